Background: an optimization exercise with open tools, aiming at small area. Do not read the settings as production practice. In this exercise RTL edits were held to simulation tests only and were not proved equivalent to the original. Runs are listed by start time; runs that overlapped did not see each other's results, and the first one shown may already differ from the original design. The series may have gaps, and a smaller design here may also do less where the tests do not look. In runs 9 and 10 the design's own scripts or RTL, not TritonCTS, make the clock network. No driver is modelled on the clock port, so clock power and skew are understated where the tree is cut down; a real chip needs a root buffer or a tree. Power is estimated from default activity; no workload was simulated.

`design/flow/run.sh`:
```
#!/bin/bash
# synth_recipe.tcl (not shown) runs the flow's synth.tcl, then flattens the netlist and writes it again
# the make line also repeats each setting of config.mk as NAME=value (left out here)
make -C /OpenROAD-flow-scripts/flow DESIGN_CONFIG=/design/flow/config.mk WORK_HOME=/design/flow/orfs CLKGATE_MAP_FILE= SYNTH_SCRIPT=/design/flow/synth_recipe.tcl finish
```
`design/flow/config.mk`:
```
export PLATFORM = sky130hd
export DESIGN_NAME = comm_top
export DESIGN_NICKNAME = comm_top
export VERILOG_FILES = /design/flow/design.v
export SDC_FILE = /design/flow/constraint.sdc
export NUM_CORES = 4
export LEC_CHECK = 0
export CAP_MARGIN = 20
export CORE_MARGIN = 2
export CORE_UTILIZATION = 40
export SLEW_MARGIN = 20
```
`design/flow/constraint.sdc`:
```
create_clock -name core_clock -period 10.0 [get_ports {sys_clk}]
set_input_delay 2.0000 -clock core_clock [delete_from_list [all_inputs] [get_ports {sys_clk}]]
set_output_delay 2.0000 -clock core_clock [all_outputs]
set_load 0.01 [all_outputs]
```
`design/flow/design.v`:
```
`timescale 1ns / 1ps
module clk_div(
   input wire sys_clk,
   input wire sys_clk_rst,
   output wire gen_clk, 
   output wire ps_clk, 
   output wire fsk_clk, 
   output wire gen_en,
   output wire ps_en,
   output wire fsk_en
);
   parameter fsk_div=5;
   parameter ps_div=fsk_div*16;
   parameter gen_div=ps_div*16;
   reg [$clog2(fsk_div)-1:0] fsk_cnt;
   reg [$clog2(ps_div)-1:0] ps_cnt;
   reg [$clog2(gen_div)-1:0] gen_cnt;
   reg gen_clk_reg;
   reg ps_clk_reg;
   reg fsk_clk_reg;
   assign gen_clk=gen_clk_reg;
   assign ps_clk=ps_clk_reg;
   assign fsk_clk=fsk_clk_reg;
   assign gen_en=~(gen_cnt<gen_div-1) & ~gen_clk_reg;
   assign ps_en=~(ps_cnt<ps_div-1) & ~ps_clk_reg;
   assign fsk_en=~(fsk_cnt<fsk_div-1) & ~fsk_clk_reg;
   always@(posedge sys_clk or posedge sys_clk_rst) begin
     if(sys_clk_rst) begin
       gen_cnt<=32'd0;
       ps_cnt<=32'd0;
       fsk_cnt<=32'd0;
       gen_clk_reg<=1'b0;
       ps_clk_reg<=1'b0;
       fsk_clk_reg<=1'b0;
     end
     else begin
       if(gen_cnt<gen_div-1) begin
         gen_cnt<=gen_cnt+32'd1;
         gen_clk_reg<=gen_clk_reg;
       end
       else begin
         gen_cnt<=32'd0;
         gen_clk_reg<=~gen_clk_reg;
       end
       if(ps_cnt<ps_div-1) begin
         ps_cnt<=ps_cnt+32'd1;
         ps_clk_reg<=ps_clk_reg;
       end
       else begin
         ps_cnt<=32'd0;
         ps_clk_reg<=~ps_clk_reg;
       end
       if(fsk_cnt<fsk_div-1) begin
         fsk_cnt<=fsk_cnt+32'd1;
         fsk_clk_reg<=fsk_clk_reg;
       end
       else begin
         fsk_cnt<=32'd0;
         fsk_clk_reg<=~fsk_clk_reg;
       end
     end
   end
endmodule
`timescale 1ns / 1ps
module sig_gen(
  input wire clk,
  input wire rst,
  input wire en,
  output wire [7:0] data_out
);
  reg [7:0] data_out_reg;
  assign data_out=data_out_reg;
  always@(posedge clk or posedge rst) begin
   if(rst) begin
    data_out_reg<=8'd0;
   end
   else if(en) begin
    data_out_reg<=data_out_reg+8'd1;
   end
  end
endmodule
`timescale 1ns / 1ps
module hamming_encode(
    input wire [7:0] bitstream,
    input wire clk,
    input wire rst,
    input wire en,
    output wire [15:0] hammingcode
);    
    reg [2:0] check1;
    reg [2:0] check2;
    reg [15:0] hammingcode_reg;
    assign hammingcode=hammingcode_reg;
always @(*) begin
    check1[2] <= bitstream[7] ^ bitstream[6] ^ bitstream[5];
    check1[1] <= bitstream[7] ^ bitstream[6] ^ bitstream[4];
    check1[0] <= bitstream[7] ^ bitstream[5] ^ bitstream[4];
    check2[2] <= bitstream[3] ^ bitstream[2] ^ bitstream[1];
    check2[1] <= bitstream[3] ^ bitstream[2] ^ bitstream[0];
    check2[0] <= bitstream[3] ^ bitstream[1] ^ bitstream[0];
end
always @(posedge clk or posedge rst) begin
    if (rst) begin
        hammingcode_reg <= 16'd0;
    end
    else if (en) hammingcode_reg <= {2'b11,bitstream[7:4], check1[2:0], bitstream[3:0], check2[2:0]};
end
endmodule
`timescale 1ns / 1ps
module P2S(
   input wire clk, 
   input wire rst,
   input wire en,
   input wire [15:0] din,
   output reg dout,
   output reg sig_valid
    );
    reg [3:0] cnt;
    always@(posedge clk or posedge rst) begin
      if(rst) begin
        cnt <= 4'd0;
        dout <= 1'b0;
        sig_valid <= 1'b0;
      end
      else if(en) begin
      if(din[15:14]==2'b11) begin
        dout <= din[15-cnt];
        sig_valid<=1'b1;
        if(cnt<=14) cnt <= cnt + 4'd1;
        else cnt <= 4'd0;
       end 
       else sig_valid<=1'b0;
      end
    end
endmodule
`timescale 1ns / 1ps
module fsk_modulate (
    input wire clk,
    input wire rst,
    input wire en,
    input wire bit_in,
    input wire sig_valid,
    output wire wave_out
);
    reg [3:0] cnt;
    reg wave_h, wave_l;
    always @(posedge clk or posedge rst) begin
		if (rst) begin
			cnt <= 4'b0000;
			wave_h <= 0;
			wave_l <= 0;
		end
		else if (en) begin
		 if(sig_valid) begin
			if(cnt == 4'b0111) begin
				wave_h <= ~wave_h;
				wave_l <= ~wave_l;
				cnt <= 4'b0000;
			end
			else if(~(cnt%4)) begin
				wave_h <= ~wave_h;
			end
			cnt <= cnt + 1;
		 end
		 else cnt<=4'b0;
		end
    end
    assign wave_out = bit_in?wave_h:wave_l;
endmodule
`timescale 1ns / 1ps
module fsk_demodulate(
   input wire clk,
   input wire rst,
   input wire en,
   input wire in,
   output reg out
 );
    reg [4:0] zeronum;
    reg [4:0] clknum;
    reg last,outreg;
    always@(posedge clk or posedge rst)
    begin
		if (rst) begin
			last<=0;
			zeronum<=0;
			clknum<=5'b0;
			outreg<=0;
			out<=0;
		end
		else if (en) begin
			clknum<=clknum+1;
			if(in!=last)
			begin
				zeronum<=zeronum+1;
			end
			if(clknum == 3) 
			begin
				if(zeronum > 1)
				begin
					outreg<=1;
				end
				else
				begin
					outreg<=0;
				end
			end 
			if(clknum == 15)
			begin
				clknum<=0;
				zeronum<=0;
				out<=outreg;
			end
			last<=in;
		end
    end
endmodule
`timescale 1ns / 1ps
module S2P(
  input wire clk, 
  input wire rst,
  input wire en,
  input wire din,
  output reg [13:0] hammingcode
    );
    reg [1:0] current;
    reg [1:0] next;
    parameter IDLE = 2'b00;
    parameter START = 2'b01;
    parameter RECEIVE = 2'b11;
    reg [13:0] temp_reg;
    reg current_bit;
    reg [15:0] cnt;
    reg flag; 
    always@(posedge clk or posedge rst) begin
      if(rst) begin
       current <= IDLE;
      end
      else if(en) begin
       current <= next;
      end
    end
    always@(*) begin
     case(current)
      IDLE:
        if(current_bit) next<=START;
        else next<=IDLE;
      START:
        if(current_bit) next<=RECEIVE;
        else next<=IDLE; 
      RECEIVE:begin
        if(cnt<13) begin
         next <= RECEIVE; 
        end
        else begin
         next <= IDLE;
        end
      end
      default:next <= IDLE;
     endcase
    end
    always@(posedge clk or posedge rst) begin
     if(rst) begin
      current_bit <= 1'b0;
      temp_reg <= 14'b0;
      cnt <= 16'd0;
      flag <= 1'b0;
      hammingcode <= 14'b0;
     end
     else if(en) begin
      current_bit<=din;
      case(current)
        IDLE:begin
         flag<=1'b0;
         temp_reg<=14'b0;
        end
        START:begin
         flag<=1'b0;
         temp_reg<=14'b0;
        end
        RECEIVE:begin
         temp_reg[13-cnt]<=current_bit;
         cnt<=cnt+16'd1;
         flag<=1'b0;
         if(cnt==13) begin
          flag<=1'b1;
          cnt<=16'd0;
         end
        end
        default:begin
         flag<=1'b0;
         temp_reg<=14'b0;
        end
      endcase
      if(flag) begin
       hammingcode <= temp_reg;
      end
     end
    end
endmodule
`timescale 1ns / 1ps
module hamming_decode(
    input [13:0] code,
    input clk,
    input rst,
    input en,
    output reg [7:0] bitstream
    );
    reg [2:0] check1;
    reg [2:0] check2;
always @(*) begin
    check1[2] <= code[13] ^ code[12] ^ code[11] ^ code[9];
    check1[1] <= code[13] ^ code[12] ^ code[10] ^ code[8];
    check1[0] <= code[13] ^ code[11] ^ code[10] ^ code[7];
    check2[2] <= code[6] ^ code[5] ^ code[4] ^ code[2];
    check2[1] <= code[6] ^ code[5] ^ code[3] ^ code[1];
    check2[0] <= code[6] ^ code[4] ^ code[3] ^ code[0];
end
always @(posedge clk or posedge rst) begin
     if (rst) begin
       bitstream <= 4'd0;
     end
     else if (en) begin
        case(check1)
            3'b111: bitstream[7:4] <= {~code[13], code[12:10]};
            3'b110: bitstream[7:4] <= {code[13], ~code[12], code[11:10]};
            3'b101: bitstream[7:4] <= {code[13:12], ~code[11], code[10]};
            3'b011: bitstream[7:4] <= {code[13:11], ~code[10]};
            default: bitstream[7:4] <= code[13:10];
        endcase
        case(check2)
            3'b111: bitstream[3:0] <= {~code[6], code[5:3]};
            3'b110: bitstream[3:0] <= {code[6], ~code[5], code[4:3]};
            3'b101: bitstream[3:0] <= {code[6:5], ~code[4], code[3]};
            3'b011: bitstream[3:0] <= {code[6:4], ~code[3]};
            default: bitstream[3:0] <= code[6:3];
        endcase
     end
end
endmodule
`timescale 1ns / 1ps
module Tx_top(
  input wire sys_clk,
  input wire sys_clk_rst,
  input wire rst,
  output wire [7:0] data_out, 
  output wire [15:0] hammingcode,
  output wire fsk_out 
);
  wire gen_clk;
  wire ps_clk;
  wire fsk_clk;
  wire gen_en;
  wire ps_en;
  wire fsk_en;
  clk_div my_clk_div(
   .sys_clk(sys_clk),
   .sys_clk_rst(sys_clk_rst),
   .gen_clk(gen_clk),
   .ps_clk(ps_clk),
   .fsk_clk(fsk_clk),
   .gen_en(gen_en),
   .ps_en(ps_en),
   .fsk_en(fsk_en)
  );
  sig_gen my_sig_gen(
    .clk(sys_clk),
    .en(gen_en),
    .rst(rst),
    .data_out(data_out)
  );
  hamming_encode my_hamming_encode(
    .bitstream(data_out),
    .clk(sys_clk),
    .en(gen_en),
    .rst(rst),
    .hammingcode(hammingcode)
  );
  wire dout;
  wire sig_valid;
  P2S my_P2S(
    .clk(sys_clk),
    .en(ps_en),
    .rst(rst),
    .din(hammingcode),
    .dout(dout),
    .sig_valid(sig_valid)
  );
  fsk_modulate my_fsk_modulate(
    .clk(sys_clk),
    .en(fsk_en),
    .rst(rst),
    .bit_in(dout),
    .sig_valid(sig_valid),
    .wave_out(fsk_out)
  );
endmodule
`timescale 1ns / 1ps
module Rx_top(
  input wire sys_clk,
  input wire sys_clk_rst,
  input wire rst,
  input wire bit_in, 
  output wire [13:0] hammingcode,
  output wire [7:0] sig_out
);
  wire gen_clk;
  wire ps_clk;
  wire fsk_clk;
  wire gen_en;
  wire ps_en;
  wire fsk_en;
  clk_div my_clk_div(
   .sys_clk(sys_clk),
   .sys_clk_rst(sys_clk_rst),
   .gen_clk(gen_clk),
   .ps_clk(ps_clk),
   .fsk_clk(fsk_clk),
   .gen_en(gen_en),
   .ps_en(ps_en),
   .fsk_en(fsk_en)
  );
  wire de_fsk_out;
  fsk_demodulate my_fsk_demodulate(
    .clk(sys_clk),
    .en(fsk_en),
    .rst(rst),
    .in(bit_in),
    .out(de_fsk_out)
  );
  S2P my_S2P(
    .clk(sys_clk),
    .en(ps_en),
    .rst(rst),
    .din(de_fsk_out),
    .hammingcode(hammingcode)
  );
  hamming_decode my_hamming_decode(
    .code(hammingcode),
    .clk(sys_clk),
    .en(gen_en),
    .rst(rst),
    .bitstream(sig_out)
  );
endmodule
`timescale 1ns / 1ps
module comm_top(
  input wire sys_clk,
  input wire sys_clk_rst,
  input wire rst,
  input wire bit_in, 
  output wire bit_out, 
  output wire [7:0] data_trans, 
  output wire [7:0] data_recev 
);
  wire [15:0] en_hamming_code; 
  wire [13:0] de_hamming_code; 
Tx_top my_Tx_top(
  .sys_clk(sys_clk),
  .sys_clk_rst(sys_clk_rst),
  .rst(rst),
  .data_out(data_trans), 
  .hammingcode(en_hamming_code),
  .fsk_out(bit_out) 
);
Rx_top my_Rx_top(
  .sys_clk(sys_clk),
  .sys_clk_rst(sys_clk_rst),
  .rst(rst),
  .bit_in(bit_in), 
  .hammingcode(de_hamming_code),
  .sig_out(data_recev) 
);
endmodule
```
==> notes.md, run 1 <==
Final layout:
- The post-route netlist has under 10% of its cells at a drive strength greater than 1.
- At the end of the flow, the number of nets in the layout was between 800 and 900.
- The register with the most flip-flops in the layout has 16 of them.
- The utilization of the core after routing is between 40% and 50%.
- The filler cell count is 1828.
- The layout overhead on the synthesized area is 12.74%.
- The total inserted antenna cells is 0.

Global routing:
- The initial antenna violation count is 0.
- The via count of the first global-routing pass is around 5200.
- For this run the aggregate overflow at the end of global routing stands at 0.
- The first global-routing pass estimated ~25000 um of wire.
- Across every metal layer, demand over resource in global routing totals between 10 and 15%.
- Entering global routing, the biggest net connects 70 pins.

Routing:
- Summing over every cut layer, the via total after detailed routing is 5433.
- In the final routed layout, each cell accounts on average for between 10 and 15 um.
- The number of vias per cell after detailed routing is ~5.0.
- After detailed routing, the number of remaining DRC violations is 0.
- The final layout contains routed wiring with a total length of about 14000 um.
- The count of nets left with antenna violations once routing finished came out at 0.
- The first TritonRoute pass finished after 5 iterations.
- In this run, the number of DRC markers left after iteration 0 of detailed routing was roughly 360.

Outcome:
- The flow ran to the end and the layout has no timing, DRC or antenna violations.

Worst setup path:
- The startpoint identified for the worst register-to-register timing path is my_Rx_top.my_S2P.cnt[2].
- The startpoint type of the worst setup path is a register.
- In this run the worst path has a maximum fanout of 11.
- The worst setup path is captured at a register.
- In this run the worst setup path begins at my_Rx_top.my_S2P.cnt[2].
- The kind of critical path is register to register.
- The data arrival time at the worst-slack endpoint is just under 4 ns.
- The worst path required time is a little over 10 ns.

Synthesis:
- After synthesis the cells add up to 7858 um2.
- The fraction of synthesized area in multiplexers is 3.965%.
- Counting flops with a built-in enable in the synthesized netlist gives 0.
- The share of synthesized area occupied by flip-flops and latches is 48.41%.
- The largest total area in the synthesized netlist belongs to sky130_fd_sc_hd__dfrtp_1.
- The average size of a mapped cell is around 9.8 um2.
- The cell count after synthesis is approximately 800.
- The XOR/XNOR share of the synthesized area is approximately an eighth.
- The most used flip-flop cell after synthesis is sky130_fd_sc_hd__dfrtp_1.
- The flip-flop and latch count after synthesis is around 150.
- The library cell with the highest instance count after synthesis is sky130_fd_sc_hd__dfrtp_1.
- The synthesized netlist contains 64 unique library cells.
- The synthesized design devotes to its leading area cell type about 48% of total area.
- The synthesized netlist devotes about a fifth of its cell area to simple gates.
- Counting instances in the post-synthesis netlist gives the leading cell types as sky130_fd_sc_hd__dfrtp_1 (152), sky130_fd_sc_hd__nand2_1 (103), sky130_fd_sc_hd__nor2_1 (89).
- The compound-gate portion of the synthesized area is about 10%.
- The number of warnings issued by yosys is 8.
- By area the synthesized netlist is led by sky130_fd_sc_hd__dfrtp_1 (48%), sky130_fd_sc_hd__xnor2_1 (6.9%), sky130_fd_sc_hd__nand2_1 (4.9%).
- The combinational family with the most area after synthesis is simple AND/OR/NAND/NOR gates.
- The number of nets handed over by synthesis was ~820.
- The fraction of registers with async set or reset after synthesis is 100.0%.
- After Yosys synthesis, full adders, half adders and majority gates account for between 3 and 4% of the synthesized area.

Timing:
- Of the available clock period, the critical path in the final layout requires between 30% and 40%.
- The highest achievable clock rate is 0.2778 GHz.
- Setup repair after global routing left no endpoint under its margin.
- The smallest clock period supported by the final layout is computed as between 3 and 4 ns.
- The final number of hold-violating endpoints is 0.
- The total count of max-transition violations in the final report is 0.
- The final number of setup-violating endpoints is 0.
- The clock skew is between 0.006 and 0.007 ns.
- For the pin with the worst max-slew slack, the measured transition is 0.9313 ns.
- Summed over all failing endpoints, the final setup total negative slack is 0 ns.
- The worst slew slack as a fraction of its limit is approximately 38%.

Clocking:
- The root buffer cell chosen for the clock tree is sky130_fd_sc_hd__clkbuf_16.
- In this run, post-CTS hold repair placed 0 buffers.
- The clock-pin slew on the worst setup and hold paths is around 0.060 ns.
- The tree built by TritonCTS fans out to approximately 150 sinks.
- Clock tree synthesis inserted a total of 17 buffers.
- The insertion delay to the later sink of the worst-skew pair is roughly 0.42 ns.
- The post-cts gate resize count is 0.
- The clock tree from TritonCTS is yes.
- Once the clock tree was built, the setup fixing pass inserted 0 buffers.
- The number of H-tree levels is 4.
- In this run the deepest clock path goes through 2 buffers.

Floorplanning:
- The die covers about 21000 um2.
- The number of top-level design ports is 21.
- The cell row count is ~50.
- The die is between 100 and 150 um tall.
- Once the floorplan was initialized, standard cells occupied 40.51% of the core.
- In this run the horizontal extent of the chip is ~140 um.
- In this run the standard cell core region covers between 15000 and 20000 um2.

Min path:
- In this run the most critical hold path is launched from my_Tx_top.my_clk_div.fsk_cnt[0].
- The min-delay analysis places its worst path in the category register to register.

Power:
- The areal power density over the cells is 147.5 nW/um2.
- IR analysis of the VDD net gives a maximum drop of around 0.00011 V.
- The leakage power figure is between 3 and 4 nW.

Placement:
- The HPWL after detailed placement is 9534 um.
- The number of input and output port buffers inserted is 20.
- The final weighted congestion in routability-driven placement is 0.7915.

Job:
- The tool flagged a number of max-cap violations equal to 0.
==> through the flow <==
step | cell area (um2) | cells | worst slack, ns | total power (W) | hold WS, ns
after floorplan | 7858 | 799 | 5.268 | 0.0006589 | 0.4031
after global placement | 8255 | 1053 | 6.257 | 0.0006679 | 0.4189
after detailed placement | 8255 | 1053 | 6.257 | 0.0006685 | 0.4188
after CTS | 8855 | 1084 | 6.388 | 0.001326 | 0.4270
after global routing | 8859 | 1084 | 6.023 | 0.001364 | 0.4390
final | 8859 | 1084 | 6.401 | 0.001307 | 0.4251
==> cell families (layout without fill, tap and decap cells) <==
| family | after synthesis | after routing |
|---|---|---|
| muxes | 24 | 24 |
| buffers and inverters | 45 | 65 |
| and+or+nand+nor | 332 | 332 |
| adders and majority gates | 20 | 20 |
| AOI/OAI and AO/OA | 122 | 122 |
| xor gates and xnor gates | 104 | 104 |
| DFF | 152 | 152 |
==> final timing paths <==
check	to	slack, ns	depth (start not counted)
setup reg to reg	my_Rx_top.my_S2P.temp_reg[1]	6.40	12
setup / recovery	my_Rx_top.my_S2P.temp_reg[1]	6.40	12
hold reg to reg	my_Tx_top.my_clk_div.fsk_cnt[0]	0.43	1
hold / removal	my_Tx_top.my_clk_div.fsk_cnt[0]	0.43	1
max in group asynchronous	my_Rx_top.my_fsk_demodulate.last	6.83	3
min in group asynchronous	my_Tx_top.my_P2S.sig_valid	1.95	2
==> report_power, final <==
| group | leakage (nW) | switching (W) | internal [W] |
|---|---|---|---|
| Sequential | 2.02 | 0.00000713 | 0.000621 |
| Clock | 0.282 | 0.000258 | 0.000393 |
| Combinational | 1.57 | 0.0000184 | 0.00000868 |
==> layout make-up <==
class                           count  area [um2]  share of cell area (%)
Multi-Input combinational cell    602        3864                   43.62
Inverter                           13       52.55                  0.5932
Tap cell                          265       331.6                   3.743
Timing Repair Buffer               21       207.7                   2.345
Clock buffer                       17       425.4                   4.802
Sequential cell                   152        3804                   42.94
Clock inverter                     14       173.9                   1.963
==> worst max-delay path: stages, from the launching register on <==
cell and delay [ns]:
sky130_fd_sc_hd__dfrtp_1 0.47, sky130_fd_sc_hd__ha_1 0.37, sky130_fd_sc_hd__a2111oi_4 0.68, sky130_fd_sc_hd__a21oi_1 0.14
sky130_fd_sc_hd__o32ai_1 0.23, sky130_fd_sc_hd__nor2_1 0.10, sky130_fd_sc_hd__and3_1 0.17, sky130_fd_sc_hd__ha_1 0.29
sky130_fd_sc_hd__nand2b_1 0.10, sky130_fd_sc_hd__nor4_1 0.40, sky130_fd_sc_hd__o21ai_0 0.22, sky130_fd_sc_hd__o21ai_0 0.20
sky130_fd_sc_hd__o21ai_0 0.10
==> layout by cell type (no fill, tap or decap), types with 7 or more instances in the layout <==
cell type / synthesis / final
sky130_fd_sc_hd__mux2_2: 17 / 17
sky130_fd_sc_hd__xnor2_1: 62 / 62
sky130_fd_sc_hd__nand3_1: 29 / 29
sky130_fd_sc_hd__o21ai_0: 56 / 56
sky130_fd_sc_hd__inv_1: 13 / 11
sky130_fd_sc_hd__dfrtp_1: 152 / 152
sky130_fd_sc_hd__nor2b_1: 17 / 17
sky130_fd_sc_hd__nand2_1: 103 / 103
sky130_fd_sc_hd__and3_1: 7 / 7
sky130_fd_sc_hd__clkbuf_16: 0 / 17
sky130_fd_sc_hd__nand2b_1: 10 / 10
sky130_fd_sc_hd__nor2_1: 89 / 88
sky130_fd_sc_hd__nand4_1: 15 / 15
sky130_fd_sc_hd__clkdlybuf4s50_1: 0 / 20
sky130_fd_sc_hd__xor2_1: 41 / 41
sky130_fd_sc_hd__nor3_1: 19 / 19
sky130_fd_sc_hd__or3_1: 8 / 8
sky130_fd_sc_hd__nor4_1: 9 / 9
sky130_fd_sc_hd__ha_1: 19 / 19
sky130_fd_sc_hd__a21oi_1: 24 / 24
==> layer usage <==
layer / track usage, % / vias to the layer above / wire length (um)
li1: - / 2765 / -
met1: 21.12 / 2593 / 7247
met2: 23.01 / 63 / 6371
met3: 3.609 / 12 / 347
met4: 4.446 / 0 / 154
met5: 0 / - / 0
==> run 2: changes to the inputs <==
==> design/flow/design.v (replaced) <==
`timescale 1ns / 1ps
module comm_top(
  input wire sys_clk,
  input wire sys_clk_rst,
  input wire rst,
  input wire bit_in,
  output wire bit_out,
  output wire [7:0] data_trans,
  output wire [7:0] data_recev
);
  reg [2:0] c5;
  reg [8:0] k;
  always @(posedge sys_clk or posedge sys_clk_rst)
    if (sys_clk_rst) begin
      c5 <= 3'd0;
      k  <= 9'd0;
    end else if (c5[2]) begin
      c5 <= 3'd0;
      k  <= k + 9'd1;
    end else
      c5 <= c5 + 3'd1;
  wire fsk_en = c5[2] & ~k[0];
  wire ps_en  = c5[2] & (k[4:0] == 5'd15);
  wire gen_en = c5[2] & (k == 9'd255);
  reg [7:0] prev;
  reg [3:0] pcnt;
  reg       valid, dout;
  reg [3:0] mcnt;
  reg       wave_h, wave_l;
  assign data_trans = prev + 8'd1;
  wire started = valid | ~&prev;
  wire [2:0] p1 = {prev[7]^prev[6]^prev[5], prev[7]^prev[6]^prev[4], prev[7]^prev[5]^prev[4]};
  wire [2:0] p2 = {prev[3]^prev[2]^prev[1], prev[3]^prev[2]^prev[0], prev[3]^prev[1]^prev[0]};
  wire [15:0] word = {2'b11, prev[7:4], p1, prev[3:0], p2};
  wire tx_bit = word[~pcnt];
  always @(posedge sys_clk or posedge rst)
    if (rst) begin
      prev   <= 8'hFF;
      pcnt   <= 4'd0;
      valid  <= 1'b0;
      dout   <= 1'b0;
      mcnt   <= 4'd0;
      wave_h <= 1'b0;
      wave_l <= 1'b0;
    end else begin
      if (gen_en) prev <= data_trans;
      if (ps_en & started) begin
        valid <= 1'b1;
        dout  <= tx_bit;
        pcnt  <= pcnt + 4'd1;
      end
      if (fsk_en) begin
        if (valid) begin
          wave_h <= ~wave_h;
          if (mcnt == 4'd7) wave_l <= ~wave_l;
          mcnt <= mcnt + 4'd1;
        end else
          mcnt <= 4'd0;
      end
    end
  assign bit_out = dout ? wave_h : wave_l;
  reg       last, dm_out;
  reg [3:0] clknum;
  reg [1:0] zn;
  reg       cb, flag;
  reg [3:0] s;
  reg [7:0] hcd, drecv;
  reg [6:0] sr;
  reg [3:0] hi;
  function [3:0] corr(input [6:0] x);
    reg [2:0] c;
    begin
      c = {x[6]^x[5]^x[4]^x[2], x[6]^x[5]^x[3]^x[1], x[6]^x[4]^x[3]^x[0]};
      corr = x[6:3] ^ {c == 3'b111, c == 3'b110, c == 3'b101, c == 3'b011};
    end
  endfunction
  wire [3:0] nib = corr(sr);
  always @(posedge sys_clk or posedge rst)
    if (rst) begin
      last   <= 1'b0;
      dm_out <= 1'b0;
      clknum <= 4'd0;
      zn     <= 2'd0;
      cb     <= 1'b0;
      flag   <= 1'b0;
      s      <= 4'd0;
      hcd    <= 8'd0;
      drecv  <= 8'd0;
    end else begin
      if (fsk_en) begin
        clknum <= clknum + 4'd1;
        last   <= bit_in;
        if (clknum == 4'd15) begin
          zn     <= 2'd0;
          dm_out <= zn[1];
        end else if ((bit_in != last) && (clknum < 4'd3))
          zn <= zn + 2'd1;
      end
      if (ps_en) begin
        cb   <= dm_out;
        s    <= (s[3:1] == 3'd0 && !cb) ? 4'd0 : s + 4'd1;
        flag <= (s == 4'd15);
        if (flag) hcd <= {hi, nib};
      end
      if (gen_en) drecv <= hcd;
    end
  always @(posedge sys_clk)
    if (ps_en) begin
      sr <= {sr[5:0], cb};
      if (s == 4'd9) hi <= nib;
    end
  assign data_recev = drecv;
endmodule
==> run 2 against run 1 <==
Net effect:
- clock-buffer cell count fell by 7
- flip-flop and latch count fell by 79
- clock skew rose by 0.0038 ns
- largest power group is now registers
- hold slack improved by 0.0050 ns
- final area fell by 55%
- largest cell class is now registers
- still clean on timing, DRC and antenna
==> notes.md, run 2 <==
Global routing:
- The initial antenna violation count came to 0.
- Entering global routing, the biggest net connects just over 50 pins.
- For this run, the total global-route usage over all layers was measured as approximately an eighth.
- The via count of the first global-routing pass is ~2200.
- For this run the aggregate overflow at the end of global routing stands at 0.
- The first global-routing pass estimated 10170 um of wire.

Synthesis:
- The top cell type by area accounts for between 30% and 40% of the synthesized area.
- By count the netlist is led by sky130_fd_sc_hd__dfrtp_1 (54), sky130_fd_sc_hd__nand2_1 (38), sky130_fd_sc_hd__xnor2_1 (27).
- The synthesized netlist contains 47 unique library cells.
- Synthesis produced 311 cells.
- The fraction of synthesized area in multiplexers is under 10%.
- The XOR/XNOR share of the synthesized area is approximately 11%.
- Sequential cells were found to cover between 50% and 60% of the synthesized design area.
- The netlist area before placement is 3520 um2.
- The fraction of registers with async set or reset after synthesis is between 80% and 90%.
- For this run, the number of Yosys warnings is 1.
- The library cell with the highest instance count after synthesis is sky130_fd_sc_hd__dfrtp_1.
- The compound-gate portion of the synthesized area is under 10%.
- After Yosys synthesis, full adders, half adders and majority gates account for around 4.3% of the synthesized area.
- Counting flops and latches in the post-synthesis netlist gives between 70 and 80.
- By area the synthesized netlist is led by sky130_fd_sc_hd__dfrtp_1 (38%), sky130_fd_sc_hd__edfxtp_1 (9.4%), sky130_fd_sc_hd__xnor2_1 (6.7%).
- In this run, synthesis inferred 11 flip-flops with an integrated enable.
- The net count after synthesis is 327.
- The post-synthesis simple-gate area fraction is 13.69%.
- A synthesized cell averages 11.32 um2.
- The cell type with the largest total area after synthesis is sky130_fd_sc_hd__dfrtp_1.
- The most used flip-flop cell after synthesis is sky130_fd_sc_hd__dfrtp_1.
- By area, the combinational part of the netlist is dominated by simple AND/OR/NAND/NOR gates.

Floorplanning:
- The number of top-level design ports is 21.
- The floorplan step defined a die boundary enclosing ~9600 um2.
- The x dimension of the die is just under 100 um.
- The cell row count is 34.
- The core region is ~8600 um2.
- The initial utilization of the core area, before any placement, comes to 40.76%.
- The die is 97.81 um tall.

Final layout:
- The number of flip-flops in the largest register is 9.
- For this run, the post-layout net count is 346.
- Relative to the synthesized area, the layout overhead comes to 13.01%.
- The fraction of final layout cells sized beyond drive strength 1 is 14.33%.
- Leaving out fill and tap cells, the most frequent cell in the layout is sky130_fd_sc_hd__dfrtp_1.
- The repair_antennas step left the layout with diodes totalling 0.
- k holds more flip-flops than any other register.
- Leaving out fill and tap cells, the most frequent cells in the layout are sky130_fd_sc_hd__dfrtp_1 (54), sky130_fd_sc_hd__nand2_1 (38), sky130_fd_sc_hd__xnor2_1 (27).
- Measured on the finished design, the core utilization comes to between 40 and 50%.

Min path:
- The path category of the worst min-delay check is register to register.

Timing:
- Setup violations remaining at the end of the flow were counted as 0.
- For the pin with the worst max-slew slack, the measured transition is around 0.72 ns.
- Setup repair after global routing left no endpoint under its margin.
- The final number of hold-violating endpoints is 0.
- Between clock sinks in the finished design, the worst skew comes to ~0.011 ns.
- Subtracting the final worst setup slack from the clock period gives about 4.4 ns.
- The total count of max-transition violations in the final report was 0.
- The sum of negative setup slack is 0 ns.
- In this run the tightest slew margin relative to its limit is between 50% and 60%.
- The highest achievable clock rate is about 0.23 GHz.
- Dividing the final minimum period by the clock period gives a little over two fifths.

Clocking:
- In this run the post-CTS setup repair buffer count came out at 0.
- The number of clock buffers added by TritonCTS is 9.
- The largest buffer count on any clock path is 2.
- The number of sinks on the clock net is between 70 and 80.
- Buffers inserted to repair hold after CTS numbered 0.
- The clock tree from TritonCTS is yes.
- The post-cts gate resize count is 0.
- The later pin in the worst-skew pair is clocked with a latency of between 0.3 and 0.4 ns.
- The clock root buffer is sky130_fd_sc_hd__clkbuf_8.
- The H-tree generated during clock tree synthesis spans 3 levels.
- After clock tree synthesis, the clock-pin slew on the worst setup and hold paths is 0.08 ns.

Routing:
- Once detail routing completed, the nets flagged for antenna violations numbered 0.
- In the final routed layout, each cell accounts on average for about 13 um.
- Using the TritonRoute via totals, the vias-per-cell ratio works out to 4.995.
- The sum of routed wire length over all layers is between 5000 and 6000 um.
- Summing over every cut layer, the via total after detailed routing is about 2200.
- For this run, the detailed router's first-pass iteration total came to 4.
- After detailed routing, the number of remaining DRC violations is 0.
- The count of routing violations after the opening detailed-route iteration is 54.

Placement:
- Detailed placement ended at an HPWL of around 3900 um.
- The count of buffers added on input and output ports is 20.
- Routability-driven placement finished with a final weighted congestion of just under 0.8.

Worst setup path:
- The worst setup path is of the register to output pin kind.
- For this design, the slowest cell found on the critical path is sky130_fd_sc_hd__dfstp_2.
- The setup check on the worst reg-to-reg path leaves a slack of approximately 7.6 ns.
- The signal on the critical path passes through nand3_1 > or2_2 > nor2_1 > xor2_1 > clkdlybuf4s50_1.
- The critical path's largest stage delay is roughly 0.63 ns.
- STA classifies the critical path startpoint as a register.
- Data arrives at the worst endpoint at around 2.4 ns.
- The worst path required time is about 8.0 ns.
- In this run the worst path has a maximum fanout of 11.
- STA classifies the critical path endpoint as an output pin.

Power:
- The worst-case IR drop observed on VDD is roughly 0.00007 V.
- In this run the static leakage power is approximately 1.7 nW.
- In this run the power density over the cells is about 130 nW/um2.

Job:
- The tool flagged a number of max-cap violations equal to 0.

Outcome:
- The flow ran to the end and the layout has no timing, DRC or antenna violations.
run 2: final timing paths:
kind / from / endpoint / cells past startpoint
min in group asynchronous: sys_clk_rst / k[1] / 2
max in group asynchronous: rst / zn[1] / 3
worst max-delay path: prev[1] / data_trans[7] / 5
worst min register to register: c5[0] / c5[0] / 1
worst max register to register: k[0] / drecv[1] / 7
worst min-delay path: c5[0] / c5[0] / 1
run 2: cells by family after synthesis:
logic type | count (synthesis)
AOI/OAI and AO/OA | 38
muxes | 23
adders and majority gates | 12
and+or+nand+nor | 100
buffers and inverters | 21
DFF | 73
xor gates and xnor gates | 44
run 2: per-stage QoR:
step | cell area [um2] | cells | hold slack (ns) | total power, W | setup slack (ns)
2_1_floorplan | 3520 | 311 | 0.4031 | 0.0003147 | 6.507
6_report | 3978 | 443 | 0.4301 | 0.0005133 | 5.611
4_1_cts | 3978 | 443 | 0.4394 | 0.0005226 | 5.574
5_1_grt | 3978 | 443 | 0.4642 | 0.0005391 | 5.447
3_5_place_dp | 3807 | 427 | 0.4290 | 0.0003188 | 5.968
3_3_place_gp | 3807 | 427 | 0.4143 | 0.0003183 | 5.988
run 2: area by class of cell:
type / count / area, um2
multi-input cells: 217 / 1543
flip-flops and latches: 73 / 1892
inverters: 8 / 30.03
repair buffers: 21 / 207.7
fillers: 810 / 4658
clock inverters: 6 / 32.53
well taps: 108 / 135.1
clock buffers: 10 / 137.6
run 2: where the power goes:
| part | internal (W) | leakage [nW] | switching (W) |
|---|---|---|---|
| Combinational | 0.00000322 | 0.735 | 0.00000606 |
| Clock | 0.0000947 | 0.0852 | 0.000106 |
| Sequential | 0.000302 | 0.869 | 0.00000102 |
run 2: critical path, delay by kind of cell, from the launching register on:
kind	cells	cell delay [ns]
buffers and inverters	1	0.56
and+or+nand+nor	3	0.67
DFF	1	0.63
xor gates and xnor gates	1	0.19
run 2: routing by layer:
layer / GRT usage [%] / share of wire (%) / up-vias
met5: 0 / 0 / -
met4: 5.128 / 1.4 / 0
met3: 3.865 / 3.8 / 6
met2: 19.89 / 45 / 25
met1: 17.87 / 50 / 1065
li1: - / - / 1117
==> run 3: changes to the inputs <==
--- a/design/flow/config.mk
+++ b/design/flow/config.mk
@@ -8,4 +8,5 @@
 export CAP_MARGIN = 20
 export CORE_MARGIN = 2
 export CORE_UTILIZATION = 40
+export CTS_BUF_LIST = sky130_fd_sc_hd__clkbuf_4
 export SLEW_MARGIN = 20
==> run 3 against run 2 <==
Net effect:
- still clean
- die area unchanged
- fmax shrank 1.3%
- synthesized cell count stayed put
- area after synthesis did not move
- clock skew increased by 0.0075 ns
- core utilization down 0.77 points
- combinational power about the same
- final area decreased by 1.7%
- non-clock buffer count stayed put
- sequential power about the same
- first-iteration DRC count shrank 7.4%
- worst setup slack got worse by 0.059 ns
==> notes.md, run 3 <==
Placement:
- Port buffering added 20 buffers.
- Counting tap cells, the placed design contains a total of 427 instances.
- Summed over all nets, the half-perimeter wirelength after detailed placement is 3900 um.
- At the end of routability-driven placement, the weighted congestion stood at slightly below 0.8.

Global routing:
- Entering global routing, the biggest net connects 51 pins.
- The via count of the first global-routing pass is roughly 2200.
- The global-route layer with the greatest usage is met2.
- The met1 usage in global routing is roughly 18%.
- For this run the aggregate overflow at the end of global routing stands at 0.
- Global routing consumed, over all layers together, roughly an eighth of the routing resources.
- The met2 global-route usage is about a fifth.
- The first-pass GRT wire length is 10020 um.
- The initial antenna violation count is 0.
- Global routing used 3.865% of the available met3 tracks.

Synthesis:
- The fraction of post-synthesis cell area in the top cell type by area is 38.39%.
- Yosys attributes the largest share of cell area to sky130_fd_sc_hd__dfrtp_1 (38%), sky130_fd_sc_hd__edfxtp_1 (9.4%), sky130_fd_sc_hd__xnor2_1 (6.7%).
- The share of synthesized area occupied by flip-flops and latches is between 50% and 60%.
- Counting instances in the post-synthesis netlist gives the leading cell types as sky130_fd_sc_hd__dfrtp_1 (54), sky130_fd_sc_hd__nand2_1 (38), sky130_fd_sc_hd__xnor2_1 (27).
- The library cell with the highest instance count after synthesis is sky130_fd_sc_hd__dfrtp_1.
- The synthesized netlist occupies a cell area of around 3500 um2.
- The post-synthesis cell type count is 47.
- The cell type with the largest total area after synthesis is sky130_fd_sc_hd__dfrtp_1.
- After synthesis, the share of flip-flops with an asynchronous set or reset is about 85%.
- Synthesis produced slightly above 300 cells.
- The flip-flop and latch count after synthesis is 73.
- The most used flip-flop cell after synthesis is sky130_fd_sc_hd__dfrtp_1.
- The net count after synthesis is about 330.
- In this run, synthesis inferred 11 flip-flops with an integrated enable.
- The average size of a mapped cell is between 10 and 15 um2.
- For this run, the number of Yosys warnings is 1.

Min path:
- The path category of the worst min-delay check is register to register.

Routing:
- The sum of routed wire length over all layers is 5633 um.
- The count of nets left with antenna violations once routing finished came out at 0.
- The count of routing violations after the opening detailed-route iteration is 50.
- The final route contains 2225 vias.
- The number of vias per cell after detailed routing is 5.023.
- The first-pass iteration count of the detailed router is 6.
- For this run, design rule violations remaining after detail routing come to 0.
- The mean routed wirelength per cell is 12.72 um.

Final layout:
- The number of flip-flops in the largest register is 9.
- The most common cell after layout, fill and taps aside is sky130_fd_sc_hd__dfrtp_1.
- The layout overhead on the synthesized area is 11.13%.
- The finished layout holds between 400 and 500 standard cells, fillers aside.
- Of the cells placed in the final design, the portion with a size suffix greater than 1 is around 14%.
- The multi-input combinational cells in the finished layout cover a total of ~1500 um2.
- More flip-flops sit in one register than any other, and that register is k.
- The number of antenna diodes in the final layout is 0.
- The filler cell count is 815.
- The top cell types in the final layout, fill and taps aside, are sky130_fd_sc_hd__dfrtp_1 (54), sky130_fd_sc_hd__nand2_1 (38), sky130_fd_sc_hd__xnor2_1 (27).
- The number of nets in the layout is about 350.
- The sequential cell area is roughly 1900 um2.

Timing:
- Clock skew on the completed layout was measured at between 0.015 and 0.02 ns.
- The worst hold-check slack is between 0.4 and 0.5 ns.
- Setup repair after global routing left no endpoint under its margin.
- The worst slew slack as a fraction of its limit is about half.
- Adding up every negative setup slack in the final design gives 0 ns.
- The measured slew at the worst slew-check pin is 0.7265 ns.
- The highest achievable clock rate is around 0.22 GHz.
- The final number of hold-violating endpoints was 0.
- The shortest period the worst path allows is 4.448 ns.
- The final number of setup-violating endpoints is 0.
- The post-route fraction of the period consumed by the critical path is 44.48%.
- The total count of max-transition violations in the final report was 0.

Clocking:
- The clock-pin slew on the worst setup and hold paths is about 0.12 ns.
- The number of hold buffers added after CTS was 0.
- The number of H-tree levels is 3.
- After clock tree synthesis, the setup repair step added 0 buffers.
- The clock tree from TritonCTS is yes.
- For this design, the sink count on the clock tree is 73.
- After clock tree synthesis, the repair step resized 0 gates.
- The clock root buffer is sky130_fd_sc_hd__clkbuf_4.
- The later pin in the worst-skew pair is clocked with a latency of 0.40 ns.
- TritonCTS created 9 clock buffers.
- The largest buffer count on any clock path is 2.

Floorplanning:
- The chip height is around 98 um.
- The effective utilization at floorplan is between 40% and 50%.
- The floorplan step defined a core boundary enclosing 8636 um2.
- The initialized floorplan defines 34 standard-cell rows.
- The die outline area is 9566 um2.
- The number of top-level design ports is 21.
- The floorplan step set the die width to 97.81 um.

Worst setup path:
- The critical path's largest stage delay is ~0.64 ns.
- The type of destination of the critical path is an output pin.
- The origin of the critical flop-to-flop path is k[0].
- The data arrival time at the worst-slack endpoint is 2.45 ns.
- The worst setup path is launched from a register.
- The kind of critical path is register to output pin.
- In this run the worst setup path terminates at data_trans[7].
- For the worst setup path, the data required time is approximately 8.0 ns.
- The worst register-to-register path has a depth of 7.
- The standard cell with the maximum stage delay on the critical path is sky130_fd_sc_hd__dfstp_2.
- The terminus of the critical flop-to-flop path is drecv[1].
- Walking the worst path, the cells encountered are nand3_1 > or2_2 > nor2_1 > xor2_1 > clkdlybuf4s50_1.
- The most critical setup path has its startpoint at prev[1].
- The critical-path maximum fanout is 11.
- The setup slack of the worst register-to-register path is 7.59 ns.

Power:
- The leakage power figure is roughly 1.7 nW.
- The maximum vdd ir drop is just under 0.00005 V.
- For this design the ratio of total power to cell area is 117.5 nW/um2.

Job:
- The tool flagged a number of max-cap violations equal to 0.

Outcome:
- The run finished with no timing, DRC or antenna violations.
## run 3: cell types whose count changed in the layout (fill, tap and decap cells not counted), sizes merged
cell | previous run | this run
clkbuf | 10 | 9
clkinv | 4 | 5
## run 3: worst min-delay path by stage
stage | from | end | slack, ns | cells past startpoint
after CTS | c5[0] | c5[0] | 0.45 | 1
after global routing | c5[0] | c5[0] | 0.47 | 1
after floorplan | c5[0] | c5[0] | 0.40 | 1
after detailed placement | c5[0] | c5[0] | 0.43 | 1
after global placement | c5[0] | c5[0] | 0.41 | 1
final | c5[0] | c5[0] | 0.44 | 1
## run 3: cell families (layout without fill, tap and decap cells)
kind of cell	Yosys count	after routing	share of synthesized area, %
muxes	23	23	7.252
xor gates and xnor gates	44	44	11.38
DFF	73	73	53.75
buffers and inverters	21	45	2.417
and+or+nand+nor	100	100	13.69
adders and majority gates	12	12	4.266
AOI/OAI and AO/OA	38	38	7.252
## run 3: report_power, final
part           switching [W]  leakage, nW  internal (W)
combinational     0.00000603        0.735    0.00000322
clock              0.0000988       0.0563     0.0000483
sequential        0.00000103        0.869      0.000302
total               0.000106         1.66      0.000354
## run 3: stage by stage
stage | cell area [um2] | worst slack [ns] | utilization [%] | power [W]
5_1_grt | 3911 | 5.362 | 45.29 | 0.0004834
3_5_place_dp | 3807 | 5.968 | 44.09 | 0.0003188
4_1_cts | 3911 | 5.484 | 45.29 | 0.0004703
2_1_floorplan | 3520 | 6.507 | - | 0.0003147
3_3_place_gp | 3807 | 5.988 | 44.09 | 0.0003183
6_report | 3911 | 5.552 | 45.29 | 0.0004595
## run 3: area by class of cell
type / instances / share of cell area [%]
multi-input cells: 217 / 39.44
well taps: 108 / 3.455
inverters: 8 / 0.7678
clock buffers: 9 / 1.727
repair buffers: 21 / 5.310
clock inverters: 7 / 0.9277
flip-flops and latches: 73 / 48.37
## run 3: critical path: cells and delay by family (launching register included)
| kind | cells | cell delay, ns |
|---|---|---|
| buffers and inverters | 1 | 0.56 |
| AND/OR/NAND/NOR | 3 | 0.67 |
| flip-flops | 1 | 0.64 |
| XOR/XNOR | 1 | 0.18 |
## run 3: per-layer routing
layer  vias up  part of all wire [%]  wire [um]
met3         4                   4.1        233
li1       1116                     -          -
met5         -                     0          0
met4         0                  0.76         43
met2        29                    45       2537
met1      1076                    50       2818
==> run 4: changes to the inputs <==
==> design/flow/flow/run.sh (new file) <==
#!/bin/bash
# Own layout flow: the standard ORFS flow (standard.sh) with these changes:
#  - synthesis maps logic with an area-oriented ABC script (flow/synth_area.tcl),
#  - ports are buffered with the smallest buffer (buf_1),
#  - clock tree built from small clock buffers, without dummy loads.
# All tool output goes to standard.log here; ORFS's per-step logs stay in orfs/logs.
set -euo pipefail
F=$(cd "$(dirname "$0")" && pwd)
bash standard.sh \
  SYNTH_SCRIPT=$F/synth_area.tcl \
  "BUFFER_PORTS_ARGS=-buffer_cell sky130_fd_sc_hd__buf_1" \
  "CTS_ARGS=-sink_clustering_enable -repair_clock_nets -buf_list {sky130_fd_sc_hd__clkbuf_4 sky130_fd_sc_hd__clkbuf_8} -dont_use_dummy_load" \
  finish > standard.log 2>&1
==> design/flow/flow/area.abc (new file) <==
strash
balance
rewrite
refactor
balance
rewrite
rewrite -z
balance
refactor -z
rewrite -z
balance
balance
rewrite
refactor
balance
rewrite
rewrite -z
balance
refactor -z
rewrite -z
balance
dch -f
amap
topo
==> design/flow/flow/synth_area.tcl (new file) <==
# The standard flow's synthesis script (synth_recipe.tcl), with one change: Yosys's abc call maps the
# logic with the area-oriented ABC script area.abc beside this file instead of ORFS's
# speed script. Registers are mapped before abc runs, so they are the same as in the
# standard synthesis.
set area_abc_script [file join [file dirname [file normalize [info script]]] area.abc]
proc use_area_abc {name1 name2 op} {
  global abc_args area_abc_script
  set i [lsearch -exact $abc_args -script]
  if { $i >= 0 && [lindex $abc_args [expr {$i + 1}]] ne $area_abc_script } {
    set abc_args [lreplace $abc_args [expr {$i + 1}] [expr {$i + 1}] $area_abc_script]
  }
}
trace add variable ::abc_args write use_area_abc

proc synth {args} { yosys synth -nofsm -noshare {*}$args }
source $::env(SCRIPTS_DIR)/synth.tcl
# left out here: clear keep_hierarchy, flatten, clean up, hide names made inside functions, write 1_2_yosys.v
==> design/flow/standard.sh (new file) <==
#!/bin/bash
# synth_recipe.tcl (not shown) runs the flow's synth.tcl, then flattens the netlist and writes it again
# the make line also repeats each setting of config.mk as NAME=value (left out here)
make -C /OpenROAD-flow-scripts/flow DESIGN_CONFIG=/design/flow/config.mk WORK_HOME=/design/flow/orfs CLKGATE_MAP_FILE= SYNTH_SCRIPT=/design/flow/synth_recipe.tcl "${@:-finish}"
--- a/design/flow/config.mk
+++ b/design/flow/config.mk
@@ -8,5 +8,4 @@
 export CAP_MARGIN = 20
 export CORE_MARGIN = 2
 export CORE_UTILIZATION = 40
-export CTS_BUF_LIST = sky130_fd_sc_hd__clkbuf_4
 export SLEW_MARGIN = 20
removed: design/flow/run.sh
==> run 4 against run 3 <==
Net effect:
- flip-flop and latch count is the same
- critical path type unchanged
- core utilization grew 0.70 points
- synthesized cell count grew 2.6%
- first-iteration DRC count grew 48%
- combinational power shrank 23%
- clock skew grew 0.0047 ns
- critical endpoint unchanged
- sequential power is essentially flat
==> notes.md, run 4 <==
Timing:
- After routing, the total negative slack on setup checks comes to 0 ns.
- The worst pin sits at a relative slew slack of approximately half.
- The final number of setup-violating endpoints is 0.
- The final number of hold-violating endpoints is 0.
- Setup repair after global routing left no endpoint under its margin.
- Between clock sinks in the finished design, the worst skew comes to between 0.02 and 0.025 ns.
- Timing would allow up to approximately 0.25 GHz.
- The measured slew at the worst slew-check pin is around 0.74 ns.
- The worst path uses around two fifths of the clock period.
- The final critical-path setup slack is around 6.0 ns.
- The total count of max-transition violations in the final report is 0.
- The worst hold-check slack is 0.4339 ns.
- After layout, the minimum clock period comes to between 4 and 5 ns.

Job:
- Across the run, the number of max-cap violations was 0.

Clocking:
- The clock root buffer is sky130_fd_sc_hd__clkbuf_8.
- After clock tree synthesis, the clock-pin slew on the worst setup and hold paths is about 0.06 ns.
- The number of setup buffers added after CTS is 0.
- The number of clock buffers inserted by TritonCTS is 9.
- The largest buffer count on any clock path is 2.
- The H-tree was split into 3 levels.
- The clock tree from TritonCTS is yes.
- The post-cts gate resize count is 0.
- Clock latency on the worst-skew pair, taken at its later pin, is ~0.35 ns.
- For this design, the sink count on the clock tree is 73.
- In this run, post-CTS hold repair placed 0 buffers.

Worst setup path:
- STA classifies the critical path endpoint as an output pin.
- In this run the worst path has a maximum fanout of 5.
- In this run the register-to-register setup slack is between 7 and 8 ns.
- The kind of critical path is register to output pin.
- The worst setup path is launched from a register.
- The worst path required time is 8.00 ns.
- The data arrival time at the worst-slack endpoint is ~2.0 ns.

Floorplanning:
- The die outline area is just under 9000 um2.
- The chip height is approximately 94 um.
- In this run the core area contains 32 standard-cell rows.
- Once the floorplan was initialized, standard cells occupied between 40% and 50% of the core.
- The standard cell core area is between 7000 and 8000 um2.
- For this design the top-level I/O count stands at 21.
- The x dimension of the die is 93.98 um.

Placement:
- The half-perimeter wire length after detailed placement is between 4000 and 5000 um.
- At the end of routability-driven placement, the weighted congestion stood at around 0.78.
- At the placement stage, the worst setup path has a slack of 6.332 ns.
- The number of input and output port buffers inserted is 20.
- The total placed cells including tap cells is roughly 440.

Global routing:
- The first-pass GRT wire length is around 10000 um.
- The maximum number of pins on one net before global-route repair is between 50 and 60.
- The initial antenna violation count came to 0.
- The via count of the first global-routing pass is between 2000 and 2500.
- The global-route congestion overflow total is 0.
- The overall routing resource usage is about 15%.

Synthesis:
- Counting flops with an async set or reset pin after synthesis yields a share of between 80 and 90%.
- Synthesis inferred 73 register bits.
- Dividing the synthesized area by the synthesized cell count gives between 10 and 15 um2.
- The share of synthesized area occupied by flip-flops and latches is between 50 and 60%.
- The most used flip-flop cell after synthesis is sky130_fd_sc_hd__dfrtp_1.
- The netlist area before placement is between 3000 and 4000 um2.
- The commonest cells after synthesis are sky130_fd_sc_hd__dfrtp_1 (54), sky130_fd_sc_hd__nor2_1 (47), sky130_fd_sc_hd__clkinv_1 (37).
- For this run, the number of Yosys warnings is 1.
- Counting flops with a built-in enable in the synthesized netlist gives 11.
- The cell type with the largest total area after synthesis is sky130_fd_sc_hd__dfrtp_1.
- The cell count after synthesis is roughly 320.
- By area the synthesized netlist is led by sky130_fd_sc_hd__dfrtp_1 (42%), sky130_fd_sc_hd__edfxtp_1 (10%), sky130_fd_sc_hd__dfstp_2 (6.5%).
- The net count after synthesis is roughly 340.
- The library cell with the highest instance count after synthesis is sky130_fd_sc_hd__dfrtp_1.
- The fraction of post-synthesis cell area in the top cell type by area is between 40% and 50%.
- The post-synthesis cell type count is 32.

Final layout:
- In the final layout, the share of cells above drive strength 1 is under 10%.
- Leaving out fill and tap cells, the most frequent cell in the layout is sky130_fd_sc_hd__dfrtp_1.
- Leaving out filler cells and counting taps, the final layout contains approximately 450.
- More flip-flops sit in one register than any other, and that register is k.
- The layout overhead on the synthesized area is 10.32%.
- The number of antenna diodes in the final layout is 0.
- At the end of the flow, the number of nets in the layout was around 370.
- The register with the most flip-flops in the layout has 9 of them.
- Leaving out fill and tap cells, the most frequent cells in the layout are sky130_fd_sc_hd__dfrtp_1 (54), sky130_fd_sc_hd__nor2_1 (47), sky130_fd_sc_hd__clkinv_1 (36).

Routing:
- The sum of routed wire length over all layers is 5819 um.
- The number of vias after detailed routing is about 2300.
- After the first detailed-routing iteration, the DRC count stood at 74.
- The antenna violation net count after detailed routing is 0.
- The mean routed wirelength per cell is ~13 um.
- The number of vias per cell after detailed routing is approximately 5.1.
- For this run, the detailed router's first-pass iteration total came to 4.
- For this run, design rule violations remaining after detail routing come to 0.

Min path:
- The min-delay analysis places its worst path in the category register to register.

Power:
- IR analysis of the VDD net gives a maximum drop of around 0.000061 V.
- Power spread over the standard cell area amounts to 135.1 nW/um2.
- Summed over all cells, the static leakage comes to 1.447 nW.
- The overall power is approximately 0.00048 W.

Outcome:
- The run finished with no timing, DRC or antenna violations.
[run 4: cell count changes after synthesis, sizes merged, moves of 7 or more]
cell / change
o21ai: +13
xnor2: -28
o22a: +22
inv: -8
clkbuf: -7
o22ai: +7
clkinv: +37
nand3: -8
nor2: +30
mux2: -20
xor2: -15
a21oi: +17
[run 4: critical path: stages, from the launching register on]
cell and delay, ns:
sky130_fd_sc_hd__dfstp_2 0.57, sky130_fd_sc_hd__clkinv_1 0.13, sky130_fd_sc_hd__nor3_1 0.24, sky130_fd_sc_hd__nand2_1 0.14, sky130_fd_sc_hd__nor3_1 0.20, sky130_fd_sc_hd__nand2_1 0.07, sky130_fd_sc_hd__o21ai_0 0.14, sky130_fd_sc_hd__buf_1 0.19
[run 4: final cells by class]
class | count | area (um2)
tap | 102 | 127.6
fill | 762 | 4195
inverter | 37 | 138.9
clock buffer | 9 | 123.9
multi-input combinational | 209 | 1207
timing repair buffer | 21 | 82.58
sequential | 73 | 1892
[run 4: worst paths after layout]
kind,from,end,depth (start not counted)
min in group asynchronous,sys_clk_rst,k[1],2
min reg2reg,c5[0],c5[0],1
min,c5[0],c5[0],1
max,prev[0],data_trans[7],7
max reg2reg,c5[2],wave_l,7
max in group asynchronous,rst,pcnt[0],3
[run 4: per-layer routing]
metal	vias up	track usage, %	part of all wire, %
met3	7	4.093	2.7
met2	29	22.14	44
met5	-	0	0
met1	1077	20.15	52
met4	0	6.884	1.2
li1	1195	-	-
[run 4: where the power goes]
group / internal (W) / total [W] / switching (W)
logic: 0.00000150 / 0.00000714 / 0.00000564
registers: 0.000302 / 0.000303 / 0.000000774
clock network: 0.0000803 / 0.000173 / 0.0000923
[run 4: kinds of logic after synthesis]
| kind of cell | count (synthesis) | share of synthesized area [%] |
|---|---|---|
| flops | 73 | 58.42 |
| buf+inv | 37 | 4.289 |
| fa+ha+maj | 12 | 4.637 |
| compound gates | 95 | 19.24 |
| xor+xnor | 1 | 0.2705 |
| simple gates | 101 | 13.14 |
[run 4: through the flow]
| step | util [%] | area (um2) |
|---|---|---|
| floorplan | - | 3238 |
| CTS | 45.99 | 3572 |
| global route | 45.99 | 3572 |
| finish | 45.99 | 3572 |
| global placement | 44.39 | 3448 |
| detailed placement | 44.39 | 3448 |
==> run 5: changes to the inputs <==
--- a/design/flow/flow/run.sh
+++ b/design/flow/flow/run.sh
@@ -9,5 +9,5 @@
 bash standard.sh \
   SYNTH_SCRIPT=$F/synth_area.tcl \
   "BUFFER_PORTS_ARGS=-buffer_cell sky130_fd_sc_hd__buf_1" \
-  "CTS_ARGS=-sink_clustering_enable -repair_clock_nets -buf_list {sky130_fd_sc_hd__clkbuf_4 sky130_fd_sc_hd__clkbuf_8} -dont_use_dummy_load" \
+  "CTS_ARGS=-sink_clustering_enable -repair_clock_nets -buf_list {sky130_fd_sc_hd__clkbuf_8} -sink_clustering_size 40 -sink_clustering_max_diameter 200 -dont_use_dummy_load" \
   finish > standard.log 2>&1
==> run 5 against run 4 <==
Net effect:
- final area unchanged
- synthesized cell count unchanged
- largest power group unchanged
- register-to-register slack is essentially flat
- global-route usage stayed put
- flip-flop and latch count unchanged
- power unchanged
- still clean
- hold slack stayed put
==> notes.md, run 5 <==
Timing:
- Static timing analysis puts the maximum clock frequency at 0.2491 GHz.
- The worst hold-check slack is around 0.43 ns.
- The worst slew slack as a fraction of its limit is roughly half.
- The final number of hold-violating endpoints is 0.
- The sum of negative setup slack is 0 ns.
- Setup repair after global routing left no endpoint under its margin.
- For the pin with the worst max-slew slack, the measured transition is around 0.74 ns.
- The clock arrives with roughly 0.023 ns of skew.
- The post-route fraction of the period consumed by the critical path is about 40%.
- The routed design could run at a clock period as short as about 4.0 ns.
- The final number of setup-violating endpoints is 0.
- The total count of max-transition violations in the final report is 0.

Power:
- The share of total power in sequential cells is between 60% and 70%.
- In this run switching power makes up around a fifth of total power.
- The internal portion of total power is approximately 0.00038 W.
- In this run the power spent charging and discharging nets is roughly 0.000099 W.
- The part of the power in the clock network is around 36%.
- Per report_power, the combinational group accounts for ~1.5% of the total.
- The analysis attributes to cell leakage a power of ~1.4 nW.
- The maximum vdd ir drop is around 0.00006 V.
- The areal power density over the cells is ~140 nW/um2.

Routing:
- The first-pass iteration count of the detailed router is 4.
- The routed layout has 2308 vias.
- The antenna violation net count after detailed routing is 0.
- Wires add up to 5819 um.
- The count of routing violations after the opening detailed-route iteration is 74.
- In the routed layout, each cell is associated on average with a via count of just over 5.
- The mean routed wirelength per cell is 12.90 um.
- After detailed routing, the number of remaining DRC violations is 0.

Global routing:
- The initial antenna violation count is 0.
- The maximum number of pins on one net before global-route repair is 51.
- The global-route congestion overflow total is 0.
- The first-pass GRT wire length is 10120 um.
- Global routing consumed, over all layers together, 14.86% of the routing resources.
- The via count of the first global-routing pass is around 2200.

Final layout:
- The most flop-heavy register is k.
- The net count of the finished layout is ~370.
- The footprint of the multi-input gates is ~1200 um2.
- The sequential cell area is about 1900 um2.
- The most common cell after layout, fill and taps aside is sky130_fd_sc_hd__dfrtp_1.
- The library cells used most frequently in the layout, excluding fill and tap cells, are sky130_fd_sc_hd__dfrtp_1 (54), sky130_fd_sc_hd__nor2_1 (47), sky130_fd_sc_hd__clkinv_1 (36).
- The number of flip-flops in the largest register is 9.
- Once layout is complete, the utilization of the core stands at a little under half.
- The layout has 762 filler cells.
- Summing all non-filler instances in the final layout gives an area of between 3000 and 4000 um2.
- The total inserted antenna cells is 0.
- The layout overhead on the synthesized area is 10.32%.
- In the final layout, the share of cells above drive strength 1 is between 5 and 6%.

Worst setup path:
- The origin of the critical flop-to-flop path is c5[2].
- The worst path required time is 8.00 ns.
- The worst setup path is launched from a register.
- Tracing the worst setup path back leads to its startpoint at prev[0].
- The data arrival time at the worst-slack endpoint is around 2.0 ns.
- Along the worst path, the maximum fanout reaches 5.
- The type of destination of the critical path is an output pin.
- The critical path is of the register to output pin type.

Min path:
- The start point of the worst min-delay path is c5[0].
- The path category of the worst min-delay check is register to register.

Synthesis:
- Each instance of the synthesized netlist takes up on average a little over 10 um2.
- The library cell with the highest instance count after synthesis is sky130_fd_sc_hd__dfrtp_1.
- The fraction of registers with async set or reset after synthesis is between 80 and 90%.
- Of all cell types, the one taking the most synthesized area is sky130_fd_sc_hd__dfrtp_1.
- The net count after synthesis is approximately 340.
- The post-synthesis cell type count is 32.
- After synthesis, flip-flops and latches occupy between 50% and 60% of the total area.
- By count the netlist is led by sky130_fd_sc_hd__dfrtp_1 (54), sky130_fd_sc_hd__nor2_1 (47), sky130_fd_sc_hd__clkinv_1 (37).
- Summed over its instances, the top area cell type makes up a little over two fifths of the synthesized netlist area.
- The flip-flop and latch count after synthesis is 73.
- In this run, synthesis inferred 11 flip-flops with an integrated enable.
- The netlist area before placement is about 3200 um2.
- After synthesis, the cell types taking the most area are sky130_fd_sc_hd__dfrtp_1 (42%), sky130_fd_sc_hd__edfxtp_1 (10%), sky130_fd_sc_hd__dfstp_2 (6.5%).
- Among all flip-flop cells after synthesis, the most frequent one is sky130_fd_sc_hd__dfrtp_1.
- For this run, the number of Yosys warnings is 1.
- The cell count after synthesis is 319.

Clocking:
- After clock tree synthesis, the clock-pin slew on the worst setup and hold paths is ~0.060 ns.
- At the later pin of the worst-skew pair, clock insertion delay measures 0.35 ns.
- The number of clock buffers inserted by TritonCTS is 9.
- The number of sinks on the clock net is 73.
- The number of H-tree levels is 3.
- The post-cts gate resize count is 0.
- The clock root buffer is sky130_fd_sc_hd__clkbuf_8.
- TritonCTS built the clock tree.
- The number of hold buffers added after CTS was 0.
- The largest buffer count on any clock path is 2.
- Post-CTS timing repair inserted 0 buffers for setup.

Outcome:
- The flow ran to the end and the layout has no timing, DRC or antenna violations.

Floorplanning:
- The cell row count is 32.
- The effective utilization at floorplan is 41.69%.
- The chip height is between 90 and 100 um.
- The standard cell core area is slightly below 8000 um2.
- In this run the count of I/O pins placed on the die edge is 21.
- The die covers roughly 9000 um2.
- The die is between 90 and 100 um wide.

Job:
- Across the run, the number of max-cap violations was 0.

Placement:
- Once detailed placement completed, the half-perimeter wirelength came to between 4000 and 5000 um.
- Buffers placed on the I/O ports in this run total 20.
- Routability-driven placement finished with a final weighted congestion of approximately 0.78.
- After detailed placement, the total cell area comes to roughly 3400 um2.
==> run 5: per-layer routing <==
| metal | routed length [um] | track usage (%) | vias to the layer above |
|---|---|---|---|
| met3 | 157 | 4.093 | 7 |
| met1 | 3029 | 20.15 | 1077 |
| met5 | 0 | 0 | - |
| li1 | - | - | 1195 |
| met4 | 69 | 6.884 | 0 |
| met2 | 2562 | 22.14 | 29 |
==> run 5: layout make-up <==
type,count,area share (%)
Timing Repair Buffer,21,2.312
Tap cell,102,3.573
Multi-Input combinational cell,209,33.80
Sequential cell,73,52.96
Inverter,37,3.888
Clock buffer,9,3.468
==> run 5: worst max-delay path, stage by stage, from the launching register on <==
cell	delay, ns
sky130_fd_sc_hd__dfstp_2	0.57
sky130_fd_sc_hd__clkinv_1	0.13
sky130_fd_sc_hd__nor3_1	0.24
sky130_fd_sc_hd__nand2_1	0.14
sky130_fd_sc_hd__nor3_1	0.20
sky130_fd_sc_hd__nand2_1	0.07
sky130_fd_sc_hd__o21ai_0	0.14
sky130_fd_sc_hd__buf_1	0.19
==> run 5: cell families (layout without fill, tap and decap cells) <==
group,after synthesis,count (layout),synth area share (%)
xor+xnor,1,1,0.2705
flops,73,73,58.42
simple gates,101,101,13.14
fa+ha+maj,12,12,4.637
buf+inv,37,67,4.289
compound gates,95,95,19.24
==> run 5: per-stage QoR <==
stage / cells / setup WS, ns / power, W
floorplan: 319 / 6.578 / 0.0003134
global placement: 442 / 6.349 / 0.0003160
detailed placement: 442 / 6.332 / 0.0003161
CTS: 451 / 5.955 / 0.0004914
global route: 451 / 5.791 / 0.0005045
finish: 451 / 5.985 / 0.0004826
==> run 5: power by group through the flow <==
stage               clock [W]  sequential, W  combinational (W)
CTS                  0.000181       0.000303         0.00000763
global route         0.000193       0.000303         0.00000852
floorplan                   0       0.000308         0.00000509
detailed placement          0       0.000308         0.00000762
global placement            0       0.000308         0.00000758
finish               0.000173       0.000303         0.00000714
==> run 5: worst paths after layout <==
check / to / slack, ns / cells past startpoint
min in group asynchronous: k[1] / 1.57 / 2
hold reg to reg: c5[0] / 0.43 / 1
max in group asynchronous: pcnt[0] / 7.76 / 3
setup reg to reg: wave_l / 7.11 / 7
hold / removal: c5[0] / 0.43 / 1
setup / recovery: data_trans[7] / 5.98 / 7
==> run 6: changes to the inputs <==
--- a/design/flow/flow/run.sh
+++ b/design/flow/flow/run.sh
@@ -9,5 +9,5 @@
 bash standard.sh \
   SYNTH_SCRIPT=$F/synth_area.tcl \
   "BUFFER_PORTS_ARGS=-buffer_cell sky130_fd_sc_hd__buf_1" \
-  "CTS_ARGS=-sink_clustering_enable -repair_clock_nets -buf_list {sky130_fd_sc_hd__clkbuf_8} -sink_clustering_size 40 -sink_clustering_max_diameter 200 -dont_use_dummy_load" \
+  "CTS_ARGS=-sink_clustering_enable -repair_clock_nets -buf_list {sky130_fd_sc_hd__clkbuf_16} -sink_clustering_size 80 -sink_clustering_max_diameter 500 -dont_use_dummy_load" \
   finish > standard.log 2>&1
==> run 6 against run 5 <==
Net effect:
- die area is the same
- clock power is 48% higher
- still clean on timing, DRC and antenna
- global-route usage increased by 0.074 points
- core utilization increased by 1.3 points
- clock-buffer cell count unchanged
- flip-flop and latch count unchanged
- routed wire length decreased by 0.65%
- first-iteration DRC count decreased by 4.1%
- via count increased by 0.30%
- largest power group unchanged
==> notes.md, run 6 <==
Outcome:
- The run finished with no timing, DRC or antenna violations.

Min path:
- The path category of the worst min-delay check is register to register.
- The worst hold path depth is 1.
- The path with the worst hold slack has its endpoint at c5[0].
- The start point of the worst min-delay path is c5[0].

Power:
- The share of total power in sequential cells is between 50% and 60%.
- In this run the static leakage power is 1.494 nW.
- Summed over all nets, the switching power comes to around 0.00011 W.
- Combinational cells account for roughly 1.3% of the total power.
- The switching share of power is roughly a fifth.
- The maximum vdd ir drop is between 0.00007 and 0.00008 V.
- The areal power density over the cells is between 150 and 200 nW/um2.
- Per report_power, the clock group accounts for a little under half of the total.
- The internal portion of total power is around 0.00046 W.

Timing:
- The final number of hold-violating endpoints is 0.
- The clock skew is approximately 0.016 ns.
- The highest achievable clock rate is 0.2502 GHz.
- The worst path uses roughly 40% of the clock period.
- Setup repair after global routing left no endpoint under its margin.
- Summed over all failing endpoints, the final setup total negative slack is 0 ns.
- At the pin with the least slew margin, the transition time is between 0.7 and 0.8 ns.
- The final number of setup-violating endpoints is 0.
- The total count of max-transition violations in the final report was 0.
- The shortest period the worst path allows is between 3 and 4 ns.
- The worst slew slack as a fraction of its limit is around half.

Synthesis:
- The count of flip-flops with a built-in enable after synthesis is 11.
- After Yosys synthesis, and, or, nand and nor cells account for about an eighth of the synthesized area.
- Ranked by total cell area, the synthesized netlist is headed by sky130_fd_sc_hd__dfrtp_1 (42%), sky130_fd_sc_hd__edfxtp_1 (10%), sky130_fd_sc_hd__dfstp_2 (6.5%).
- The netlist area before placement is approximately 3200 um2.
- The largest total area in the synthesized netlist belongs to sky130_fd_sc_hd__dfrtp_1.
- The synthesized netlist devotes less than 1% of its cell area to XOR and XNOR gates.
- The library cell with the highest instance count after synthesis is sky130_fd_sc_hd__dfrtp_1.
- Summing the areas of all compound-gate instances in the mapped netlist gives roughly a fifth of the synthesized area.
- Summing the areas of all fa, ha and maj instances in the mapped netlist gives 4.637% of the synthesized area.
- The combinational family with the most area after synthesis is compound AO/OA/AOI/OAI gates.
- The most used flip-flop cell after synthesis is sky130_fd_sc_hd__dfrtp_1.
- The cell count after synthesis is ~320.
- A synthesized cell averages 10.15 um2.
- The flip-flop and latch count after synthesis is 73.
- The fraction of post-synthesis cell area in the top cell type by area is between 40% and 50%.
- The net count after synthesis is 335.
- In the synthesized netlist, mux cells make up 0% of the area.
- The post-synthesis cell type count is 32.
- For this run, the number of Yosys warnings is 1.
- The fraction of registers with async set or reset after synthesis is 84.93%.
- Summing the sequential cell areas from Yosys gives 58.42% of the chip area.
- Counting instances in the post-synthesis netlist gives the leading cell types as sky130_fd_sc_hd__dfrtp_1 (54), sky130_fd_sc_hd__nor2_1 (47), sky130_fd_sc_hd__clkinv_1 (37).

Final layout:
- Leaving out fill and tap cells, the most frequent cell in the layout is sky130_fd_sc_hd__dfrtp_1.
- The utilization of the core after routing is 47.29%.
- The fraction of final layout cells sized beyond drive strength 1 is 5.444%.
- The non-filler instance count after layout is between 400 and 500.
- After the last flow step, the layout net total stands at 367.
- Relative to the synthesized area, the layout overhead comes to 13.45%.
- The filler cell count is about 750.
- The register with the most flip-flops in the final layout is k.
- The total inserted antenna cells is 0.
- The number of flip-flops in the largest register is 9.
- Leaving out fill and tap cells, the most frequent cells in the layout are sky130_fd_sc_hd__dfrtp_1 (54), sky130_fd_sc_hd__nor2_1 (47), sky130_fd_sc_hd__clkinv_1 (36).

Global routing:
- The via count of the first global-routing pass is roughly 2200.
- The first-pass GRT wire length is a little over 10000 um.
- The global-route congestion overflow total is 0.
- The initial antenna violation count was 0.
- The maximum number of pins on one net before global-route repair is 51.
- The overall routing resource usage is 14.94%.

Worst setup path:
- Counting cells, the worst reg-to-reg path comes to 7.
- The worst path required time is approximately 8 ns.
- The data arrival time at the worst-slack endpoint is about 2 ns.
- The terminus of the critical flop-to-flop path is wave_l.
- The startpoint identified for the worst register-to-register timing path is c5[2].
- The kind of critical path is register to output pin.
- The critical-path maximum fanout is 5.
- The startpoint type of the worst setup path is a register.
- The setup slack of the worst register-to-register path is ~7.1 ns.
- The worst setup path is captured at an output pin.

Clocking:
- The post-cts gate resize count is 0.
- The number of sinks on the clock net is between 70 and 80.
- At the later pin of the worst-skew pair, clock insertion delay measures about 0.33 ns.
- The cell sitting at the root of the clock tree is a sky130_fd_sc_hd__clkbuf_16.
- The number of clock buffers inserted by TritonCTS is 9.
- The largest buffer count on any clock path is 2.
- Post-CTS timing repair inserted 0 buffers for setup.
- Clock-pin slew was measured on the worst setup and hold paths at ~0.040 ns.
- The number of H-tree levels is 3.
- The total of hold buffers inserted after clock tree synthesis is 0.
- The clock tree from TritonCTS is yes.

Placement:
- The number of input and output port buffers inserted is 20.
- Once placement completed, the tool counted placed cells totaling between 400 and 500.
- Once detailed placement completed, the half-perimeter wirelength came to 4034 um.
- The final weighted congestion in routability-driven placement is roughly 0.78.

Routing:
- The number of vias per cell after detailed routing is a little over 5.
- For this block, the routed nets add up to 5781 um of wire.
- The count of unresolved DRC violations after routing is 0.
- The mean routed wirelength per cell is approximately 13 um.
- The number of vias after detailed routing is roughly 2300.
- The count of routing violations after the opening detailed-route iteration is between 70 and 80.
- The antenna violation net count after detailed routing is 0.
- Before antenna repair, the detailed router went through 4 iterations.

Floorplanning:
- In this run the horizontal extent of the chip is roughly 94 um.
- The initial utilization of the core area, before any placement, comes to a little over two fifths.
- The die is between 90 and 100 um tall.
- The standard cell core area is 7767 um2.
- The cell row count is 32.
- The number of top-level design ports is 21.
- The die outline area is around 8800 um2.

Job:
- The max-cap violation count is 0.
## run 6: cells by family (layout without fill, tap and decap cells)
| group | count (synthesis) | in the layout |
|---|---|---|
| buf+inv | 37 | 67 |
| fa+ha+maj | 12 | 12 |
| flops | 73 | 73 |
| compound gates | 95 | 95 |
| simple gates | 101 | 101 |
| xor+xnor | 1 | 1 |
## run 6: worst max-delay path by stage
stage                    endpoint    start  slack, ns
floorplan           data_trans[7]  prev[0]       6.58
global placement    data_trans[7]  prev[0]       6.35
detailed placement  data_trans[7]  prev[0]       6.33
CTS                 data_trans[7]  prev[0]       5.98
global route        data_trans[7]  prev[1]       5.82
finish              data_trans[7]  prev[0]       6.00
## run 6: layer usage
layer,routed length [um],global-route usage [%]
met2,2491,21.90
met4,132,7.971
met3,180,3.852
met1,2976,20.27
met5,0,0
## run 6: final cells by class
class                           count  area [um2]  area share [%]
Sequential cell                    73        1892           51.50
Tap cell                          102       127.6           3.474
Multi-Input combinational cell    209        1207           32.87
Clock buffer                        9       225.2           6.131
Inverter                           37       138.9           3.781
Timing Repair Buffer               21       82.58           2.248
## run 6: power by group through the flow
stage | sequential [W] | combinational (W) | clock, W
2_1_floorplan | 0.000308 | 0.00000509 | 0
3_3_place_gp | 0.000308 | 0.00000758 | 0
3_5_place_dp | 0.000308 | 0.00000762 | 0
4_1_cts | 0.000303 | 0.00000764 | 0.000265
5_1_grt | 0.000303 | 0.00000855 | 0.000280
6_report | 0.000304 | 0.00000718 | 0.000256
## run 6: worst max-delay path, stage by stage (launching register included)
cell and delay (ns):
sky130_fd_sc_hd__dfstp_2 0.57, sky130_fd_sc_hd__clkinv_1 0.13, sky130_fd_sc_hd__nor3_1 0.24, sky130_fd_sc_hd__nand2_1 0.14, sky130_fd_sc_hd__nor3_1 0.20, sky130_fd_sc_hd__nand2_1 0.07, sky130_fd_sc_hd__o21ai_0 0.14, sky130_fd_sc_hd__buf_1 0.19
## run 6: stage by stage
stage / total power [W] / worst slack [ns] / hold slack [ns] / cell area [um2]
after floorplan: 0.0003134 / 6.578 / 0.4031 / 3238
after global placement: 0.0003160 / 6.349 / 0.4235 / 3448
after detailed placement: 0.0003161 / 6.332 / 0.4277 / 3448
after CTS: 0.0005765 / 5.980 / 0.4348 / 3674
after global routing: 0.0005915 / 5.824 / 0.4536 / 3674
final: 0.0005668 / 6.004 / 0.4317 / 3674
==> run 7: changes to the inputs <==
--- a/design/flow/design.v
+++ b/design/flow/design.v
@@ -25,8 +25,7 @@
   reg [7:0] prev;
   reg [3:0] pcnt;
   reg       valid, dout;
-  reg [3:0] mcnt;
-  reg       wave_h, wave_l;
+  reg [4:0] m;
   assign data_trans = prev + 8'd1;
   wire started = valid | ~&prev;
   wire [2:0] p1 = {prev[7]^prev[6]^prev[5], prev[7]^prev[6]^prev[4], prev[7]^prev[5]^prev[4]};
@@ -39,9 +38,7 @@
       pcnt   <= 4'd0;
       valid  <= 1'b0;
       dout   <= 1'b0;
-      mcnt   <= 4'd0;
-      wave_h <= 1'b0;
-      wave_l <= 1'b0;
+      m      <= 5'd8;
     end else begin
       if (gen_en) prev <= data_trans;
       if (ps_en & started) begin
@@ -49,16 +46,9 @@
         dout  <= tx_bit;
         pcnt  <= pcnt + 4'd1;
       end
-      if (fsk_en) begin
-        if (valid) begin
-          wave_h <= ~wave_h;
-          if (mcnt == 4'd7) wave_l <= ~wave_l;
-          mcnt <= mcnt + 4'd1;
-        end else
-          mcnt <= 4'd0;
-      end
+      if (fsk_en & valid) m <= m + 5'd1;
     end
-  assign bit_out = dout ? wave_h : wave_l;
+  assign bit_out = dout ? m[0] : m[4];
   reg       last, dm_out;
   reg [3:0] clknum;
   reg [1:0] zn;
==> design/flow/flow/run.sh (replaced) <==
#!/bin/bash
# Own layout flow: the standard ORFS flow (standard.sh) with these changes:
#  - synthesis maps logic with an area-oriented ABC script (flow/synth_area.tcl),
#  - ports are buffered with the smallest buffer (buf_1),
#  - the clock tree is one clock buffer driving all registers (flow/clock_buffer.tcl).
# All tool output goes to standard.log here; ORFS's per-step logs stay in orfs/logs.
set -euo pipefail
F=$(cd "$(dirname "$0")" && pwd)
export CLOCK_BUFFER_CELL=${CLOCK_BUFFER_CELL:-sky130_fd_sc_hd__clkbuf_16}
bash standard.sh \
  SYNTH_SCRIPT=$F/synth_area.tcl \
  "BUFFER_PORTS_ARGS=-buffer_cell sky130_fd_sc_hd__buf_1" \
  PRE_CTS_TCL=$F/clock_buffer.tcl \
  finish > standard.log 2>&1
==> design/flow/flow/clock_buffer.tcl (new file) <==
# PRE_CTS_TCL hook: the clock tree is one clock buffer, placed at the centre of the
# registers, that drives every register's clock pin. clock_tree_synthesis is then a
# no-op for the rest of cts.tcl, which goes on to legalise, repair timing and save.
set cell $::env(CLOCK_BUFFER_CELL)
set block [ord::get_db_block]
set dbu [$block getDbUnitsPerMicron]
set clk_net [$block findNet sys_clk]
set sx 0.0
set sy 0.0
set n 0
foreach it [$clk_net getITerms] {
  set box [[$it getInst] getBBox]
  set sx [expr {$sx + ([$box xMin] + [$box xMax]) / 2.0}]
  set sy [expr {$sy + ([$box yMin] + [$box yMax]) / 2.0}]
  incr n
}
set x [expr {$sx / $n / $dbu}]
set y [expr {$sy / $n / $dbu}]
puts "clock buffer: $cell at ($x, $y) driving $n clock pins"
insert_buffer -buffer_cell $cell -net sys_clk -location [list $x $y] \
  -buffer_name clkbuf_root -net_name sys_clk_buf
[$block findNet sys_clk_buf] setSigType CLOCK
proc clock_tree_synthesis {args} { puts "clock_tree_synthesis skipped: one clock buffer inserted" }
==> run 7 against run 6 <==
Net effect:
- the run now fails in 4_1_cts
- synthesized cell count rose by 0.94%
- area after synthesis decreased by 0.54%
==> notes.md, run 7 <==
Synthesis:
- The most used flip-flop cell after synthesis is sky130_fd_sc_hd__dfrtp_1.
- The adder and majority gate portion of the synthesized area is around 4.7%.
- The net count after synthesis is between 300 and 400.
- The share of synthesized area occupied by flip-flops and latches is around 58%.
- Summing every instance area after synthesis gives about 3200 um2.
- Sorting the synthesized cells by area gives the leading types as sky130_fd_sc_hd__dfrtp_1 (40%), sky130_fd_sc_hd__edfxtp_1 (10%), sky130_fd_sc_hd__dfstp_2 (7.3%).
- After synthesis, the share of cell area in mux cells is 0%.
- The average size of a mapped cell is between 10 and 15 um2.
- The post-synthesis cell type count is 30.
- The XOR/XNOR share of the synthesized area is less than 1%.
- The largest total area in the synthesized netlist belongs to sky130_fd_sc_hd__dfrtp_1.
- The fraction of post-synthesis cell area in the top cell type by area is between 40% and 50%.
- The cell count after synthesis is 322.
- The number of warnings issued by yosys is 1.
- The synthesized design contains 11 enable-type register cells.
- In the synthesized netlist the async set-or-reset flop fraction comes to roughly 85%.
- The compound-gate portion of the synthesized area is 18.96%.
- The synthesized netlist devotes about an eighth of its cell area to simple gates.
- The synthesized design contains 72 register bits.
- By count the netlist is led by sky130_fd_sc_hd__dfrtp_1 (52), sky130_fd_sc_hd__nor2_1 (52), sky130_fd_sc_hd__clkinv_1 (46).
- By area, the combinational part of the netlist is dominated by compound AO/OA/AOI/OAI gates.

Placement:
- The congestion estimate from routability-driven global placement came to around 0.86.
- The setup slack at placement is about 6.3 ns.
- The half-perimeter wire length after detailed placement is slightly above 4000 um.
- The number of input and output port buffers inserted is 20.
- The total placed cells including tap cells is around 440.
- After detailed placement, the total cell area comes to roughly 3400 um2.

Floorplanning:
- Measured along the y axis, the die boundary spans ~94 um.
- The effective utilization at floorplan is roughly 41%.
- Measured along the x axis, the die boundary spans about 94 um.
- 21 I/O pins were placed.
- The cell row count is 32.

Outcome:
- The run stopped with a tool error.
- The tool reported: "Error: cts.tcl, 6 invalid command name ”NULL”".
- It got as far as 4_1_cts and failed there.
run 7: changes by cell type after synthesis, moves of 3 or more:
cell / change
sky130_fd_sc_hd__nor2_1: +5
sky130_fd_sc_hd__o22a_1: -3
sky130_fd_sc_hd__clkinv_1: +9
sky130_fd_sc_hd__nand2_1: -7
sky130_fd_sc_hd__a21oi_1: +3
sky130_fd_sc_hd__o21ai_0: -5
run 7: stage by stage:
step                      utilization (%)  power [W]
after detailed placement            44.07  0.0003117
after global placement              44.07  0.0003115
after floorplan                         -  0.0003092
run 7: power groups by stage:
stage	Clock [W]	Combinational, W	Sequential (W)
after detailed placement	0	0.00000741	0.000304
after global placement	0	0.00000717	0.000304
after floorplan	0	0.00000498	0.000304
run 7: kinds of logic after synthesis:
family,count (synthesis)
AO/OA/AOI/OAI,93
XOR/XNOR,1
adder cells (fa/ha/maj),12
buffers and inverters,46
flip-flops,72
AND/OR/NAND/NOR,98
run 7: how the worst min path moves through the flow:
| stage | start | to | cells after the start |
|---|---|---|---|
| floorplan | c5[0] | c5[0] | 1 |
| global placement | c5[0] | c5[0] | 1 |
| detailed placement | c5[0] | c5[0] | 1 |
==> run 8: changes to the inputs <==
--- a/design/flow/flow/clock_buffer.tcl
+++ b/design/flow/flow/clock_buffer.tcl
@@ -19,5 +19,7 @@
 puts "clock buffer: $cell at ($x, $y) driving $n clock pins"
 insert_buffer -buffer_cell $cell -net sys_clk -location [list $x $y] \
   -buffer_name clkbuf_root -net_name sys_clk_buf
-[$block findNet sys_clk_buf] setSigType CLOCK
+set buf_net [[[$block findInst clkbuf_root] findITerm X] getNet]
+$buf_net setSigType CLOCK
+puts "clock buffer output net: [$buf_net getName]"
 proc clock_tree_synthesis {args} { puts "clock_tree_synthesis skipped: one clock buffer inserted" }
==> run 8 against run 7 <==
Net effect:
- the flow again stops in 4_1_cts
- synthesized cell count is the same
- area after synthesis did not move
==> notes.md, run 8 <==
Synthesis:
- The flip-flop and latch count after synthesis is 72.
- The cell count after synthesis is 322.
- After synthesis, the share of flip-flops with an asynchronous set or reset is between 80% and 90%.
- Counting every net in the synthesized netlist gives about 340.
- In this run the mean area of a mapped cell was 10.00 um2.
- After synthesis the cells add up to 3221 um2.
- For this run, the number of Yosys warnings is 1.
- The top cell type by area accounts for about 40% of the synthesized area.
- Counting instances in the post-synthesis netlist gives the leading cell types as sky130_fd_sc_hd__dfrtp_1 (52), sky130_fd_sc_hd__nor2_1 (52), sky130_fd_sc_hd__clkinv_1 (46).
- In the post-synthesis netlist, the biggest area contributors are sky130_fd_sc_hd__dfrtp_1 (40%), sky130_fd_sc_hd__edfxtp_1 (10%), sky130_fd_sc_hd__dfstp_2 (7.3%).
- After synthesis, the netlist uses 30 different library cells.
- The count of flip-flops with a built-in enable after synthesis is 11.
- The biggest area contributor in the post-synthesis netlist is sky130_fd_sc_hd__dfrtp_1.
- The most used flip-flop cell after synthesis is sky130_fd_sc_hd__dfrtp_1.
- The share of synthesized area occupied by flip-flops and latches is roughly three fifths.

Placement:
- The final weighted congestion in routability-driven placement is between 0.8 and 0.9.
- Buffers placed on the I/O ports in this run total 20.
- The placed instances occupy a cell area of ~3400 um2.
- Detailed placement finished with a half-perimeter wire length of 4065 um.

Floorplanning:
- The effective utilization at floorplan is 41.46%.
- In this run the core area contains 32 standard-cell rows.
- For this design the top-level I/O count stands at 21.
- The x dimension of the die is between 90 and 100 um.
- The chip height is around 94 um.

Outcome:
- The run stopped with a tool error.
- The tool reported: "Error: cts.tcl, 6 invalid command name ”NULL”".
- The run ended at 4_1_cts.
==> run 8: cell counts after synthesis <==
Identical to the previous run, type by type.
==> run 8: logic make-up after synthesis <==
logic type	count (synthesis)	synth area share (%)
AND/OR/NAND/NOR	98	12.74
AO/OA/AOI/OAI	93	18.96
flip-flops	72	58.00
buffers and inverters	46	5.361
adder cells (fa/ha/maj)	12	4.662
XOR/XNOR	1	0.2720
==> run 8: worst max path at each step <==
stage,startpoint,to,slack [ns],cells after the start
3_5_place_dp,prev[1],data_trans[7],6.31,9
2_1_floorplan,prev[0],data_trans[7],6.52,8
3_3_place_gp,prev[1],data_trans[7],6.34,9
==> run 8: metrics by stage <==
step                setup slack [ns]  power (W)  instances
floorplan                      6.524  0.0003092        322
global placement               6.341  0.0003115        444
detailed placement             6.306  0.0003117        444
==> run 8: power groups by stage <==
stage | sequential (W) | combinational, W | clock (W)
after floorplan | 0.000304 | 0.00000498 | 0
after global placement | 0.000304 | 0.00000717 | 0
after detailed placement | 0.000304 | 0.00000741 | 0
==> run 9: changes to the inputs <==
==> design/flow/flow/run.sh (replaced) <==
#!/bin/bash
# Own layout flow: the standard ORFS flow (standard.sh) with these changes:
#  - synthesis maps logic with an area-oriented ABC script (flow/synth_area.tcl),
#  - ports are buffered with the smallest buffer (buf_1),
#  - the clock tree is a few clock buffers, each driving a group of nearby registers
#    (flow/clock_buffer.tcl).
# All tool output goes to standard.log here; ORFS's per-step logs stay in orfs/logs.
set -euo pipefail
F=$(cd "$(dirname "$0")" && pwd)
export CLOCK_BUFFER_CELL=${CLOCK_BUFFER_CELL:-sky130_fd_sc_hd__clkbuf_8}
export CLOCK_GROUPS=${CLOCK_GROUPS:-4}
bash standard.sh \
  SYNTH_SCRIPT=$F/synth_area.tcl \
  "BUFFER_PORTS_ARGS=-buffer_cell sky130_fd_sc_hd__buf_1" \
  PRE_CTS_TCL=$F/clock_buffer.tcl \
  finish > standard.log 2>&1
==> design/flow/flow/clock_buffer.tcl (replaced) <==
# PRE_CTS_TCL hook: a small clock tree built by hand. The registers are split into
# CLOCK_GROUPS groups by position (halves in x, then halves in y), and each group's
# clock pins are driven by one CLOCK_BUFFER_CELL placed at the group's centre; the
# clock port drives only these buffers. clock_tree_synthesis is then a no-op for the
# rest of cts.tcl, which goes on to legalise, repair timing and save.
set cell $::env(CLOCK_BUFFER_CELL)
set groups $::env(CLOCK_GROUPS)
set block [ord::get_db_block]
set dbu [$block getDbUnitsPerMicron]
set clk_net [$block findNet sys_clk]

set sinks {}
foreach it [$clk_net getITerms] {
  set inst [$it getInst]
  set box [$inst getBBox]
  lappend sinks [list [expr {([$box xMin] + [$box xMax]) / 2.0 / $dbu}] \
    [expr {([$box yMin] + [$box yMax]) / 2.0 / $dbu}] \
    "[$inst getName]/[[$it getMTerm] getName]"]
}

# split a list of sinks in two halves along coordinate index k
proc halves {sinks k} {
  set s [lsort -real -index $k $sinks]
  set h [expr {[llength $s] / 2}]
  return [list [lrange $s 0 [expr {$h - 1}]] [lrange $s $h end]]
}
set parts [list $sinks]
set k 0
while { [llength $parts] < $groups } {
  set next {}
  foreach p $parts { lappend next {*}[halves $p $k] }
  set parts $next
  set k [expr {1 - $k}]
}

set i 0
foreach p $parts {
  set sx 0.0
  set sy 0.0
  set pins {}
  foreach s $p {
    set sx [expr {$sx + [lindex $s 0]}]
    set sy [expr {$sy + [lindex $s 1]}]
    lappend pins [get_pins [lindex $s 2]]
  }
  set x [expr {$sx / [llength $p]}]
  set y [expr {$sy / [llength $p]}]
  puts "clock buffer $i: $cell at ($x, $y) driving [llength $p] clock pins"
  insert_buffer -buffer_cell $cell -net sys_clk -load_pins $pins -location [list $x $y] \
    -buffer_name clkbuf_$i -net_name sys_clk_$i
  incr i
}
foreach it [$clk_net getITerms] {
  set buf_net [[[$it getInst] findITerm X] getNet]
  $buf_net setSigType CLOCK
  puts "clock buffer [[$it getInst] getName] drives net [$buf_net getName] with [expr {[llength [$buf_net getITerms]] - 1}] pins"
}
proc clock_tree_synthesis {args} { puts "clock_tree_synthesis skipped: clock buffers inserted by hand" }
==> run 9 against run 8 <==
Net effect:
- now clean on timing, DRC and antenna
- synthesized cell count unchanged
- area after synthesis unchanged
==> notes.md, run 9 <==
Final layout:
- The library cells used most frequently in the layout, excluding fill and tap cells, are sky130_fd_sc_hd__nor2_1 (52), sky130_fd_sc_hd__dfrtp_1 (52), sky130_fd_sc_hd__clkinv_1 (45).
- Ranked by flip-flop count, first place goes to k.
- The number of flip-flops in the largest register is 9.
- The utilization of the core after routing is approximately 45%.
- The post-route netlist has 4.046% of its cells at a drive strength greater than 1.
- The layout overhead on the synthesized area is 8.042%.
- The repair_antennas step left the layout with diodes totalling 0.
- The number of nets in the layout is between 300 and 400.
- The filler cell count is 756.

Routing:
- The antenna violation net count after detailed routing is 0.
- The routed design uses around 200 um of met3 wire.
- The met1 layer wirelength in the final routing is 2949 um.
- In the routed layout, each cell is associated on average with a via count of between 5 and 6.
- The detailed router finished its first iteration with 47 violations.
- The sum of routed wire length over all layers is roughly 5600 um.
- The first-pass iteration count of the detailed router is 4.
- Detailed routing inserted a total of around 2300 vias.
- The uppermost layer routed is met4.
- Summed over all nets, wire length on met2 after detailed routing comes to ~2400 um.
- After detailed routing, the number of remaining DRC violations is 0.
- Dividing the detail-routed wire length by the instance count gives around 13 um.

Global routing:
- The initial antenna violation count is 0.
- The via count of the first global-routing pass is ~2300.
- The total overflow left after global routing is 0.
- The overall routing resource usage is roughly 14%.
- The maximum number of pins on one net before global-route repair is 50.
- The first-pass GRT wire length is 10320 um.

Floorplanning:
- The number of top-level design ports is 21.
- The floorplan step defined a core boundary enclosing a little under 8000 um2.
- In this run the vertical extent of the chip is around 94 um.
- For this configuration, the core starts out at a cell density of between 40 and 50%.
- The x dimension of the die is 93.73 um.
- The cell row count is 32.
- The floorplan step defined a die boundary enclosing slightly below 9000 um2.

Timing:
- Setup repair after global routing left no endpoint under its margin.
- The post-route fraction of the period consumed by the critical path is 39.16%.
- At the pin with the least slew margin, the transition time is around 0.83 ns.
- The clock arrives with between 0.01 and 0.015 ns of skew.
- The worst slew slack as a fraction of its limit is about 44%.
- Static timing analysis puts the maximum clock frequency at 0.2554 GHz.
- The total count of max-transition violations in the final report is 0.
- Setup total negative slack on the finished layout was measured at 0 ns.
- Setup violations remaining at the end of the flow were counted as 0.
- The final number of hold-violating endpoints is 0.
- The shortest period the worst path allows is about 4 ns.
- The tightest hold path in the finished design has a slack of about 0.45 ns.

Synthesis:
- sky130_fd_sc_hd__dfrtp_1 takes more of the synthesized area than any other cell.
- The mapped netlist covers approximately 3200 um2.
- After synthesis, flip-flops and latches occupy roughly 58% of the total area.
- The flip-flop and latch count after synthesis is 72.
- For this run, the leading register cell type out of synthesis is sky130_fd_sc_hd__dfrtp_1.
- Ranked by instance count, the synthesized netlist is headed by sky130_fd_sc_hd__dfrtp_1 (52), sky130_fd_sc_hd__nor2_1 (52), sky130_fd_sc_hd__clkinv_1 (46).
- The fraction of registers with async set or reset after synthesis is a little over four fifths.
- The cell count after synthesis came out at roughly 320.
- Of the post-synthesis cell area, the dominant cell type holds 40.40%.
- The net count after synthesis is about 340.
- The count of flip-flops with a built-in enable after synthesis is 11.
- The average size of a mapped cell is 10.00 um2.
- The number of warnings issued by yosys is 1.
- In the post-synthesis netlist, the biggest area contributors are sky130_fd_sc_hd__dfrtp_1 (40%), sky130_fd_sc_hd__edfxtp_1 (10%), sky130_fd_sc_hd__dfstp_2 (7.3%).
- The post-synthesis cell type count is 30.

Worst setup path:
- The critical-path maximum fanout is 5.
- On the worst path, the slowest cell contributes a delay of between 0.5 and 0.6 ns.
- The count of buffering cells on the critical path with inverters included is 3.
- The worst setup path is captured at an output pin.
- The critical path is of the register to output pin type.
- The standard cell with the maximum stage delay on the critical path is sky130_fd_sc_hd__dfstp_2.
- The worst path required time is approximately 8 ns.
- The largest delay contributor family on the critical path is simple AND/OR/NAND/NOR gates.
- The startpoint type of the worst setup path is a register.
- Data arrives at the worst endpoint at approximately 1.9 ns.
- Traced cell by cell, the critical path runs through clkinv_1 > nor3_1 > nand2_1 > nor2_1 > clkinv_1 > nor2_1 > nand2_1 > o21ai_0 > buf_1.

Power:
- The worst-case IR drop observed on VDD is 0.00005471 V.
- The areal power density over the cells is roughly 120 nW/um2.
- The leakage power figure is between 1 and 1.5 nW.
- The design draws around 0.00042 W.

Clocking:
- The clock reaches the later pin of the worst-skew pair after approximately 0.17 ns.
- The total of hold buffers inserted after clock tree synthesis is 0.
- After clock tree synthesis, the clock-pin slew on the worst setup and hold paths is between 0.1 and 0.15 ns.
- After clock tree synthesis, the setup repair step added 0 buffers.
- Once the clock tree was built, the resizer swapped 0 gates to a different size.

Placement:
- The half-perimeter wire length after detailed placement is 4065 um.
- The final weighted congestion in routability-driven placement is ~0.86.
- The number of input and output port buffers inserted is 20.

Outcome:
- The run finished with no timing, DRC or antenna violations.

Min path:
- The min-delay analysis places its worst path in the category register to register.

Job:
- The max-cap violation count is 0.
## run 9: cell counts after synthesis
No cell type changed its count.
## run 9: worst register-to-register path, stage by stage (launching register included)
cell and delay (ns):
sky130_fd_sc_hd__dfrtp_1 0.51, sky130_fd_sc_hd__clkinv_1 0.24, sky130_fd_sc_hd__nor2_1 0.51, sky130_fd_sc_hd__clkinv_1 0.34, sky130_fd_sc_hd__nor2_1 0.25, sky130_fd_sc_hd__clkinv_1 0.16, sky130_fd_sc_hd__nor4_1 0.42, sky130_fd_sc_hd__nand2_1 0.09
sky130_fd_sc_hd__o21ai_0 0.08
## run 9: kinds of logic after synthesis
family | count (synthesis) | share of synthesized area, %
AO/OA/AOI/OAI | 93 | 18.96
buffers and inverters | 46 | 5.361
XOR/XNOR | 1 | 0.2720
flip-flops | 72 | 58.00
adder cells (fa/ha/maj) | 12 | 4.662
AND/OR/NAND/NOR | 98 | 12.74
## run 9: stage by stage
stage               instances  setup WS [ns]  cell area (um2)
floorplan                 322          6.524             3221
global placement          444          6.341             3423
detailed placement        444          6.306             3423
CTS                       448          6.302             3478
global route              448          5.731             3480
finish                    448          6.084             3480
## run 9: report_power, final
part	total [W]	internal [W]	switching (W)	leakage, nW
Sequential	0.000299	0.000298	0.000000707	0.850
Clock	0.000110	0.0000374	0.0000728	0.0288
Combinational	0.00000678	0.00000120	0.00000558	0.507
## run 9: layer usage
metal / global-route usage (%) / vias to the layer above
li1: - / 1189
met1: 19.89 / 1065
met2: 23.57 / 24
met3: 1.284 / 7
met4: 1.570 / 0
met5: 0 / -
## run 9: cell type report, without the clock buffers
cell class              count  area [um2]  share of cell area (%)
repair buffers             20       75.07                   2.157
inverters                  46       173.9                   4.998
well taps                 102       127.6                   3.668
multi-input cells         204        1180                   33.91
flip-flops and latches     72        1868                   53.69
## run 9: worst paths after layout
kind	cells after the start	from	slack (ns)	endpoint
max	9	prev[1]	6.08	data_trans[7]
min	1	c5[0]	0.45	c5[0]
max reg2reg	8	c5[2]	7.32	m[3]
min reg2reg	1	c5[0]	0.45	c5[0]
max in group asynchronous	2	rst	7.56	drecv[4]
min in group asynchronous	2	sys_clk_rst	1.73	k[7]
==> run 10: changes to the inputs <==
--- a/design/flow/design.v
+++ b/design/flow/design.v
@@ -22,25 +22,26 @@
   wire fsk_en = c5[2] & ~k[0];
   wire ps_en  = c5[2] & (k[4:0] == 5'd15);
   wire gen_en = c5[2] & (k == 9'd255);
-  reg [7:0] prev;
+  reg [7:0] nprev;                  
+  wire [7:0] prev = ~nprev;
   reg [3:0] pcnt;
   reg       valid, dout;
   reg [4:0] m;
-  assign data_trans = prev + 8'd1;
-  wire started = valid | ~&prev;
+  assign data_trans = 8'd0 - nprev;
+  wire started = valid | (|nprev);
   wire [2:0] p1 = {prev[7]^prev[6]^prev[5], prev[7]^prev[6]^prev[4], prev[7]^prev[5]^prev[4]};
   wire [2:0] p2 = {prev[3]^prev[2]^prev[1], prev[3]^prev[2]^prev[0], prev[3]^prev[1]^prev[0]};
   wire [15:0] word = {2'b11, prev[7:4], p1, prev[3:0], p2};
   wire tx_bit = word[~pcnt];
   always @(posedge sys_clk or posedge rst)
     if (rst) begin
-      prev   <= 8'hFF;
+      nprev  <= 8'd0;
       pcnt   <= 4'd0;
       valid  <= 1'b0;
       dout   <= 1'b0;
       m      <= 5'd8;
     end else begin
-      if (gen_en) prev <= data_trans;
+      if (gen_en) nprev <= nprev - 8'd1;
       if (ps_en & started) begin
         valid <= 1'b1;
         dout  <= tx_bit;
@@ -84,7 +85,7 @@
           zn     <= 2'd0;
           dm_out <= zn[1];
         end else if ((bit_in != last) && (clknum < 4'd3))
-          zn <= zn + 2'd1;
+          zn <= {zn[1] | zn[0], 1'b1};
       end
       if (ps_en) begin
         cb   <= dm_out;
--- a/design/flow/flow/run.sh
+++ b/design/flow/flow/run.sh
@@ -1,6 +1,7 @@
 #!/bin/bash
 # Own layout flow: the standard ORFS flow (standard.sh) with these changes:
 #  - synthesis maps logic with an area-oriented ABC script (flow/synth_area.tcl),
+#    and leaves adders to ABC instead of mapping them to half/full-adder cells,
 #  - ports are buffered with the smallest buffer (buf_1),
 #  - the clock tree is a few clock buffers, each driving a group of nearby registers
 #    (flow/clock_buffer.tcl).
@@ -13,4 +14,5 @@
   SYNTH_SCRIPT=$F/synth_area.tcl \
   "BUFFER_PORTS_ARGS=-buffer_cell sky130_fd_sc_hd__buf_1" \
   PRE_CTS_TCL=$F/clock_buffer.tcl \
+  ADDER_MAP_FILE= \
   finish > standard.log 2>&1
==> run 10 against run 9 <==
Net effect:
- still clean
- power fell by 0.77%
- cell count shrank 6.9%
- fmax grew 0.61%
- largest power group unchanged
- core utilization shrank 0.10 points
- register-to-register slack lost 0.92 ns
- clock power barely moved
- sequential power is essentially flat
==> notes.md, run 10 <==
Outcome:
- The run finished with no timing, DRC or antenna violations.

Synthesis:
- In the synthesized netlist, the cells that appear most often are sky130_fd_sc_hd__dfrtp_1 (60), sky130_fd_sc_hd__nor2_1 (49), sky130_fd_sc_hd__clkinv_1 (38).
- The portion of synthesized area spent on multiplexers is 0%.
- The fraction of post-synthesis cell area in the top cell type by area is 50.27%.
- The post-synthesis simple-gate area fraction is 13.36%.
- The adder and majority gate portion of the synthesized area is 0%.
- The most used flip-flop cell after synthesis is sky130_fd_sc_hd__dfrtp_1.
- In this run, synthesis produced a sequential element count of between 70 and 80.
- The number of nets in the synthesized netlist is 298.
- The cell count after synthesis came out at between 200 and 300.
- The number of warnings issued by yosys is 1.
- Ranked by total cell area, the synthesized netlist is headed by sky130_fd_sc_hd__dfrtp_1 (50%), sky130_fd_sc_hd__edfxtp_1 (11%), sky130_fd_sc_hd__nor2_1 (6.2%).
- In this run, synthesis inferred 11 flip-flops with an integrated enable.
- The share of synthesized area occupied by flip-flops and latches is 62.21%.
- In the post-synthesis netlist, the cell with the most instances is sky130_fd_sc_hd__dfrtp_1.
- The post-synthesis cell type count is 25.
- Summing the areas of all compound-gate instances in the mapped netlist gives between 10% and 20% of the synthesized area.
- The fraction of registers with async set or reset after synthesis is a little over four fifths.
- The netlist area before placement is ~3000 um2.
- The average size of a mapped cell is about 10 um2.
- The XOR/XNOR share of the synthesized area is less than 1%.
- By area, the combinational part of the netlist is dominated by compound AO/OA/AOI/OAI gates.
- The cell type with the largest total area after synthesis is sky130_fd_sc_hd__dfrtp_1.

Power:
- Summed over all nets, the switching power comes to 0.00007762 W.
- The areal power density over the cells is 127.2 nW/um2.
- The maximum vdd ir drop is roughly 0.000055 V.
- The internal portion of the total power is between 0.0003 and 0.0004 W.
- Of the total power, the share spent switching nets is 18.83%.
- The leakage power figure is 1.395 nW.
- In this run, the clock network consumes a little over a quarter of the power.
- Combinational cells account for around 1.4% of the total power.
- Power comes to between 0.0004 and 0.0005 W.
- Per report_power, the sequential group accounts for between 70% and 80% of the total.

Timing:
- In the final timing run, aggregate negative setup slack is 0 ns.
- The shortest period the worst path allows is ~3.9 ns.
- At the pin with the least slew margin, the transition time is ~1 ns.
- The final number of hold-violating endpoints is 0.
- The final number of setup-violating endpoints is 0.
- Setup repair after global routing left no endpoint under its margin.
- The post-route fraction of the period consumed by the critical path is roughly 39%.
- On the final layout, the worst hold slack is approximately 0.46 ns.
- Between clock sinks in the finished design, the worst skew comes to 0.01031 ns.
- The total count of max-transition violations in the final report is 0.
- In this run the tightest slew margin relative to its limit is around a third.
- The highest achievable clock rate is 0.2569 GHz.

Clocking:
- The insertion delay to the later sink of the worst-skew pair is 0.17 ns.
- The count of buffers added by post-CTS timing repair for setup is 0.
- The clock-pin slew on the worst setup and hold paths is between 0.1 and 0.15 ns.
- Gates resized during post-CTS repair numbered 0.
- The total of hold buffers inserted after clock tree synthesis is 0.

Worst setup path:
- The critical-path maximum fanout is 5.
- For the worst setup path, the data arrival time is 1.89 ns.
- Data on the critical path is required at its endpoint by ~8 ns.
- Measured in cells, the most critical reg-to-reg path has a length of 12.
- The critical path contains buffers and inverters numbering 3 combined.
- The critical path's largest stage delay is roughly 0.43 ns.
- The setup slack of the worst register-to-register path is between 6 and 7 ns.
- The instance count on the critical path is 10.
- STA classifies the critical path startpoint as a register.
- The critical path goes through clkinv_1 > nand2_1 > nor3_1 > nand2_1 > clkinv_1 > nand2_1 > nor2_1 > nand2_1 > o21a_1 > buf_1.
- The cell that appears most often on the critical path is sky130_fd_sc_hd__nand2_1.
- The worst setup path is captured at an output pin.
- The cell family contributing the most delay on the critical path is simple AND/OR/NAND/NOR gates.
- The terminus of the critical flop-to-flop path is nprev[3].
- Among all stages on the critical path, the largest delay is contributed by sky130_fd_sc_hd__dfrtp_1.
- The kind of critical path is register to output pin.
- The startpoint identified for the worst register-to-register timing path is c5[2].

Routing:
- The number of vias per cell after detailed routing is 4.966.
- The first-pass iteration count of the detailed router is 4.
- The antenna violation net count after detailed routing is 0.
- Across all layers, the routed design uses between 2000 and 2500 vias.
- For this block, the routed nets add up to ~5100 um of wire.
- After detailed routing, the number of remaining DRC violations is 0.
- The count of routing violations after the opening detailed-route iteration is 63.
- Dividing the detail-routed wire length by the instance count gives 12.27 um.

Min path:
- The destination of the worst hold path is c5[0].
- The worst hold path depth is 1.
- The startpoint identified for the worst hold timing path is c5[0].
- The min-delay analysis places its worst path in the category register to register.

Final layout:
- The library cell used most frequently in the layout, excluding fill and tap cells, is sky130_fd_sc_hd__dfrtp_1.
- The fraction of final layout cells sized beyond drive strength 1 is under 10%.
- The sequential cell area is between 1500 and 2000 um2.
- The library cells used most frequently in the layout, excluding fill and tap cells, are sky130_fd_sc_hd__dfrtp_1 (60), sky130_fd_sc_hd__nor2_1 (49), sky130_fd_sc_hd__clkinv_1 (37).
- At the end of the flow the core is filled with cells to between 40 and 50%.
- The most flop-heavy register is k.
- The register with the most flip-flops in the layout has 9 of them.
- The number of nets in the layout is between 300 and 400.
- The finished cells cover about 3200 um2.
- The footprint of the multi-input gates is between 900 and 1000 um2.
- 0 antenna diodes ended up in the layout.
- The filler cell count is between 600 and 700.
- The layout overhead on the synthesized area is 8.546%.

Global routing:
- The via count of the first global-routing pass is around 1900.
- The maximum number of pins on one net before global-route repair is 50.
- The initial antenna violation count is 0.
- The first global-routing pass estimated between 8000 and 9000 um of wire.
- The global-route congestion overflow total is 0.
- The overall routing resource usage is 12.46%.

Placement:
- During placement, the flow inserted port buffers numbering 20.
- The half-perimeter wire length after detailed placement is ~3700 um.
- Summing all placed instances gives a cell area of 3186 um2.
- The final weighted congestion in routability-driven placement is between 0.8 and 0.9.

Floorplanning:
- The die is about 90 um wide.
- The number of top-level design ports is 21.
- The die is around 90 um tall.
- For this configuration, the core starts out at a cell density of about two fifths.
- The total area inside the core boundary comes to around 7300 um2.
- The die covers about 8000 um2.
- In this run the core area contains 31 standard-cell rows.

Job:
- The max-cap violation count is 0.
==> run 10: cell types whose count changed in the layout (fill, tap and decap cells not counted), moves of 4 or more <==
cell,previous run,this run
sky130_fd_sc_hd__and3_1,0,7
sky130_fd_sc_hd__dfstp_2,9,1
sky130_fd_sc_hd__o21a_1,1,5
sky130_fd_sc_hd__o22ai_1,11,17
sky130_fd_sc_hd__a21oi_1,29,25
sky130_fd_sc_hd__clkinv_1,45,37
sky130_fd_sc_hd__nor4_1,6,0
sky130_fd_sc_hd__ha_1,12,0
sky130_fd_sc_hd__dfrtp_1,52,60
==> run 10: worst max path at each step <==
stage | slack [ns] | to | startpoint
final | 6.11 | data_trans[7] | nprev[0]
after global routing | 5.86 | data_trans[7] | nprev[0]
after CTS | 6.31 | data_trans[7] | nprev[0]
after detailed placement | 6.32 | data_trans[7] | nprev[0]
after global placement | 6.38 | data_trans[7] | nprev[0]
after floorplan | 6.62 | data_trans[7] | nprev[0]
==> run 10: layer usage <==
metal	wire length [um]	up-vias	global-route usage, %
met5	0	-	0
met4	53	0	1.154
met3	145	4	1.336
met2	2357	22	21.62
met1	2560	959	17.67
li1	-	1086	-
==> run 10: worst reg2reg max path, stage by stage, from the launching register on <==
cell and delay, ns:
sky130_fd_sc_hd__dfrtp_1 0.41, sky130_fd_sc_hd__and3_1 0.21, sky130_fd_sc_hd__and2_0 0.19, sky130_fd_sc_hd__nand2_1 0.10
sky130_fd_sc_hd__clkinv_1 0.07, sky130_fd_sc_hd__and3_1 0.19, sky130_fd_sc_hd__and2_0 0.19, sky130_fd_sc_hd__nand2_1 0.10
sky130_fd_sc_hd__nor2_1 0.78, sky130_fd_sc_hd__clkinv_1 0.75, sky130_fd_sc_hd__nor2_1 0.31, sky130_fd_sc_hd__clkinv_1 0.11
sky130_fd_sc_hd__o22ai_1 0.13
==> run 10: area by class of cell, without the clock buffers <==
| class | count | share of cell area [%] |
|---|---|---|
| Multi-Input combinational cell | 183 | 30.18 |
| Tap cell | 99 | 3.821 |
| Inverter | 38 | 4.438 |
| Timing Repair Buffer | 21 | 2.547 |
| Sequential cell | 72 | 57.31 |
==> run 10: power groups by stage <==
stage	clock network, W	logic [W]	registers [W]
2_1_floorplan	0	0.00000414	0.000303
4_1_cts	0.0000801	0.00000634	0.000303
6_report	0.000110	0.00000587	0.000297
3_3_place_gp	0	0.00000628	0.000303
5_1_grt	0.000125	0.00000698	0.000297
3_5_place_dp	0	0.00000631	0.000303
==> run 10: cells by family (layout without fill, tap and decap cells) <==
kind of cell    after synthesis  count (layout)
simple gates                 94              94
compound gates               88              88
flops                        72              72
buf+inv                      39              63
xor+xnor                      1               1
==> run 10: per-stage QoR <==
stage | worst slack, ns | std cells
floorplan | 6.617 | 294
global placement | 6.384 | 413
detailed placement | 6.322 | 413
CTS | 6.313 | 417
global route | 5.857 | 417
finish | 6.108 | 417

-- what the ideal ports hide --
No port has a modelled driver above. Below, the same layouts with a new extraction and two added sets of constraints.
Step 1, drivers: a clkbuf_16 drives sys_clk and a buf_2 each remaining input, both assumed.
Step 2 moves the port delays by t, midway between the first and last clock arrival at a register: inputs arrive t later, outputs are due t later. That takes back most of the time a late clock gives input paths.
Slacks: no drivers / after step 1 / after step 2; pairs: no drivers / after step 1.
| run | t (ns) | setup WS [ns] | worst setup path at the end | clock arrival spread, ns |
|---|---|---|---|---|
| run 1 | 0.455 | 6.401 / 6.376 / 6.384 | input, reset recovery | 0.007 / 0.007 |
| run 2 | 0.363 | 5.611 / 5.581 / 5.945 | register to output | 0.011 / 0.011 |
| run 3 | 0.421 | 5.552 / 5.524 / 5.945 | register to output | 0.020 / 0.020 |
| run 4 | 0.363 | 5.985 / 5.956 / 6.319 | register to output | 0.023 / 0.023 |
| run 5 | 0.363 | 5.985 / 5.956 / 6.319 | register to output | 0.023 / 0.023 |
| run 6 | 0.355 | 6.004 / 5.969 / 6.324 | register to output | 0.016 / 0.016 |
| run 9 | 0.227 | 6.084 / 6.019 / 6.246 | register to output | 0.014 / 0.014 |
| run 10 | 0.221 | 6.108 / 6.048 / 6.269 | register to output | 0.010 / 0.010 |
After both steps setup and hold are still met in every run listed. For run 1, which loses most, drivers alone change the setup slack by -0.025 ns; drivers and shift together by -0.017 ns. The worst setup slack also covers recovery checks on asynchronous resets.
